This is an optimization exercise on Yosys and OpenROAD, whose aim is small area and a short achievable clock period, not a production implementation.
Where RTL was checked, it was by simulation tests only, not by an equivalence proof against the original.
Runs are listed by start time; runs that overlapped did not see each other's results, and the first one shown may already differ from the original design.
Not every run is shown, and edits may drop behaviour that the tests do not exercise.
The RTL of run 2 was laid out without a check of its function.

$ cat design/flow/config.mk
export PLATFORM = sky130hd
export DESIGN_NAME = CPU
export DESIGN_NICKNAME = CPU
export VERILOG_FILES = /design/flow/design.v
export SDC_FILE = /design/flow/constraint.sdc
export NUM_CORES = 4
export LEC_CHECK = 0
export CAP_MARGIN = 20
export CORE_MARGIN = 2
export CORE_UTILIZATION = 40
export PLACE_DENSITY = 0.6
export SLEW_MARGIN = 20
$ cat design/flow/run.sh
#!/bin/bash
# synth_recipe.tcl (not shown) runs the flow's synth.tcl, then flattens the netlist and writes it again
# the make line also repeats each setting of config.mk as NAME=value (left out here)
make -C /OpenROAD-flow-scripts/flow DESIGN_CONFIG=/design/flow/config.mk WORK_HOME=/design/flow/orfs CLKGATE_MAP_FILE= SYNTH_SCRIPT=/design/flow/synth_recipe.tcl finish
$ cat design/flow/constraint.sdc
create_clock -name core_clock -period 4.3 [get_ports {clk}]
set_input_delay 0.8600 -clock core_clock [delete_from_list [all_inputs] [get_ports {clk}]]
set_output_delay 0.8600 -clock core_clock [all_outputs]
set_load 0.01 [all_outputs]
$ cat design/flow/design.v
`timescale 1ns / 1ps
module CPU(clk, rst, pc, instr, wb_we, wb_rd, wb_data, st_we, st_addr, st_data);
    input clk;
    input rst;
    output [8:0] pc;           
    input [31:0] instr;        
    output wb_we;              
    output [4:0] wb_rd;
    output [31:0] wb_data;
    output st_we;              
    output [4:0] st_addr;
    output [31:0] st_data;
    wire [8:0] PC_in_x;
    wire [8:0] PC_out_x;
    wire [31:0] IF_ID_out_x;
    wire wreg_x;
    wire mem2reg_x;
    wire wmem_x;
    wire [3:0] aluc_x;
    wire aluimm_x;
    wire regrt_x;
    wire [4:0] rd_or_rt_x;
    wire [31:0] rs_x;
    wire [31:0] rt_x;
    wire [31:0] extender_x;
    wire wreg_EX;
    wire mem2reg_EX;
    wire wmem_EX;
    wire [3:0] aluc_EX;
    wire aluimm_EX;
    wire [4:0] rd_or_rt_EX;
    wire [31:0] rs_EX;
    wire [31:0] rt_EX;
    wire [31:0] extender_EX;
    wire [31:0] Sign_or_RT_out;
    wire [31:0] ALU_out;
    wire wreg_ExMem;
    wire m2reg_ExMem;
    wire wmem_ExMem;
    wire [4:0] rd_rt_ExMem;
    wire [31:0] ALU_ExMem;
    wire [31:0] rt_ExMem;
    wire [31:0] MemFile_out;
    wire wreg_MemW;
    wire m2reg_MemW;
    wire [4:0] rd_rt_MemW;
    wire [31:0] ALU_MemW;
    wire [31:0] MemFile_MemW;
    wire [31:0] WB_mux;
    wire [1:0] fwdb;
    wire [1:0] fwda;
    wire [31:0] forwardA_out;
    wire [31:0] forwardB_out;
    PC PC_x(PC_in_x, PC_out_x, clk, rst);
    Adder Adder_x(PC_out_x, PC_in_x);
    IF_ID IF_ID_x(instr, IF_ID_out_x, clk, rst);
    ControlUnit ControlUnit_x(IF_ID_out_x, wreg_x, mem2reg_x, wmem_x, aluc_x, aluimm_x, regrt_x, rd_rt_ExMem, m2reg_ExMem, wreg_ExMem, rd_or_rt_EX, mem2reg_EX, wreg_EX, fwdb, fwda);
    rd_rt_mux rd_rt_mux_x(regrt_x, IF_ID_out_x, rd_or_rt_x);
    RegFile RegFile_x(clk, rst, IF_ID_out_x, wreg_MemW, rd_rt_MemW, WB_mux, rs_x, rt_x);
    forwardA forwardA_x(fwda, rs_x, ALU_out, ALU_ExMem, MemFile_out, forwardA_out);
    forwardB forwardB_x(fwdb, rt_x, ALU_out, ALU_ExMem, MemFile_out, forwardB_out);
    Extender Extender_x(IF_ID_out_x, extender_x);
    ID_EXE ID_EXE_x(clk, rst, wreg_x, mem2reg_x, wmem_x, aluc_x, aluimm_x, rd_or_rt_x, forwardA_out, forwardB_out, extender_x, wreg_EX, mem2reg_EX, wmem_EX, aluc_EX, aluimm_EX, rd_or_rt_EX, rs_EX, rt_EX, extender_EX);
    Sign_or_RT Sign_or_RT_x(aluimm_EX, extender_EX, rt_EX, Sign_or_RT_out);
    ALU ALU_x(aluc_EX, rs_EX, Sign_or_RT_out, ALU_out);
    EXE_MEM EXE_MEM_x(clk, rst, wreg_EX, mem2reg_EX, wmem_EX, rd_or_rt_EX, ALU_out, rt_EX, wreg_ExMem, m2reg_ExMem, wmem_ExMem, rd_rt_ExMem, ALU_ExMem, rt_ExMem);
    MEMORY_FILE MEMORY_FILE_x(clk, rst, wmem_ExMem, ALU_ExMem, rt_ExMem, MemFile_out);
    MEM_WB MEM_WB_x(clk, rst, wreg_ExMem, m2reg_ExMem, rd_rt_ExMem, ALU_ExMem, MemFile_out, wreg_MemW, m2reg_MemW, rd_rt_MemW, ALU_MemW, MemFile_MemW);
    Mux_ALU_MEM Mux_ALU_MEM_x(ALU_MemW, MemFile_MemW, m2reg_MemW, WB_mux);
    assign pc = PC_out_x;
    assign wb_we = wreg_MemW;
    assign wb_rd = rd_rt_MemW;
    assign wb_data = WB_mux;
    assign st_we = wmem_ExMem;
    assign st_addr = ALU_ExMem[4:0];
    assign st_data = rt_ExMem;
endmodule
module PC(PC_in,PC_out,clk,rst);
    input clk;
    input rst;
    input [8:0] PC_in;    
    output reg [8:0] PC_out;  
    always @(posedge clk) begin
        if (rst)
            PC_out <= 9'd100;   
        else
            PC_out <= PC_in;     
    end
endmodule
module Adder(adder_in,adder_out);       
    input [8:0] adder_in;
    output [8:0] adder_out;
    assign adder_out = adder_in + 9'd4;
endmodule
module IF_ID(IF_ID_in,IF_ID_out,clk,rst);  
    input clk;
    input rst;
    input [31:0] IF_ID_in;
    output reg [31:0] IF_ID_out;
    always @(posedge clk) begin
        if (rst)
            IF_ID_out <= 32'h00000000;    
        else
            IF_ID_out <= IF_ID_in;
    end
endmodule
module ControlUnit(CU_in,wreg,mem2reg,wmem,aluc,aluimm,regrt, mrn, mm2reg, mwreg, ern, em2reg, ewreg, fwdb, fwda);
    input [31:0] CU_in;  
    input [4:0] mrn;
    input mm2reg;
    input mwreg;
    input [4:0] ern;
    input em2reg;
    input ewreg;
    output reg [1:0] fwdb;
    output reg [1:0] fwda;
    output reg wreg;
    output reg mem2reg;
    output reg wmem;
    output reg [3:0] aluc;
    output reg aluimm;
    output reg regrt;
    always @(*) begin
        wreg = 0;
        mem2reg = 0;
        wmem = 0;
        aluc = 0;
        aluimm = 0;
        regrt = 0;
        if (CU_in[31:26] == 6'b100011) begin  
            wreg = 1;
            mem2reg = 1;
            wmem = 0;
            aluc = 2;
            aluimm = 1;
            regrt = 1;
        end
        else if (CU_in[31:26] == 6'b101011) begin  
            wreg = 0;
            mem2reg = 1;  
            wmem = 1;
            aluc = 2;
            aluimm = 1;
            regrt = 1;  
        end
        else if (CU_in[31:26] == 6'b000000) begin  
            case(CU_in[5:0])
                6'b100000 : begin    
                             wreg = 1;
                             mem2reg = 0;
                             wmem = 0;
                             aluc = 2;
                             aluimm = 0;
                             regrt = 0;
                             end
                6'b100010 : begin    
                             wreg = 1;
                             mem2reg = 0;
                             wmem = 0;
                             aluc = 6;
                             aluimm = 0;
                             regrt = 0;
                             end
                 6'b100101 : begin    
                             wreg = 1;
                             mem2reg = 0;
                             wmem = 0;
                             aluc = 1;
                             aluimm = 0;
                             regrt = 0;
                             end
                 6'b100110 : begin    
                             wreg = 1;
                             mem2reg = 0;
                             wmem = 0;
                             aluc = 7;
                             aluimm = 0;
                             regrt = 0;
                             end
                 6'b100100 : begin    
                             wreg = 1;
                             mem2reg = 0;
                             wmem = 0;
                             aluc = 0;
                             aluimm = 0;
                             regrt = 0;
                             end
                 default :   begin    
                              wreg = 0;
                              mem2reg = 0;
                              wmem = 0;
                              aluc = 0;
                              aluimm = 0;
                              regrt = 0;
                              end
            endcase
        end
        if(ern == CU_in [25:21] & ewreg == 1) begin  
            fwda = 1;
        end
        else if (mrn == CU_in [25:21] & mwreg == 1 & mm2reg == 0) begin  
            fwda = 2;
        end
        else if (mrn == CU_in [25:21] & mwreg == 1 & mm2reg == 1) begin  
            fwda = 3;
        end
        else begin
            fwda = 0;
        end
        if(ern == CU_in [20:16] & ewreg == 1) begin  
            fwdb = 1;
        end
        else if (mrn == CU_in [20:16] & mwreg == 1 & mm2reg == 0) begin  
            fwdb = 2;
        end
        else if (mrn == CU_in [20:16] & mwreg == 1 & mm2reg == 1) begin  
            fwdb = 3;
        end
        else begin
            fwdb = 0;
        end
    end
endmodule
module rd_rt_mux(regrt,rd_or_rt_in,rd_or_rt);
    input regrt;                              
    input [31:0] rd_or_rt_in;                   
    output reg [4:0] rd_or_rt;
    always @(*) begin
        if(regrt) begin
            rd_or_rt = rd_or_rt_in[20:16];  
        end
        else begin
            rd_or_rt = rd_or_rt_in[15:11];  
        end
    end
endmodule
module RegFile(clk, rst, RegFile_in, wreg, write, data, rs, rt);
    integer i;
    reg [31:0] regs [0:31];          
    input clk;
    input rst;
    input [31:0] RegFile_in;       
    input wreg;
    input [4:0] write;
    input [31:0] data;
    output [31:0] rs;
    output [31:0] rt;
    always @(posedge clk) begin
        if (rst) begin
            regs[0] <= 32'h00000000;
            regs[1] <= 32'hA00000AA;
            regs[2] <= 32'h10000011;
            regs[3] <= 32'h20000022;
            regs[4] <= 32'h30000033;
            regs[5] <= 32'h40000044;
            regs[6] <= 32'h50000055;
            regs[7] <= 32'h60000066;
            regs[8] <= 32'h70000077;
            regs[9] <= 32'h80000088;
            regs[10] <= 32'h90000099;
            for (i=11; i<32; i = i + 1) begin
                regs[i] <= 0;
            end
        end
        else if (wreg) begin
            regs[write] <= data;
        end
    end
    assign rs = (wreg && write == RegFile_in[25:21]) ? data : regs[RegFile_in[25:21]];
    assign rt = (wreg && write == RegFile_in[20:16]) ? data : regs[RegFile_in[20:16]];
endmodule
module forwardA(fwda, rs, ealu, malu, mfile, forwardA);
    input [1:0] fwda;
    input [31:0] rs;
    input [31:0] ealu;
    input [31:0] malu;
    input [31:0] mfile;
    output reg [31:0] forwardA;
    always @(*) begin
        case(fwda)
                0 : begin
                     forwardA = rs;
                     end
                1 : begin
                     forwardA = ealu;
                     end
                2 : begin
                     forwardA = malu;
                     end
                3 : begin
                     forwardA = mfile;
                     end
                default : begin
                            forwardA = rs;
                            end
        endcase
    end
endmodule
module forwardB(fwdb, rt, ealu, malu, mfile, forwardB);
    input [1:0] fwdb;
    input [31:0] rt;
    input [31:0] ealu;
    input [31:0] malu;
    input [31:0] mfile;
    output reg [31:0] forwardB;
    always @(*) begin
        case(fwdb)
                0 : begin
                     forwardB = rt;
                     end
                1 : begin
                     forwardB = ealu;
                     end
                2 : begin
                     forwardB = malu;
                     end
                3 : begin
                     forwardB = mfile;
                     end
                default : begin
                            forwardB = rt;
                            end
        endcase
    end
endmodule
module Extender(extender_in, extender);
    input [31:0] extender_in;                   
    output [31:0] extender;
    assign extender = {16'h0000,extender_in[15:0]};
endmodule
module ID_EXE(clk, rst, wreg_in, mem2reg_in, wmem_in, aluc_in, aluimm_in, rd_rt_in, read_rs_in , read_rt_in, extender_in2, wreg, mem2reg, wmem, aluc, aluimm, rd_rt, read_rs, read_rt, extender2);
    input clk;
    input rst;
    input wreg_in;
    input mem2reg_in;
    input wmem_in;
    input [3:0] aluc_in;
    input aluimm_in;
    input [4:0] rd_rt_in;
    input [31:0] read_rs_in;
    input [31:0] read_rt_in;
    input [31:0] extender_in2;
    output reg wreg;
    output reg mem2reg;
    output reg wmem;
    output reg [3:0] aluc;
    output reg aluimm;
    output reg [4:0] rd_rt;
    output reg [31:0] read_rs;
    output reg [31:0] read_rt;
    output reg [31:0] extender2;
    always @(posedge clk) begin
        if (rst) begin
            wreg <= 0;
            wmem <= 0;
        end
        else begin
            wreg <= wreg_in;
            wmem <= wmem_in;
        end
        mem2reg <= mem2reg_in;
        aluc <= aluc_in;
        aluimm <= aluimm_in;
        rd_rt <= rd_rt_in;
        read_rs <= read_rs_in;
        read_rt <= read_rt_in;
        extender2 <= extender_in2;
    end
endmodule
module Sign_or_RT(ealuimm,sign,RT,Sign_or_RT_out);
    input ealuimm;
    input [31:0] sign;  
    input [31:0] RT;    
    output reg [31:0] Sign_or_RT_out;
    always @(*) begin
          if (ealuimm) begin  
            Sign_or_RT_out = sign;
          end
          else begin
            Sign_or_RT_out = RT;
          end
    end
endmodule
module ALU(ealuc,RS, Sign_RT, ALU_out);
    input [3:0] ealuc;
    input [31:0] RS;          
    input [31:0] Sign_RT;     
    output reg [31:0] ALU_out;
    always@(*) begin
        if (ealuc == 2) begin
            ALU_out = RS + Sign_RT;  
        end
        else if (ealuc == 6) begin
            ALU_out = RS - Sign_RT;  
        end
        else if (ealuc == 1) begin
            ALU_out = RS | Sign_RT;  
        end
        else if (ealuc == 7) begin
            ALU_out = RS ^ Sign_RT;  
        end
        else begin
            ALU_out = RS & Sign_RT;  
        end
    end
endmodule
module EXE_MEM(clk,rst,wreg_in,m2reg_in,wmem_in,rd_rt_in,ALU_in,rt_in,wreg,m2reg,wmem,rd_rt,ALU,rt);
    input clk;
    input rst;
    input wreg_in;
    input m2reg_in;
    input wmem_in;
    input [4:0] rd_rt_in;
    input [31:0] ALU_in;
    input [31:0] rt_in;
    output reg wreg;
    output reg m2reg;
    output reg wmem;
    output reg [4:0] rd_rt;
    output reg [31:0] ALU;
    output reg [31:0] rt;
    always@(posedge clk)begin
        if (rst) begin
            wreg <= 0;
            wmem <= 0;
        end
        else begin
            wreg <= wreg_in;
            wmem <= wmem_in;
        end
        m2reg <= m2reg_in;
        rd_rt <= rd_rt_in;
        ALU <= ALU_in;
        rt <= rt_in;
    end
endmodule
module MEMORY_FILE(clk, rst, wmem, address, write_data, MemFile_out);
    integer i;
    reg [31:0] MemFile [0:31];
    input clk;
    input rst;
    input wmem;
    input [31:0] address;       
    input [31:0] write_data;
    output [31:0] MemFile_out;
    always@(posedge clk)begin
        if (rst) begin
            for (i=0; i<32; i = i + 1) begin
                MemFile[i] <= 0;
            end
            MemFile[0] <= 32'hA00000AA;
            MemFile[4] <= 32'h10000011;
            MemFile[8] <= 32'h20000022;
            MemFile[12] <= 32'h30000033;
            MemFile[16] <= 32'h40000044;
            MemFile[20] <= 32'h50000055;
            MemFile[24] <= 32'h60000066;
            MemFile[28] <= 32'h70000077;
        end
        else if(wmem == 1)begin  
            MemFile[address[4:0]] <= write_data;
        end
    end
    assign MemFile_out = MemFile[address[4:0]];
endmodule
module MEM_WB(clk,rst,wreg_in,m2reg_in,rd_rt_in,ALU_in,MemFile_in,wreg,mem2reg,rd_rt,ALU,MemFile);
    input clk;
    input rst;
    input wreg_in;
    input m2reg_in;
    input [4:0] rd_rt_in;
    input [31:0] ALU_in;
    input [31:0] MemFile_in;
    output reg wreg;
    output reg mem2reg;
    output reg [4:0] rd_rt;
    output reg [31:0] ALU;
    output reg [31:0] MemFile;
    always@(posedge clk)begin
        if (rst)
            wreg <= 0;
        else
            wreg <= wreg_in;
        mem2reg <= m2reg_in;
        rd_rt <= rd_rt_in;
        ALU <= ALU_in;
        MemFile <= MemFile_in;
    end
endmodule
module Mux_ALU_MEM(ALU, MemFile, m2reg, MuxOut);
    input [31:0 ]ALU;
    input [31:0] MemFile;
    input m2reg;
    output reg [31:0] MuxOut;
    always@(*)begin
        if (m2reg) begin
            MuxOut = MemFile;
        end
        else begin
            MuxOut = ALU;
        end
    end
endmodule
==> notes.md, run 1 <==
worst hold path type=flop to flop; clk sink count=2321; first-pass GRT wire length=547000 µm; routed len/inst=32.7 µm; Num CTS Buffers=263; CORE AREA=274000 µm²; post-synthesis cell type count=83; WP data required=5.06 ns; post-route ant nets=0; Final GP Congestion=0.922; largest net degree at the start of global routing=84; antenna violations before repair=16; Mapped Cells=7899; Rows=192; Setup crit start kind=flop; Reg-to-Reg Start=ID_EXE_x.aluimm; worst skew pair latency=0.91 ns; DIE AREA=280000 µm²; fraction of layout cells with a size suffix above 1=0.247; boundary pin count=119; Die Height=529 µm; yosys warns=14; CTS Buffer Depth=4; post-synth top area share=0.540; DRT iter0 DRCs=10810; sequential fraction of the synthesis area=0.601; Yosys top cell by area=edfxtp_1; Port Buffers=116; CTS Root Cell=clkbuf_16; GRT Overall Usage=0.275; non-filler instance count after layout=11901; r2r endpoint=ID_EXE_x.read_rs[28]; DR vias/cell=6.16; worst-case reg-to-reg path depth=13; Fmax=244 MHz; Nets=8131; Arr. time, crit path=4.86 ns; multi-input logic area=40900 µm²; cell area after layout=127000 µm²; synthesized area=110000 µm²; Post-synth EDFFs=1984; CP max FO=19; largest cells by area after synthesis=edfxtp_1 54%, mux4_2 20%, nor2_1 7.1%; Tcrit/Tclk final=0.954; clock skew=0.0532 ns; Area Growth Syn to Fin=15.1%; Worst slew margin=0.251; Final setup viols=0; WHS Endpoint=MEM_WB_x.ALU[8]; total gr overflow=0; final setup TNS=0 ns; ys async rst share=0; Hold Startpoint=EXE_MEM_x.ALU[8]; Synth Flop Type=edfxtp_1; max cap viols=0; worst hold path cell count=0; Initial Utilization=0.403; Final Hold Viols=0; final WL=389000 µm; Die W=529 µm; drt drc=0; Max H-tree Level=5; Tightest Pin Transition=1.12 ns; vias in the first global route=73216; Tmin final=4.10 ns; Reg clk slew, reported paths=0.06 ns; drt first pass iters=6; Post-DP HPWL=248000 µm; unrepaired setup endpoints after global routing=yes; flop2flop setup slack=0.20 ns; CTS Hold Bufs=0; CTS tree=built; Worst Setup End Kind=flop; Max Slew Vio Count=0; fill count=23860; WS Path Type=flop to flop; Avg Cell Area, Syn=14.0 µm²; FF+latch count, synth=2321; register area=66400 µm²; DR vias=73358; placed insts=11420; Cell Area, Placed=119000 µm²; status=no timing/DRC/antenna violations
## cells in the mapped netlist (10+ instances only)
cell type     n
xor2_1       30
o21bai_1     10
a21o_1       14
mux2i_1      74
o211ai_1     12
a221oi_1     11
clkbuf_1    604
a31oi_1      25
edfxtp_1   1984
nor3_1       30
o221ai_1     12
ha_1         96
nand2_1     284
o31ai_1      15
mux4_2      960
nor4_1       20
and2_1       11
mux2_2       60
or2_2        11
o21ai_0      91
nand2b_1     91
buf_2        86
inv_1       165
nand3_1      16
xnor2_1      24
nor2_1     2101
buf_4        21
dfxtp_1     337
o22ai_1      29
a211oi_1    167
a21oi_1     191
a211o_1      18
and3_1       17
nor2b_1     110
buf_1        44
## area by class of cell
type,instances,area share
Antenna cell,7,0.000138
Timing Repair Buffer,596,0.0471
Inverter,170,0.00503
Clock inverter,103,0.00840
Sequential cell,2321,0.523
Tap cell,3686,0.0363
Multi-Input combinational cell,4647,0.322
Clock buffer,371,0.0577
## sequential cells by signal (all words and copies together) (netlist names)
register / flops
ID_EXE_x.extender2: 16
MEM_WB_x.mem2reg: 1
IF_ID_x.IF_ID_out: 32
PC_x.PC_out: 7
RegFile_x.regs: 1024
MEM_WB_x.ALU: 32
MEM_WB_x.wreg: 1
ID_EXE_x.wreg: 1
MEM_WB_x.rd_rt: 5
ID_EXE_x.read_rs: 32
ID_EXE_x.read_rt: 32
EXE_MEM_x.ALU: 32
ID_EXE_x.aluimm: 1
ID_EXE_x.aluc: 3
EXE_MEM_x.wreg: 1
MEMORY_FILE_x.MemFile: 1024
ID_EXE_x.rd_rt: 5
EXE_MEM_x.rt: 32
EXE_MEM_x.m2reg: 1
EXE_MEM_x.wmem: 1
ID_EXE_x.wmem: 1
MEM_WB_x.MemFile: 32
EXE_MEM_x.rd_rt: 5
## cell usage in the layout, fill, tap and decap left out, drive strengths merged, types with 16 or more instances in the layout
cell / synthesis / routed
a21oi: 191 / 191
mux2: 62 / 62
inv: 165 / 176
xor2: 30 / 30
edfxtp: 1984 / 1984
nor4: 20 / 20
clkinv: 5 / 79
nand3: 16 / 16
mux4: 960 / 960
a211oi: 167 / 167
nor2: 2101 / 2101
ha: 96 / 96
o21ai: 91 / 91
mux2i: 74 / 74
dfxtp: 337 / 337
o31ai: 16 / 16
buf: 158 / 481
nor2b: 110 / 110
a31oi: 27 / 27
nand2b: 91 / 91
xnor2: 24 / 24
clkbuf: 604 / 371
and3: 17 / 17
o22ai: 29 / 29
nand2: 284 / 284
nor3: 30 / 30
a211o: 18 / 18
clkdlybuf4s50: 0 / 115
## worst max-delay path by stage
stage | start | end | depth (start not counted)
2_1_floorplan | ID_EXE_x.aluimm | ID_EXE_x.read_rt[28] | 14
6_report | ID_EXE_x.aluimm | ID_EXE_x.read_rs[28] | 13
3_3_place_gp | ID_EXE_x.aluimm | ID_EXE_x.read_rt[26] | 12
3_5_place_dp | ID_EXE_x.aluimm | ID_EXE_x.read_rt[26] | 12
5_1_grt | ID_EXE_x.aluimm | ID_EXE_x.read_rs[28] | 13
4_1_cts | ID_EXE_x.aluimm | ID_EXE_x.read_rs[28] | 13
## kinds of logic (layout without fill, tap and decap cells)
family / after synthesis / count (layout) / share of synthesized area
AO/OA/AOI/OAI: 668 / 668 / 0.0400
XOR/XNOR: 54 / 54 / 0.00429
adder cells (fa/ha/maj): 98 / 98 / 0.0112
buffers and inverters: 932 / 1240 / 0.0339
flip-flops: 2321 / 2321 / 0.601
multiplexers: 1096 / 1096 / 0.209
other: 1 / 9 / 0.0000340
AND/OR/NAND/NOR: 2729 / 2729 / 0.101
## through the flow
step	hold slack, ns	util	setup WS, ns
final	0.340	0.463	0.198
after global routing	0.344	0.463	0.0151
after global placement	0.318	0.432	0.0816
after detailed placement	0.323	0.432	0.0315
after CTS	0.338	0.463	0.0335
after floorplan	0.310	-	0.390
## repair_timing
item | CTS | global route
setup endpoints to repair | 2 | 10
pin swaps | 0 | 0
buffers inserted | 0 | 0
endpoints found under the hold margin | 0 | 0
gates resized for setup | 1 | 3
## worst max-delay path, cell delays in order (launching register included)
cell,delay (ns)
dfxtp_1,0.39
buf_4,0.40
mux2i_1,0.17
ha_1,0.44
inv_1,0.10
o311ai_2,0.46
a41oi_1,0.18
buf_4,0.18
o41ai_2,0.40
a311o_1,0.45
a21oi_1,0.14
mux2i_1,0.16
o31ai_1,0.16
mux2_1,0.32
## per-layer routing
| metal | global-route usage | wire [µm] | up-vias |
|---|---|---|---|
| met4 | 0.130 | 21400 | 4 |
| met1 | 0.373 | 145000 | 37999 |
| met3 | 0.0609 | 45500 | 838 |
| met2 | 0.422 | 176000 | 4811 |
| li1 | - | - | 29706 |
| met5 | 0 | 22 | - |
Power of run 1 is not shown: the default activity estimate is doubtful for this run.
==> inputs of run 2 (changes only) <==
==> design/flow/design.v (replaced) <==
`timescale 1ns / 1ps
module CPU(clk, rst, pc, instr, wb_we, wb_rd, wb_data, st_we, st_addr, st_data);
    input clk;
    input rst;
    output [8:0] pc;           
    input [31:0] instr;        
    output wb_we;              
    output [4:0] wb_rd;
    output [31:0] wb_data;
    output st_we;              
    output [4:0] st_addr;
    output [31:0] st_data;
    integer k;
    reg [6:0] pc_q;            
    always @(posedge clk) begin
        if (rst) pc_q <= 7'd25;    
        else     pc_q <= pc_q + 7'd1;
    end
    assign pc = {pc_q, 2'b00};
    wire [5:0] f_op = instr[31:26];
    wire [5:0] f_fn = instr[5:0];
    wire f_r   = (f_op == 6'b000000);
    wire f_add = f_r & (f_fn == 6'b100000);
    wire f_sub = f_r & (f_fn == 6'b100010);
    wire f_or  = f_r & (f_fn == 6'b100101);
    wire f_xor = f_r & (f_fn == 6'b100110);
    wire f_and = f_r & (f_fn == 6'b100100);
    wire f_lw  = (f_op == 6'b100011);
    wire f_sw  = (f_op == 6'b101011);
    reg d_wreg, d_wmem;        
    reg d_lw, d_sub, d_or, d_xor, d_and;
    reg [4:0] d_rs, d_rt;
    reg [15:0] d_imm;
    always @(posedge clk) begin
        if (rst) begin
            d_wreg <= 1'b0;
            d_wmem <= 1'b0;
        end else begin
            d_wreg <= f_add | f_sub | f_or | f_xor | f_and | f_lw;
            d_wmem <= f_sw;
        end
        d_lw  <= f_lw;
        d_sub <= f_sub;
        d_or  <= f_or;
        d_xor <= f_xor;
        d_and <= f_and;
        d_rs  <= instr[25:21];
        d_rt  <= instr[20:16];
        d_imm <= instr[15:0];
    end
    function [31:0] rf_init(input integer i);
        case (i)
            1:  rf_init = 32'hA00000AA;
            2:  rf_init = 32'h10000011;
            3:  rf_init = 32'h20000022;
            4:  rf_init = 32'h30000033;
            5:  rf_init = 32'h40000044;
            6:  rf_init = 32'h50000055;
            7:  rf_init = 32'h60000066;
            8:  rf_init = 32'h70000077;
            9:  rf_init = 32'h80000088;
            10: rf_init = 32'h90000099;
            default: rf_init = 32'h00000000;
        endcase
    endfunction
    function [31:0] mem_init(input integer i);
        case (i)
            0:  mem_init = 32'hA00000AA;
            4:  mem_init = 32'h10000011;
            8:  mem_init = 32'h20000022;
            12: mem_init = 32'h30000033;
            16: mem_init = 32'h40000044;
            20: mem_init = 32'h50000055;
            24: mem_init = 32'h60000066;
            28: mem_init = 32'h70000077;
            default: mem_init = 32'h00000000;
        endcase
    endfunction
    reg [31:0] rf [0:31];      
    reg [31:0] rf_ok;          
    reg [31:0] mem [0:31];     
    reg [31:0] mem_ok;
    reg        e_wreg, e_wmem, e_lw, e_sub, e_or, e_xor, e_and;
    reg  [4:0] e_dest;
    reg        m_wreg, m_wmem, m_lw;
    reg  [4:0] m_dest;
    reg [31:0] m_alu, m_st;
    reg        w_we;
    reg  [4:0] w_rd;
    reg [31:0] w_res;
    wire [4:0] d_dest = d_lw ? d_rt : d_imm[15:11];
    wire d_aluimm = d_lw | d_wmem;
    wire [31:0] rs_dec = 32'd1 << d_rs;
    wire [31:0] rt_dec = 32'd1 << d_rt;
    reg [31:0] rs_rf, rt_rf;
    always @(*) begin
        rs_rf = 32'h00000000;
        rt_rf = 32'h00000000;
        for (k = 0; k < 32; k = k + 1) begin
            rs_rf = rs_rf | ({32{rs_dec[k] &  rf_ok[k]}} & rf[k])
                          | ({32{rs_dec[k] & ~rf_ok[k]}} & rf_init(k));
            rt_rf = rt_rf | ({32{rt_dec[k] &  rf_ok[k]}} & rf[k])
                          | ({32{rt_dec[k] & ~rf_ok[k]}} & rf_init(k));
        end
    end
    wire [31:0] rs_val = (w_we && w_rd == d_rs) ? w_res : rs_rf;
    wire [31:0] rt_val = (w_we && w_rd == d_rt) ? w_res : rt_rf;
    wire a1 = e_wreg && e_dest == d_rs;
    wire a2 = !a1 && m_wreg && m_dest == d_rs;
    wire b1 = e_wreg && e_dest == d_rt;
    wire b2 = !b1 && m_wreg && m_dest == d_rt;
    reg [31:0] e_a, e_b;
    reg [15:0] e_imm;
    reg e_a1, e_a2, e_a0;      
    reg e_b1, e_b2, e_b0, e_bi;  
    reg e_s1, e_s2, e_s0;      
    always @(posedge clk) begin
        if (rst) begin
            e_wreg <= 1'b0;
            e_wmem <= 1'b0;
        end else begin
            e_wreg <= d_wreg;
            e_wmem <= d_wmem;
        end
        e_lw   <= d_lw;
        e_sub  <= d_sub;
        e_or   <= d_or;
        e_xor  <= d_xor;
        e_and  <= d_and;
        e_dest <= d_dest;
        e_a    <= rs_val;
        e_b    <= rt_val;
        e_imm  <= d_imm;
        e_a1   <= a1;
        e_a2   <= a2;
        e_a0   <= !a1 && !a2;
        e_b1   <= b1 && !d_aluimm;
        e_b2   <= b2 && !d_aluimm;
        e_b0   <= !b1 && !b2 && !d_aluimm;
        e_bi   <= d_aluimm;
        e_s1   <= b1;
        e_s2   <= b2;
        e_s0   <= !b1 && !b2;
    end
    wire [31:0] opa = ({32{e_a1}} & m_alu) | ({32{e_a2}} & w_res) | ({32{e_a0}} & e_a);
    wire [31:0] opb = ({32{e_b1}} & m_alu) | ({32{e_b2}} & w_res) | ({32{e_b0}} & e_b)
                    | ({32{e_bi}} & {16'h0000, e_imm});
    wire [31:0] sdat = ({32{e_s1}} & m_alu) | ({32{e_s2}} & w_res) | ({32{e_s0}} & e_b);
    wire [31:0] sum = opa + (opb ^ {32{e_sub}}) + {31'd0, e_sub};
    wire e_sum = !(e_or | e_xor | e_and);
    wire [31:0] res = ({32{e_sum}} & sum) | ({32{e_or}} & (opa | opb))
                    | ({32{e_xor}} & (opa ^ opb)) | ({32{e_and}} & (opa & opb));
    always @(posedge clk) begin
        if (rst) begin
            m_wreg <= 1'b0;
            m_wmem <= 1'b0;
        end else begin
            m_wreg <= e_wreg;
            m_wmem <= e_wmem;
        end
        m_lw   <= e_lw;
        m_dest <= e_dest;
        m_alu  <= res;
        m_st   <= sdat;
    end
    wire [4:0] m_addr = m_alu[4:0];
    wire [31:0] m_dec = 32'd1 << m_addr;
    reg [31:0] mem_rd;
    always @(*) begin
        mem_rd = 32'h00000000;
        for (k = 0; k < 32; k = k + 1)
            mem_rd = mem_rd | ({32{m_dec[k] &  mem_ok[k]}} & mem[k])
                            | ({32{m_dec[k] & ~mem_ok[k]}} & mem_init(k));
    end
    always @(posedge clk) begin
        for (k = 0; k < 32; k = k + 1)
            if (m_wmem && m_dec[k]) mem[k] <= m_st;
        if (rst)         mem_ok <= 32'h00000000;
        else if (m_wmem) mem_ok <= mem_ok | m_dec;
    end
    always @(posedge clk) begin
        if (rst) w_we <= 1'b0;
        else     w_we <= m_wreg;
        w_rd  <= m_dest;
        w_res <= m_lw ? mem_rd : m_alu;
    end
    wire [31:0] w_dec = 32'd1 << w_rd;
    always @(posedge clk) begin
        for (k = 0; k < 32; k = k + 1)
            if (w_we && w_dec[k]) rf[k] <= w_res;
        if (rst)       rf_ok <= 32'h00000000;
        else if (w_we) rf_ok <= rf_ok | w_dec;
    end
    assign wb_we   = w_we;
    assign wb_rd   = w_rd;
    assign wb_data = w_res;
    assign st_we   = m_wmem;
    assign st_addr = m_addr;
    assign st_data = m_st;
endmodule
==> notes.md, run 2 <==
Yosys top cell by area=edfxtp_1; Worst Setup EP=e_b[16]; commonest non-fill, non-tap cells in the layout=2048 x edfxtp_1, 889 x a22oi_1, 362 x buf_4; post-synthesis cell type count=70; non-filler instance count after layout=9676; worst hold path type=flop to flop; worst-case reg-to-reg path depth=8; Initial Utilization=0.403; Port Buffers=116; Post-synth EDFFs=2048; Setup crit start kind=flop; CP Depth=8; DRT iter0 DRCs=15599; Reg clk slew, reported paths=0.07 ns; delay-heaviest family, CP=simple AND/OR/NAND/NOR gates; count leader, synth=edfxtp_1; CP startpoint=d_rt[3]; Post-DP HPWL=240000 µm; WP buf/inv=1; yosys warns=3; Final Hold Viols=0; worst skew pair latency=0.90 ns; cell mode on critical path=nor2b_1; Num CTS Buffers=225; CP max stage delay=0.98 ns; met2 WL=178000 µm; vias in the first global route=64875; top flop regs=mem: 1024 flops, rf: 1024 flops; clock skew=0.0689 ns; multi-input logic area=23200 µm²; Max Used Layer=met5; CTS Buffer Depth=3; fraction of layout cells with a size suffix above 1=0.144; CTS Root Cell=clkbuf_16; Mapped Cells=6165; drt first pass iters=14; FF+latch count, synth=2364; final worst slack=-0.136 ns; post-route ant nets=0; slowest cell on the critical path=and3_2; Die Height=486 µm; Final GP Congestion=0.975; drt drc=0; WS Path Type=flop to flop; DR vias=69759; Nets=6574; CORE AREA=230000 µm²; CP max FO=20; DR vias/cell=7.21; placed insts=9241; Synth Flop Type=edfxtp_1; ys async rst share=0; DIE AREA=236000 µm²; Synth top cells by count=2048 x edfxtp_1, 889 x a22oi_1, 421 x clkbuf_1, 333 x nor2_1, 316 x dfxtp_1; clk sink count=2364; synthesized area=92800 µm²; layout check failures=negative setup slack; Tcrit/Tclk final=1.03; critical path cell sequence=nor2b_1, nor2b_1, and3_2, buf_4, a22oi_1, nand4_1, a2111oi_0, a31oi_1; Tightest Pin Transition=1.36 ns; Reg-to-Reg Start=d_rt[3]; Worst Setup End Kind=flop; Tmin final=4.44 ns; Setup Fix Bufs, Post-CTS=0; Fmax=225 MHz; unrepaired setup endpoints after global routing=no; sequential fraction of the synthesis area=0.731; fill count=19646; max cap viols=0; WP data required=4.97 ns; post-synth top area share=0.663; commonest non-fill, non-tap cell in the layout=edfxtp_1; Rows=176; Area Growth Syn to Fin=16.5%; GRT Overall Usage=0.338; Die W=486 µm; largest cells by area after synthesis=edfxtp_1 66%, a22oi_1 7.2%, dfxtp_1 6.8%; Arr. time, crit path=5.10 ns; Avg Cell Area, Syn=15.1 µm²; status=finished with violations; r2r endpoint=e_b[16]; flop2flop setup slack=-0.14 ns; register area=67800 µm²; total gr overflow=0; CTS tree=built; Hold Startpoint=d_xor; Final setup viols=1; antenna violations before repair=23; final WL=411000 µm; Max Slew Vio Count=0; M1 WL=140000 µm; largest net degree at the start of global routing=54; Max H-tree Level=4; Worst slew margin=0.0949; routed length on met3=63400 µm; routed len/inst=42.5 µm; first-pass GRT wire length=551000 µm; boundary pin count=119
[run 2: kinds of logic (layout without fill, tap and decap cells)]
family          count (synthesis)  in the layout  share of synthesized area
buf+inv                       636           1104                     0.0264
xor+xnor                       96             96                    0.00906
flops                        2364           2364                      0.731
simple gates                 1071           1071                     0.0585
fa+ha+maj                      96             96                     0.0130
compound gates               1890           1890                      0.161
other cells                     1             18                  0.0000404
mux                            11             11                    0.00127
[run 2: how the worst min path moves through the flow]
| stage | to | slack (ns) | depth (start not counted) |
|---|---|---|---|
| floorplan | e_and | 0.31 | 0 |
| global placement | e_or | 0.32 | 0 |
| detailed placement | e_or | 0.32 | 0 |
| CTS | e_or | 0.33 | 0 |
| global route | m_lw | 0.33 | 0 |
| finish | e_xor | 0.33 | 0 |
[run 2: final cells by class]
class,instances,area share
flip-flops and latches,2364,0.627
multi-input cells,3166,0.215
clock buffers,279,0.0558
repair buffers,547,0.0485
well taps,3026,0.0350
clock inverters,138,0.0136
inverters,140,0.00486
diodes,16,0.000370
[run 2: through the flow]
| stage | setup slack (ns) | utilization | area [µm²] | TNS [ns] | hold slack (ns) |
|---|---|---|---|---|---|
| 2_1_floorplan | 0.588 | - | 92800 | 0 | 0.310 |
| 3_3_place_gp | 0.170 | 0.437 | 101000 | 0 | 0.316 |
| 3_5_place_dp | 0.284 | 0.437 | 101000 | 0 | 0.316 |
| 4_1_cts | 0.239 | 0.469 | 108000 | 0 | 0.328 |
| 5_1_grt | 0.0751 | 0.469 | 108000 | 0 | 0.332 |
| 6_report | -0.136 | 0.469 | 108000 | -0.136 | 0.327 |
[run 2: metal layers]
metal  track usage  vias up
met4         0.189       16
met1         0.422    34668
met3         0.121     1882
met2         0.511     7123
li1              -    26070
met5       0.00306        -
[run 2: what timing repair did]
item / CTS / global route
endpoints found under the setup margin: 0 / 1
hold buffers: 0 / 0
gates resized for setup: 0 / 1
[run 2: worst register-to-register path, cell delays in order, from the launching register on]
cell	delay, ns
dfxtp_1	0.47
nor2b_1	0.59
nor2b_1	0.33
and3_2	0.98
buf_4	0.50
a22oi_1	0.17
nand4_1	0.12
a2111oi_0	0.11
a31oi_1	0.96
Power of run 2 is not shown: the default activity estimate is doubtful for this run.
==> inputs of run 3 (changes only) <==
--- a/design/flow/design.v
+++ b/design/flow/design.v
@@ -114,3 +114,3 @@
     reg e_a1, e_a2, e_a0;      
-    reg e_b1, e_b2, e_b0, e_bi;  
+    reg e_b1, e_b2, e_b0, e_bi, e_b1n, e_b2n;  
     reg e_s1, e_s2, e_s0;      
@@ -131,3 +131,3 @@
         e_a    <= rs_val;
-        e_b    <= rt_val;
+        e_b    <= rt_val ^ {32{d_sub}};    
         e_imm  <= d_imm;
@@ -136,4 +136,6 @@
         e_a0   <= !a1 && !a2;
-        e_b1   <= b1 && !d_aluimm;
-        e_b2   <= b2 && !d_aluimm;
+        e_b1   <= b1 && !d_aluimm && !d_sub;
+        e_b2   <= b2 && !d_aluimm && !d_sub;
+        e_b1n  <= b1 && d_sub;
+        e_b2n  <= b2 && d_sub;
         e_b0   <= !b1 && !b2 && !d_aluimm;
@@ -146,8 +148,31 @@
     wire [31:0] opb = ({32{e_b1}} & m_alu) | ({32{e_b2}} & w_res) | ({32{e_b0}} & e_b)
+                    | ({32{e_b1n}} & ~m_alu) | ({32{e_b2n}} & ~w_res)
                     | ({32{e_bi}} & {16'h0000, e_imm});
     wire [31:0] sdat = ({32{e_s1}} & m_alu) | ({32{e_s2}} & w_res) | ({32{e_s0}} & e_b);
-    wire [31:0] sum = opa + (opb ^ {32{e_sub}}) + {31'd0, e_sub};
+    wire [31:0] pp = opa ^ opb;
+    wire [31:0] gg = opa & opb;
+    wire [31:0] pl [0:5];
+    wire [31:0] gl [0:5];
+    assign pl[0] = pp;
+    assign gl[0] = {gg[31:1], gg[0] | (pp[0] & e_sub)};
+    genvar s, j;
+    generate
+        for (s = 0; s < 5; s = s + 1) begin : ks
+            for (j = 0; j < 32; j = j + 1) begin : kb
+                if (j >= (1 << s)) begin : op
+                    assign gl[s+1][j] = gl[s][j] | (pl[s][j] & gl[s][j - (1 << s)]);
+                    assign pl[s+1][j] = pl[s][j] & pl[s][j - (1 << s)];
+                end else begin : pass
+                    assign gl[s+1][j] = gl[s][j];
+                    assign pl[s+1][j] = pl[s][j];
+                end
+            end
+        end
+    endgenerate
+    wire [31:0] cin = {gl[5][30:0], e_sub};    
+    wire [31:0] lres = ({32{e_xor}} & pp) | ({32{e_and}} & gg) | ({32{e_or}} & (pp | gg));
     wire e_sum = !(e_or | e_xor | e_and);
-    wire [31:0] res = ({32{e_sum}} & sum) | ({32{e_or}} & (opa | opb))
-                    | ({32{e_xor}} & (opa ^ opb)) | ({32{e_and}} & (opa & opb));
+    wire [31:0] res0 = e_sum ? pp : lres;      
+    wire [31:0] res1 = e_sum ? ~pp : lres;     
+    wire [31:0] res = (cin & res1) | (~cin & res0);
     always @(posedge clk) begin
--- a/design/flow/config.mk
+++ b/design/flow/config.mk
@@ -11,2 +11,3 @@
 export PLACE_DENSITY = 0.6
+export SETUP_SLACK_MARGIN = 1.0
 export SLEW_MARGIN = 20
==> notes.md, run 3 <==
Tcrit/Tclk final=0.817; DIE AREA=237000 µm²; vias in the first global route=65405; Tightest Pin Transition=1.29 ns; ys async rst share=0; Setup crit start kind=flop; clock skew=0.0654 ns; Min Hold Slack=0.329 ns; drt first pass iters=14; first-pass GRT wire length=559000 µm; Max Slew Vio Count=0; boundary pin count=119; CTS Root Cell=clkbuf_16; Area Growth Syn to Fin=17.0%; unrepaired setup endpoints after global routing=yes; CTS tree=built; max cap viols=0; fraction of layout cells with a size suffix above 1=0.163; largest net degree at the start of global routing=54; CTS Buffer Depth=3; Yosys top cell by area=edfxtp_1; Tmin final=3.51 ns; final WL=421000 µm; GRT Overall Usage=0.344; CP max FO=16; clk sink count=2366; Worst slew margin=0.139; DR vias/cell=7.32; post-synthesis cell type count=70; Final Hold Viols=0; WS Path Type=flop to flop; CORE AREA=232000 µm²; Reg clk slew, reported paths=0.06 ns; Nets=6509; routed len/inst=43.5 µm; post-synth top area share=0.660; Rows=177; commonest non-fill, non-tap cells in the layout=2048 x edfxtp_1, 610 x a22oi_1, 385 x a22o_1; drt drc=0; total gr overflow=0; Post-DP HPWL=245000 µm; DR vias=70767; commonest non-fill, non-tap cell in the layout=edfxtp_1; Final setup viols=0; worst hold path type=flop to flop; Mapped Cells=6109; Final GP Congestion=0.997; WP data required=5.04 ns; worst skew pair latency=0.93 ns; Max H-tree Level=4; Die W=487 µm; Avg Cell Area, Syn=15.3 µm²; Arr. time, crit path=4.26 ns; sequential fraction of the synthesis area=0.728; Die Height=487 µm; top flop regs=mem: 1024 flops, rf: 1024 flops; Fmax=285 MHz; Synth Flop Type=edfxtp_1; DRT iter0 DRCs=16798; yosys warns=3; Worst Setup End Kind=flop; Initial Utilization=0.401; count leader, synth=edfxtp_1; status=no timing/DRC/antenna violations; Synth top cells by count=2048 x edfxtp_1, 610 x a22oi_1, 385 x a22o_1, 380 x a221oi_1, 318 x dfxtp_1; synthesized area=93200 µm²; post-route ant nets=0; antenna violations before repair=25; Post-synth EDFFs=2048; FF+latch count, synth=2366; largest cells by area after synthesis=edfxtp_1 66%, dfxtp_1 6.8%, a22oi_1 4.9%; Port Buffers=116; final setup TNS=0 ns; Num CTS Buffers=227
## run 3: path summary, 6_finish.rpt
check	start	end	slack, ns	cells after the start
setup / recovery	d_rt[4]	e_b[7]	0.79	7
hold / removal	d_imm[2]	e_imm[2]	0.33	0
setup reg to reg	d_rt[4]	e_b[7]	0.79	7
hold reg to reg	d_imm[2]	e_imm[2]	0.33	0
## run 3: per-layer routing
layer,GRT usage,wire length [µm]
met4,0.200,31200
met5,0.000612,193
met1,0.456,151000
met3,0.130,67800
met2,0.479,171000
## run 3: critical path, cell delays in order, from the launching register on
cell and delay, ns:
dfxtp_2 0.65, and3b_1 0.33, and3_2 0.85, buf_4 0.43, a22oi_1 0.18, nand4_1 0.14, o22ai_1 0.16, xnor2_2 0.58
## run 3: cells by family (layout without fill, tap and decap cells)
| group | count (synthesis) | count (layout) | synth area share |
|---|---|---|---|
| multiplexers | 61 | 61 | 0.00662 |
| AND/OR/NAND/NOR | 1092 | 1092 | 0.0598 |
| flip-flops | 2366 | 2366 | 0.728 |
| XOR/XNOR | 86 | 86 | 0.00808 |
| buffers and inverters | 647 | 1147 | 0.0299 |
| adder cells (fa/ha/maj) | 65 | 65 | 0.00873 |
| AO/OA/AOI/OAI | 1791 | 1791 | 0.158 |
| other | 1 | 21 | 0.0000403 |
## run 3: cell type report
class                      instances  area (µm²)
antenna                           19        47.5
clock buffer                     296        6220
clock inverter                   133        1430
fill                           19737      123000
inverter                         144         541
multi-input combinational       3097       23600
sequential                      2366       67900
tap                             3043        3810
timing repair buffer             574        5450
## run 3: repair_timing
item / 4_1_cts / 5_1_grt
hold buffers: 0 / 0
resized for setup: 73 / 74
setup buffers: 34 / 22
pin swaps: 7 / 37
gates cloned: 0 / 1
setup endpoints to repair: 76 / 69
hold endpoints to repair: 0 / 0
## run 3: per-stage QoR
step	instance area, µm²	worst slack [ns]	instances	utilization
2_1_floorplan	93200	1.04	6110	-
3_3_place_gp	100000	0.468	9165	0.432
3_5_place_dp	100000	0.468	9166	0.432
4_1_cts	108000	0.967	9629	0.467
5_1_grt	109000	0.816	9655	0.469
6_report	109000	0.785	9672	0.470
Power of run 3 is not shown: the default activity estimate is doubtful for this run.
==> inputs of run 4 (changes only) <==
--- a/design/flow/design.v
+++ b/design/flow/design.v
@@ -32,2 +32,3 @@
     reg [4:0] d_rs, d_rt;
+    reg [31:0] d_rsd, d_rtd;   
     reg [15:0] d_imm;
@@ -48,2 +49,4 @@
         d_rt  <= instr[20:16];
+        d_rsd <= 32'd1 << instr[25:21];
+        d_rtd <= 32'd1 << instr[20:16];
         d_imm <= instr[15:0];
@@ -87,2 +90,3 @@
     reg [31:0] m_alu, m_st;
+    reg [31:0] m_dec;          
     reg        w_we;
@@ -90,6 +94,8 @@
     reg [31:0] w_res;
+    reg [31:0] m_fwn, w_fwn;
+    reg [31:0] m_stn;          
     wire [4:0] d_dest = d_lw ? d_rt : d_imm[15:11];
     wire d_aluimm = d_lw | d_wmem;
-    wire [31:0] rs_dec = 32'd1 << d_rs;
-    wire [31:0] rt_dec = 32'd1 << d_rt;
+    wire [31:0] rs_dec = d_rsd;
+    wire [31:0] rt_dec = d_rtd;
     reg [31:0] rs_rf, rt_rf;
@@ -146,5 +152,5 @@
     end
-    wire [31:0] opa = ({32{e_a1}} & m_alu) | ({32{e_a2}} & w_res) | ({32{e_a0}} & e_a);
-    wire [31:0] opb = ({32{e_b1}} & m_alu) | ({32{e_b2}} & w_res) | ({32{e_b0}} & e_b)
-                    | ({32{e_b1n}} & ~m_alu) | ({32{e_b2n}} & ~w_res)
+    wire [31:0] opa = ({32{e_a1}} & ~m_fwn) | ({32{e_a2}} & ~w_fwn) | ({32{e_a0}} & e_a);
+    wire [31:0] opb = ({32{e_b1}} & ~m_fwn) | ({32{e_b2}} & ~w_fwn) | ({32{e_b0}} & e_b)
+                    | ({32{e_b1n}} & m_fwn) | ({32{e_b2n}} & w_fwn)
                     | ({32{e_bi}} & {16'h0000, e_imm});
@@ -188,6 +194,8 @@
         m_alu  <= res;
+        m_fwn  <= ~res;
+        m_dec  <= 32'd1 << res[4:0];
         m_st   <= sdat;
+        m_stn  <= ~sdat;
     end
     wire [4:0] m_addr = m_alu[4:0];
-    wire [31:0] m_dec = 32'd1 << m_addr;
     reg [31:0] mem_rd;
@@ -201,3 +209,3 @@
         for (k = 0; k < 32; k = k + 1)
-            if (m_wmem && m_dec[k]) mem[k] <= m_st;
+            if (m_wmem && m_dec[k]) mem[k] <= ~m_stn;
         if (rst)         mem_ok <= 32'h00000000;
@@ -210,2 +218,3 @@
         w_res <= m_lw ? mem_rd : m_alu;
+        w_fwn <= ~(m_lw ? mem_rd : m_alu);
     end
@@ -220,3 +229,3 @@
     assign wb_rd   = w_rd;
-    assign wb_data = w_res;
+    assign wb_data = ~w_fwn;
     assign st_we   = m_wmem;
==> design/flow/flow/run.sh (new file) <==
#!/bin/bash
# Own flow: the standard layout, with the synthesis step run through
# flow/my_synth.tcl (the standard synthesis script with a two-part ABC
# mapping, see there). Each step's output goes to a log file here.
set -euo pipefail
W=$(pwd)
export MY_WORK_DIR=$W
export MY_FLOW_DIR=$W/flow
bash standard.sh SYNTH_SCRIPT=$W/flow/my_synth.tcl synth > $W/synth.log 2>&1
bash standard.sh finish > $W/layout.log 2>&1
ls -la $W/out/final.def
==> design/flow/flow/alu_abc.script (new file) <==
strash
dch
map -B 0.9
topo
stime -c
buffer -c
upsize -c
dnsize -c
==> design/flow/flow/my_synth.tcl (new file) <==
# The standard synthesis (synth_recipe.tcl), except that the technology
# mapping of the execute stage's logic (the cone feeding the m_alu
# registers, stopped at registers) is done first with ABC's delay-oriented
# classic mapper; the rest is then mapped with ORFS's usual ABC script.
# Registers are untouched: they are mapped before ABC runs.
proc abc {args} {
  set i [lsearch $args -script]
  set alu_args $args
  lset alu_args [expr {$i + 1}] $::env(MY_FLOW_DIR)/alu_abc.script
  yosys select -set my_dw {c:m_alu*} {c:m_fwn*} {%ci1:+sky130_fd_sc_hd__dfxtp_1[D]} {c:m_alu*} {c:m_fwn*} {%d}
  yosys select -set my_alu {@my_dw} {%ci*:-sky130_fd_sc_hd__dfxtp_1,sky130_fd_sc_hd__edfxtp_1} {t:$_*} {%i}
  yosys select -count {@my_alu}
  yosys abc {*}$alu_args {@my_alu}
  yosys select -clear
  yosys abc {*}$args
}
source $::env(MY_WORK_DIR)/synth_recipe.tcl
==> design/flow/standard.sh (new file) <==
#!/bin/bash
# synth_recipe.tcl (not shown) runs the flow's synth.tcl, then flattens the netlist and writes it again
# the make line also repeats each setting of config.mk as NAME=value (left out here)
make -C /OpenROAD-flow-scripts/flow DESIGN_CONFIG=/design/flow/config.mk WORK_HOME=/design/flow/orfs CLKGATE_MAP_FILE= SYNTH_SCRIPT=/design/flow/synth_recipe.tcl "${@:-finish}"
--- a/design/flow/config.mk
+++ b/design/flow/config.mk
@@ -11,3 +11,3 @@
 export PLACE_DENSITY = 0.6
-export SETUP_SLACK_MARGIN = 1.0
+export SETUP_SLACK_MARGIN = 1.6
 export SLEW_MARGIN = 20
removed: design/flow/run.sh
==> notes.md, run 4 <==
first-pass GRT wire length=582000 µm; Setup crit start kind=flop; Mapped Cells=7117; Final setup viols=0; commonest non-fill, non-tap cell in the layout=edfxtp_1; ys async rst share=0; post-synth top area share=0.619; Synth top cells by count=2048 x edfxtp_1, 932 x a22oi_1, 539 x nand2_1, 510 x dfxtp_1, 390 x nor2_1; CP max FO=16; Tightest Pin Transition=1.27 ns; clk sink count=2558; met3 global-route usage=0.121; Port Buffers=116; Final Hold Viols=0; WS Path Type=flop to flop; Die Height=502 µm; largest cells by area after synthesis=edfxtp_1 62%, dfxtp_1 10%, a22oi_1 7.0%; Reg-to-Reg Start=rf_ok[6]; Hold Startpoint=d_and; fraction of layout cells with a size suffix above 1=0.164; Nets=7473; final WL=439000 µm; synthesized area=99400 µm²; max cap viols=0; DRT iter0 DRCs=15555; met1 usage=0.405; CTS tree=built; boundary pin count=119; Die W=502 µm; post-route ant nets=0; commonest non-fill, non-tap cells in the layout=2048 x edfxtp_1, 932 x a22oi_1, 466 x nand2_1; status=no timing/DRC/antenna violations; worst hold path type=flop to flop; sequential fraction of the synthesis area=0.722; antenna violations before repair=28; Reg clk slew, reported paths=0.07 ns; Fmax=347 MHz; Yosys top cell by area=edfxtp_1; clock skew=0.0831 ns; Area Growth Syn to Fin=16.9%; Synth Flop Type=edfxtp_1; register area=71900 µm²; Post-DP HPWL=246000 µm; total gr overflow=0; GRT Overall Usage=0.335; Final GP Congestion=0.960; Post-synth EDFFs=2048; GRT met2 Usage=0.513; fill count=21483; CTS Hold Bufs=0; DR vias/cell=6.86; critical path cell sequence=and2_2, a22o_1, a221oi_1, nand4_1, o311a_1, nor3_2; WP data required=5.11 ns; CORE AREA=246000 µm²; Tcrit/Tclk final=0.671; slowest cell on the critical path=and2_2; largest net degree at the start of global routing=85; dpl ws=0.871 ns; post-synthesis cell type count=70; yosys warns=3; Num CTS Buffers=241; FF+latch count, synth=2558; Avg Cell Area, Syn=14.0 µm²; count leader, synth=edfxtp_1; DIE AREA=252000 µm²; multi-input logic area=26300 µm²; Tmin final=2.88 ns; final worst slack=1.42 ns; worst skew pair latency=0.95 ns; CP max stage delay=0.68 ns; drt first pass iters=19; Max Slew Vio Count=0; Worst slew margin=0.152; Top Usage Layer GRT=met2; top flop regs=mem: 1024 flops, rf: 1024 flops; Arr. time, crit path=3.70 ns; DR vias=74908; Max H-tree Level=4; routed len/inst=40.2 µm; CTS Root Cell=clkbuf_16; Worst Setup End Kind=flop; drt drc=0; Initial Utilization=0.403; unrepaired setup endpoints after global routing=yes; Min Hold Slack=0.326 ns; CP startpoint=rf_ok[6]; CTS Buffer Depth=3; final setup TNS=0 ns; vias in the first global route=69871; Rows=182
-- run 4: cell types whose count changed in the layout (fill, tap and decap cells not counted), sizes merged, moves of 63 or more --
cell,before,now
inv,158,388
and2,6,132
dfxtp,318,510
a222oi,173,40
a22o,385,278
a22oi,610,932
clkdlybuf4s50,109,46
nor2,281,394
buf,458,344
nand2,166,550
a221oi,388,276
-- run 4: kinds of logic after synthesis --
family                   count (synthesis)  synth area share
AO/OA/AOI/OAI                         1861             0.146
XOR/XNOR                                65           0.00573
adder cells (fa/ha/maj)                 65           0.00818
buffers and inverters                  833            0.0337
flip-flops                            2558             0.722
multiplexers                             5          0.000567
other                                    1         0.0000377
AND/OR/NAND/NOR                       1729            0.0839
-- run 4: final cells by class --
cell class,count,share of cell area
Tap cell,3312,0.0357
Clock inverter,127,0.0107
Sequential cell,2558,0.618
Antenna cell,22,0.000474
Clock buffer,329,0.0572
Timing Repair Buffer,464,0.0387
Multi-Input combinational cell,3730,0.226
Timing Repair inverter,1,0.0000646
Inverter,378,0.0125
-- run 4: routing by layer --
layer	vias up	part of all wire
met5	-	0.00064
met3	2116	0.15
met1	36913	0.33
li1	28462	-
met4	20	0.082
met2	7397	0.44
-- run 4: worst paths after layout --
path | endpoint | slack, ns | cells after the start
setup / recovery | e_b[7] | 1.42 | 6
hold / removal | e_and | 0.33 | 0
setup reg to reg | e_b[7] | 1.42 | 6
hold reg to reg | e_and | 0.33 | 0
-- run 4: critical path: cells and delay by family (launching register included) --
| kind | cells | cell delay, ns |
|---|---|---|
| AND/OR/NAND/NOR | 3 | 1.19 |
| AO/OA/AOI/OAI | 3 | 1.04 |
| flip-flops | 1 | 0.50 |
-- run 4: per-stage QoR --
stage / utilization / instance area, µm² / cells
6_report: 0.472 / 116000 / 10921
5_1_grt: 0.471 / 116000 / 10905
4_1_cts: 0.464 / 114000 / 10832
3_5_place_dp: 0.428 / 106000 / 10348
3_3_place_gp: 0.428 / 106000 / 10346
2_1_floorplan: - / 99400 / 7118
-- run 4: timing repair --
action / in CTS / in global routing
setup buffers: 25 / 60
cloned: 3 / 7
pin swaps: 17 / 61
gates resized for setup: 269 / 274
endpoints found under the setup margin: 336 / 229
Power of run 4 is not shown: the default activity estimate is doubtful for this run.
==> inputs of run 5 (changes only) <==
==> design/flow/flow/run.sh (replaced) <==
#!/bin/bash
# Own flow: the standard layout (standard.sh) with these changes:
#  - synthesis runs flow/my_synth.tcl: the standard synthesis script with a
#    two-part ABC mapping (see there); registers are the standard ones;
#  - port buffers are buf_2 cells, and repairs may resize a cell to any
#    footprint (MATCH_CELL_FOOTPRINT=0);
#  - clock tree: sinks clustered 24 at most, 80 um across, no dummy loads.
# Each step's output goes to a log file in this folder.
set -euo pipefail
W=$(pwd)
export MY_WORK_DIR=$W
export MY_FLOW_DIR=$W/flow
bash standard.sh SYNTH_SCRIPT=$W/flow/my_synth.tcl synth > $W/synth.log 2>&1
bash standard.sh MATCH_CELL_FOOTPRINT=0 \
  "BUFFER_PORTS_ARGS=-buffer_cell sky130_fd_sc_hd__buf_2" \
  "CTS_ARGS=-sink_clustering_enable -repair_clock_nets -sink_clustering_size 24 -sink_clustering_max_diameter 80 -dont_use_dummy_load" \
  finish > $W/layout.log 2>&1
ls -la $W/out/final.def
--- a/design/flow/config.mk
+++ b/design/flow/config.mk
@@ -11,3 +11,3 @@
 export PLACE_DENSITY = 0.6
-export SETUP_SLACK_MARGIN = 1.6
+export SETUP_SLACK_MARGIN = 1.7
 export SLEW_MARGIN = 20
==> notes.md, run 5 <==
status=no timing/DRC/antenna violations; CTS Root Cell=clkbuf_16; post-route ant nets=0; critical path cell sequence=and2_4, buf_4, a22oi_1, nand4_1, nor2_1, a31oi_2, xor2_1; total gr overflow=0; clk sink count=2558; Max H-tree Level=4; Final Hold Viols=0; Min Hold Slack=0.0931 ns; WS Path Type=flop to flop; antenna violations before repair=24; DR vias=74203; Port Buffers=116; Yosys top cell by area=edfxtp_1; first-pass GRT wire length=581000 µm; top flop regs=mem: 1024 flops, rf: 1024 flops; Nets=7431; Compound-Gate Fraction of Synth Area=0.146; CP max FO=16; Initial Utilization=0.403; unrepaired setup endpoints after global routing=yes; Avg Cell Area, Syn=14.0 µm²; final worst slack=1.55 ns; Reg clk slew, reported paths=0.09 ns; vias in the first global route=68416; final WL=444000 µm; FF+latch count, synth=2558; CTS tree=built; Tightest Pin Transition=1.25 ns; Synth Flop Type=edfxtp_1; GRT Overall Usage=0.336; WP data required=4.98 ns; sequential fraction of the synthesis area=0.722; Tmin final=2.75 ns; max cap viols=0; Synth Area in Adders=0.00818; non-filler instance count after layout=10660; Post-DP HPWL=247000 µm; Num CTS Buffers=133; slowest cell on the critical path=and2_4; Area Growth Syn to Fin=13.0%; Die Height=502 µm; largest net degree at the start of global routing=50; dpl ws=1.03 ns; Fmax=363 MHz; DR vias/cell=6.96; CP startpoint=rf_ok[10]; clock skew=0.0997 ns; Hold Startpoint=instr[8]; largest cells by area after synthesis=edfxtp_1 62%, dfxtp_1 10%, a22oi_1 7.0%; commonest non-fill, non-tap cell in the layout=edfxtp_1; CTS Buffer Depth=3; post-synth top area share=0.619; worst skew pair latency=0.88 ns; drt first pass iters=10; Tcrit/Tclk final=0.641; Rows=182; CTS Hold Bufs=0; drt drc=0; boundary pin count=119; ys async rst share=0; multi-input logic area=26900 µm²; Synth top cells by count=2048 x edfxtp_1, 932 x a22oi_1, 539 x nand2_1, 510 x dfxtp_1, 390 x nor2_1; main combinational cell family by area after synthesis=compound AO/OA/AOI/OAI gates; CP max stage delay=0.60 ns; commonest non-fill, non-tap cells in the layout=2048 x edfxtp_1, 932 x a22oi_1, 474 x dfxtp_1; CORE AREA=246000 µm²; Mapped Cells=7117; count leader, synth=edfxtp_1; register area=71800 µm²; Synth Area in Simple Gates=0.0839; Worst Setup End Kind=flop; Worst slew margin=0.167; synthesized area=99400 µm²; worst hold path type=input port to flop; Final GP Congestion=0.960; DIE AREA=252000 µm²; fraction of layout cells with a size suffix above 1=0.171; yosys warns=3; Final setup viols=0; mux share of post-synthesis cell area=0.000567; fill count=21759; Reg-to-Reg Start=rf_ok[10]; DRT iter0 DRCs=15519; Max Slew Vio Count=0; final setup TNS=0 ns; Post-synth EDFFs=2048; routed len/inst=41.7 µm; Post-Synth XOR/XNOR Area=0.00573; post-synthesis cell type count=70; Die W=502 µm; Arr. time, crit path=3.43 ns; placed insts=10347; Setup crit start kind=flop
## run 5: metrics by stage
step | area, µm² | utilization
6_report | 112000 | 0.456
5_1_grt | 112000 | 0.456
4_1_cts | 110000 | 0.446
3_5_place_dp | 105000 | 0.426
3_3_place_gp | 105000 | 0.425
2_1_floorplan | 99400 | -
## run 5: routing by layer
layer / global-route usage / routed length [µm] / vias to the layer above
met1: 0.407 / 146000 / 36836
met5: 0.00171 / 163 / -
met3: 0.111 / 64100 / 2060
met2: 0.520 / 196000 / 7159
li1: - / - / 28130
met4: 0.205 / 38600 / 18
## run 5: final cells by class
type                    instances  area share
inverters                     378      0.0129
repair buffers                527      0.0414
flip-flops and latches       2558       0.639
diodes                         18    0.000401
multi-input cells            3734       0.239
well taps                    3312      0.0369
clock buffers                 133      0.0296
## run 5: worst max-delay path: cells and delay by family (launching register included)
| family | cells | cell delay (ns) |
|---|---|---|
| xor gates and xnor gates | 1 | 0.13 |
| DFF | 1 | 0.53 |
| buffers and inverters | 1 | 0.40 |
| and+or+nand+nor | 3 | 0.82 |
| AOI/OAI and AO/OA | 2 | 0.66 |
## run 5: worst paths after layout
path	end	slack, ns	cells past startpoint
setup / recovery	e_b[9]	1.55	7
hold / removal	d_imm[8]	0.09	1
setup reg to reg	e_b[9]	1.55	7
hold reg to reg	e_imm[7]	0.33	0
## run 5: kinds of logic after synthesis
logic type      after synthesis
compound gates             1861
xor+xnor                     65
fa+ha+maj                    65
buf+inv                     833
flops                      2558
mux                           5
other cells                   1
simple gates               1729
## run 5: repair_timing
action	in CTS	in global routing
gates resized for setup	273	310
gates cloned	7	11
setup endpoints to repair	618	475
setup buffers	64	78
pin swaps	33	104
hold endpoints to repair	0	0
Power of run 5 is not shown: the default activity estimate is doubtful for this run.
==> inputs of run 6 (changes only) <==
--- a/design/flow/design.v
+++ b/design/flow/design.v
@@ -195,3 +195,3 @@
         m_fwn  <= ~res;
-        m_dec  <= 32'd1 << res[4:0];
+        m_dec  <= 32'd1 << (opa[4:0] + e_imm[4:0]);    
         m_st   <= sdat;
==> notes.md, run 6 <==
status=no timing/DRC/antenna violations; CTS Hold Bufs=0; boundary pin count=119; Nets=7454; Die W=503 µm; clock skew=0.115 ns; routed len/inst=41.1 µm; CTS Buffer Depth=3; worst hold path type=input port to flop; ys async rst share=0; Max H-tree Level=4; fill count=22080; Worst slew margin=0.144; Setup crit start kind=flop; post-synthesis cell type count=69; DR vias=74257; Final GP Congestion=0.942; Mapped Cells=7157; Rows=183; first-pass GRT wire length=579000 µm; Port Buffers=116; antenna violations before repair=21; Num CTS Buffers=135; WP data required=4.97 ns; count leader, synth=edfxtp_1; clk sink count=2558; Worst Setup End Kind=flop; synthesized area=99700 µm²; largest cells by area after synthesis=edfxtp_1 62%, dfxtp_1 10%, a22oi_1 7.5%; total gr overflow=0; CP max FO=11; Synth top cells by count=2048 x edfxtp_1, 997 x a22oi_1, 539 x nand2_1, 510 x dfxtp_1, 414 x nor2_1; commonest non-fill, non-tap cells in the layout=2048 x edfxtp_1, 997 x a22oi_1, 478 x dfxtp_1; final setup TNS=0 ns; post-route ant nets=0; Initial Utilization=0.402; max cap viols=0; DIE AREA=253000 µm²; Final setup viols=0; Area Growth Syn to Fin=12.2%; CTS Root Cell=clkbuf_16; yosys warns=3; Final Hold Viols=0; commonest non-fill, non-tap cell in the layout=edfxtp_1; WS Path Type=flop to flop; Fmax=336 MHz; multi-input logic area=26700 µm²; post-synth top area share=0.617; Post-DP HPWL=249000 µm; final WL=439000 µm; final worst slack=1.32 ns; Tcrit/Tclk final=0.692; Post-synth EDFFs=2048; worst skew pair latency=0.87 ns; GRT Overall Usage=0.333; DR vias/cell=6.95; drt first pass iters=10; Arr. time, crit path=3.65 ns; vias in the first global route=69293; Reg clk slew, reported paths=0.10 ns; Tmin final=2.98 ns; DRT iter0 DRCs=15581; Avg Cell Area, Syn=13.9 µm²; FF+latch count, synth=2558; drt drc=0; Die Height=503 µm; Tightest Pin Transition=1.28 ns; CTS tree=built; fraction of layout cells with a size suffix above 1=0.164; register area=71800 µm²; top flop regs=mem: 1024 flops, rf: 1024 flops; sequential fraction of the synthesis area=0.719; largest net degree at the start of global routing=86; dpl ws=0.912 ns; Max Slew Vio Count=0; Synth Flop Type=edfxtp_1; CORE AREA=248000 µm²; unrepaired setup endpoints after global routing=yes; Yosys top cell by area=edfxtp_1
## run 6: layout make-up
type | count | area share
multi-input cells | 3763 | 0.239
clock buffers | 135 | 0.0302
repair buffers | 513 | 0.0394
inverters | 379 | 0.0129
flip-flops and latches | 2558 | 0.641
well taps | 3330 | 0.0372
diodes | 10 | 0.000224
## run 6: kinds of logic after synthesis
logic type / share of synthesized area
flip-flops: 0.719
AO/OA/AOI/OAI: 0.146
AND/OR/NAND/NOR: 0.0831
buffers and inverters: 0.0355
XOR/XNOR: 0.00650
adder cells (fa/ha/maj): 0.00886
multiplexers: 0.000565
other: 0.0000376
## run 6: final timing paths
| path | start | endpoint | slack (ns) | depth (start not counted) |
|---|---|---|---|---|
| setup / recovery | rf_ok[5] | e_b[14] | 1.32 | 7 |
| hold / removal | instr[15] | d_imm[15] | 0.12 | 1 |
| hold reg to reg | d_imm[8] | e_imm[8] | 0.32 | 0 |
| setup reg to reg | rf_ok[5] | e_b[14] | 1.32 | 7 |
## run 6: worst max-delay path: stages, from the launching register on
cell,delay [ns]
dfxtp_1,0.56
and2_4,0.51
buf_4,0.41
a22oi_1,0.15
nand4_1,0.13
nor2_1,0.07
a31oi_1,0.78
xor2_1,0.15
## run 6: metrics by stage
| step | utilization | cells | cell area [µm²] | hold slack (ns) |
|---|---|---|---|---|
| CTS | 0.443 | 10608 | 110000 | 0.0827 |
| floorplan | - | 7158 | 99700 | 0.310 |
| global route | 0.451 | 10680 | 112000 | 0.0867 |
| finish | 0.451 | 10688 | 112000 | 0.116 |
| detailed placement | 0.424 | 10416 | 105000 | 0.312 |
| global placement | 0.424 | 10415 | 105000 | 0.317 |
## run 6: per-layer routing
layer | routed length (µm) | global-route usage | part of all wire
met1 | 147000 | 0.410 | 0.33
met2 | 192000 | 0.514 | 0.44
met3 | 64400 | 0.104 | 0.15
met4 | 35400 | 0.197 | 0.081
met5 | 207 | 0 | 0.00047
## run 6: timing repair
item / in CTS / in global routing
endpoints found under the hold margin: 0 / 0
gates cloned: 1 / 9
pin swaps: 30 / 96
resized for setup: 215 / 308
setup endpoints to repair: 621 / 253
buffers inserted: 56 / 57
Power of run 6 is not shown: the default activity estimate is doubtful for this run.
==> inputs of run 7 (changes only) <==
--- a/design/flow/design.v
+++ b/design/flow/design.v
@@ -32,3 +32,3 @@
     reg [4:0] d_rs, d_rt;
-    reg [31:0] d_rsd, d_rtd;   
+    reg d_byps, d_bypt;        
     reg [15:0] d_imm;
@@ -49,4 +49,4 @@
         d_rt  <= instr[20:16];
-        d_rsd <= 32'd1 << instr[25:21];
-        d_rtd <= 32'd1 << instr[20:16];
+        d_byps <= !rst && m_wreg && m_dest == instr[25:21];
+        d_bypt <= !rst && m_wreg && m_dest == instr[20:16];
         d_imm <= instr[15:0];
@@ -98,4 +98,13 @@
     wire d_aluimm = d_lw | d_wmem;
-    wire [31:0] rs_dec = d_rsd;
-    wire [31:0] rt_dec = d_rtd;
+    wire [31:0] w_dec = 32'd1 << w_rd;
+    wire [31:0] rf_nx = rst ? 32'h00000000 : w_we ? (rf_ok | w_dec) : rf_ok;
+    wire [31:0] f_rsd = 32'd1 << instr[25:21];
+    wire [31:0] f_rtd = 32'd1 << instr[20:16];
+    reg [31:0] d_rsv, d_rtv, d_rsi, d_rti;
+    always @(posedge clk) begin
+        d_rsv <= f_rsd & rf_nx;
+        d_rtv <= f_rtd & rf_nx;
+        d_rsi <= f_rsd & ~rf_nx;
+        d_rti <= f_rtd & ~rf_nx;
+    end
     reg [31:0] rs_rf, rt_rf;
@@ -105,10 +114,8 @@
         for (k = 0; k < 32; k = k + 1) begin
-            rs_rf = rs_rf | ({32{rs_dec[k] &  rf_ok[k]}} & rf[k])
-                          | ({32{rs_dec[k] & ~rf_ok[k]}} & rf_init(k));
-            rt_rf = rt_rf | ({32{rt_dec[k] &  rf_ok[k]}} & rf[k])
-                          | ({32{rt_dec[k] & ~rf_ok[k]}} & rf_init(k));
-        end
-    end
-    wire [31:0] rs_val = (w_we && w_rd == d_rs) ? w_res : rs_rf;
-    wire [31:0] rt_val = (w_we && w_rd == d_rt) ? w_res : rt_rf;
+            rs_rf = rs_rf | ({32{d_rsv[k]}} & rf[k]) | ({32{d_rsi[k]}} & rf_init(k));
+            rt_rf = rt_rf | ({32{d_rtv[k]}} & rf[k]) | ({32{d_rti[k]}} & rf_init(k));
+        end
+    end
+    wire [31:0] rs_val = d_byps ? w_res : rs_rf;
+    wire [31:0] rt_val = d_bypt ? w_res : rt_rf;
     wire a1 = e_wreg && e_dest == d_rs;
@@ -220,3 +227,2 @@
     end
-    wire [31:0] w_dec = 32'd1 << w_rd;
     always @(posedge clk) begin
==> notes.md, run 7 <==
GRT Overall Usage=0.356; final WL=472000 µm; Synth top cells by count=2048 x edfxtp_1, 715 x a22oi_1, 687 x nand3_1, 547 x nand2_1, 532 x dfxtp_1; Final Hold Viols=0; CTS tree=built; Tmin final=2.79 ns; yosys warns=3; WP data required=4.96 ns; Tcrit/Tclk final=0.649; post-synth top area share=0.610; met2 WL=190000 µm; worst hold path type=input port to flop; Max H-tree Level=4; ys async rst share=0; Rows=184; clock skew=0.106 ns; largest net degree at the start of global routing=64; Nets=7885; Initial Utilization=0.402; CP max FO=17; routed length on met3=79400 µm; largest cells by area after synthesis=edfxtp_1 61%, dfxtp_1 11%, a22oi_1 5.3%; fraction of layout cells with a size suffix above 1=0.159; Mapped Cells=7509; synthesized area=101000 µm²; first-pass GRT wire length=627000 µm; CORE AREA=251000 µm²; Fmax=358 MHz; Setup crit start kind=flop; final setup TNS=0 ns; Max Used Layer=met5; Max Slew Vio Count=0; Avg Cell Area, Syn=13.4 µm²; fill count=22305; fin util=0.454; DIE AREA=256000 µm²; non-filler instance count after layout=11154; Tightest Pin Transition=1.25 ns; drt drc=0; Post-synth EDFFs=2048; CTS Root Cell=clkbuf_16; post-synthesis cell type count=65; post-route ant nets=0; Area Growth Syn to Fin=12.9%; Worst Setup EP=e_a[7]; worst skew pair latency=0.89 ns; DRT iter0 DRCs=18098; cell area after layout=114000 µm²; count leader, synth=edfxtp_1; Num CTS Buffers=135; sequential fraction of the synthesis area=0.715; commonest non-fill, non-tap cells in the layout=2048 x edfxtp_1, 715 x a22oi_1, 674 x nand3_1; Cell Area, Placed=108000 µm²; boundary pin count=119; worst-case reg-to-reg path depth=5; Final GP Congestion=1.01; CTS Hold Bufs=0; Die Height=506 µm; Yosys top cell by area=edfxtp_1; Arr. time, crit path=3.45 ns; Worst slew margin=0.168; FF+latch count, synth=2580; total gr overflow=0; Die W=506 µm; Reg clk slew, reported paths=0.10 ns; DR vias/cell=7.14; r2r endpoint=e_a[7]; max cap viols=0; Reg-to-Reg Start=d_rsv[3]; Post-DP HPWL=288000 µm; vias in the first global route=73668; commonest non-fill, non-tap cell in the layout=edfxtp_1; Worst Setup End Kind=flop; flop2flop setup slack=1.51 ns; routed len/inst=42.3 µm; antenna violations before repair=35; clk sink count=2580; DR vias=79662; status=no timing/DRC/antenna violations; CP startpoint=d_rsv[3]; CTS Buffer Depth=3; Port Buffers=116; WS Path Type=flop to flop; drt first pass iters=19; unrepaired setup endpoints after global routing=yes; M1 WL=158000 µm; Synth Flop Type=edfxtp_1; Final setup viols=0; top flop regs=mem: 1024 flops, rf: 1024 flops; placed insts=10903
run 7: cell count changes in the layout (fill, tap and decap cells not counted), sizes merged, moves of 45 or more:
cell and delta:
nor2 -100, and2 -70, nand3 +583, a222oi +49, a22oi -285, nor4 +45, a21oi +52, buf +102
run 7: what timing repair did:
action	in CTS	in global routing
setup buffers	48	33
gates cloned	2	6
resized for setup	224	203
pin swaps	25	30
endpoints found under the setup margin	439	157
hold endpoints to repair	0	0
run 7: cells by family after synthesis:
| group | after synthesis | share of synthesized area |
|---|---|---|
| AND/OR/NAND/NOR | 2317 | 0.113 |
| other | 1 | 0.0000372 |
| multiplexers | 5 | 0.000558 |
| flip-flops | 2580 | 0.715 |
| AO/OA/AOI/OAI | 1568 | 0.121 |
| adder cells (fa/ha/maj) | 70 | 0.00876 |
| buffers and inverters | 890 | 0.0342 |
| XOR/XNOR | 78 | 0.00677 |
run 7: metal layers:
metal / up-vias / GRT usage
met5: - / 0.00370
met3: 2299 / 0.153
met2: 8495 / 0.497
met4: 33 / 0.251
met1: 39228 / 0.441
li1: 29607 / -
run 7: worst min-delay path by stage:
stage,start,cells after the start,endpoint
after floorplan,d_and,0,e_and
after global placement,d_imm[2],0,e_imm[2]
after detailed placement,d_imm[3],0,e_imm[3]
after CTS,instr[8],1,d_imm[8]
after global routing,instr[7],1,d_imm[7]
final,instr[7],1,d_imm[7]
run 7: stage by stage:
step	hold slack, ns	setup WS (ns)
after global placement	0.315	0.977
final	0.117	1.51
after CTS	0.0937	1.58
after global routing	0.0925	1.54
after detailed placement	0.312	1.09
after floorplan	0.310	1.27
run 7: critical path, stage by stage (launching register included):
cell	delay (ns)
dfxtp_2	1.06
buf_4	0.43
a221oi_1	0.14
nand4_1	0.20
nor3_1	0.09
a32oi_1	0.64
run 7: area by class of cell:
| cell class | count | area, µm² | share of cell area |
|---|---|---|---|
| diodes | 27 | 67.6 | 0.000593 |
| repair inverters | 1 | 7.51 | 0.0000659 |
| well taps | 3348 | 4190 | 0.0368 |
| inverters | 407 | 1550 | 0.0136 |
| multi-input cells | 4040 | 27200 | 0.239 |
| repair buffers | 616 | 5180 | 0.0455 |
| flip-flops and latches | 2580 | 72400 | 0.635 |
| clock buffers | 135 | 3380 | 0.0297 |
Power of run 7 is not shown: the default activity estimate is doubtful for this run.
==> inputs of run 8 (changes only) <==
--- a/design/flow/flow/run.sh
+++ b/design/flow/flow/run.sh
@@ -3,3 +3,5 @@
 #  - synthesis runs flow/my_synth.tcl: the standard synthesis script with a
-#    two-part ABC mapping (see there); registers are the standard ones;
+#    two-part ABC mapping (see there), and without the full/half adder cell
+#    extraction (ADDER_MAP_FILE empty), so ABC maps adders as plain logic;
+#    registers are the standard ones;
 #  - port buffers are buf_2 cells, and repairs may resize a cell to any
@@ -12,3 +14,3 @@
 export MY_FLOW_DIR=$W/flow
-bash standard.sh SYNTH_SCRIPT=$W/flow/my_synth.tcl synth > $W/synth.log 2>&1
+bash standard.sh SYNTH_SCRIPT=$W/flow/my_synth.tcl ADDER_MAP_FILE= synth > $W/synth.log 2>&1
 bash standard.sh MATCH_CELL_FOOTPRINT=0 \
==> notes.md, run 8 <==
largest cells by area after synthesis=edfxtp_1 61%, dfxtp_1 11%, a22oi_1 4.5%; Tcrit/Tclk final=0.666; Die Height=507 µm; largest net degree at the start of global routing=65; mux share of post-synthesis cell area=0.000556; final WL=482000 µm; Compound-Gate Fraction of Synth Area=0.123; DIE AREA=257000 µm²; boundary pin count=119; fill count=22473; Arr. time, crit path=3.51 ns; count leader, synth=edfxtp_1; Synth Area in Simple Gates=0.124; WHS Endpoint=d_imm[15]; Nets=7972; DR vias/cell=7.18; Die W=507 µm; DR vias=81268; CORE AREA=252000 µm²; Avg Cell Area, Syn=13.2 µm²; Rows=184; post-synthesis cell type count=68; Worst Setup End Kind=flop; DRT iter0 DRCs=19029; commonest non-fill, non-tap cells in the layout=2048 x edfxtp_1, 788 x nand3_1, 611 x a22oi_1; commonest non-fill, non-tap cell in the layout=edfxtp_1; Synth Area in Adders=0; flop2flop setup slack=1.43 ns; Reg-to-Reg Start=d_rsv[7]; Synth Flop Type=edfxtp_1; Setup crit start kind=flop; clock skew=0.110 ns; vias in the first global route=74598; Max H-tree Level=4; Tmin final=2.87 ns; Max Slew Vio Count=0; final setup TNS=0 ns; GRT Overall Usage=0.361; Post-synth EDFFs=2048; Hold Startpoint=instr[15]; Post-Synth XOR/XNOR Area=0.00614; unrepaired setup endpoints after global routing=yes; sequential fraction of the synthesis area=0.712; CP max FO=18; Post-DP HPWL=295000 µm; CTS Root Cell=clkbuf_16; post-synth top area share=0.607; Final setup viols=0; max cap viols=0; Yosys top cell by area=edfxtp_1; drt drc=0; Tightest Pin Transition=1.24 ns; status=no timing/DRC/antenna violations; CTS Buffer Depth=3; Num CTS Buffers=136; Port Buffers=116; FF+latch count, synth=2580; Synth top cells by count=2048 x edfxtp_1, 794 x nand3_1, 612 x a22oi_1, 609 x nand2_1, 532 x dfxtp_1; worst-case reg-to-reg path depth=6; r2r endpoint=e_a[22]; clk sink count=2580; post-route ant nets=0; Final GP Congestion=0.997; main combinational cell family by area after synthesis=simple AND/OR/NAND/NOR gates; Fmax=349 MHz; Reg clk slew, reported paths=0.10 ns; routed len/inst=42.6 µm; WP data required=4.94 ns; Mapped Cells=7700; CTS tree=built; Worst slew margin=0.174; fraction of layout cells with a size suffix above 1=0.144; total gr overflow=0; drt first pass iters=13; Final Hold Viols=0; yosys warns=3; worst hold path cell count=1; synthesized area=101000 µm²; antenna violations before repair=37; Initial Utilization=0.403; ys async rst share=0; worst hold path type=input port to flop; Area Growth Syn to Fin=11.7%; top flop regs=mem: 1024 flops, rf: 1024 flops; WS Path Type=flop to flop; first-pass GRT wire length=637000 µm; worst skew pair latency=0.87 ns
run 8: changes by cell type after synthesis, moves of 40 or more:
cell     delta
a22o_1     +45
ha_1       -69
a22oi_1   -103
nor3_1     -43
o21ai_0    +83
nand3_1   +107
nor2_1     +46
o22ai_1    -40
nand2_1    +62
run 8: what timing repair did:
action / in CTS / in global routing
hold buffers: 0 / 0
gates resized for setup: 125 / 106
gates cloned: 0 / 1
endpoints found under the setup margin: 680 / 176
pin swaps: 13 / 11
setup buffers: 27 / 16
run 8: layout make-up:
type | count | area (µm²) | share of cell area
flip-flops and latches | 2580 | 72400 | 0.639
multi-input cells | 4247 | 26800 | 0.237
clock buffers | 136 | 3400 | 0.0301
repair buffers | 574 | 4800 | 0.0424
inverters | 399 | 1540 | 0.0136
well taps | 3348 | 4190 | 0.0370
diodes | 29 | 72.6 | 0.000641
run 8: cells by family (layout without fill, tap and decap cells):
kind of cell,Yosys count,in the layout
mux,5,5
other cells,1,31
flops,2580,2580
compound gates,1620,1620
simple gates,2549,2549
xor+xnor,71,71
buf+inv,874,1109
run 8: how the worst max path moves through the flow:
stage | start | to | slack, ns | cells past startpoint
2_1_floorplan | w_rd[1] | rf[11][0] | 1.03 | 4
6_report | d_rsv[7] | e_a[22] | 1.43 | 6
3_3_place_gp | e_a0 | m_dec[14] | 1.09 | 9
4_1_cts | w_rd[1] | wb_rd[1] | 1.44 | 2
5_1_grt | e_b0 | m_alu[31] | 1.69 | 15
3_5_place_dp | e_b2 | m_alu[13] | 1.13 | 13
run 8: worst max-delay path, cell delays in order (launching register included):
cell and delay, ns:
dfxtp_2 0.72, buf_4 0.62, a22o_1 0.27, a221oi_1 0.06
nand4_1 0.19, nor3_4 0.10, a21oi_1 0.64
run 8: routing by layer:
| metal | GRT usage | vias up | part of all wire |
|---|---|---|---|
| met1 | 0.452 | 39768 | 0.33 |
| met3 | 0.151 | 2298 | 0.17 |
| met5 | 0.00444 | - | 0.00099 |
| met4 | 0.240 | 40 | 0.086 |
| met2 | 0.511 | 8973 | 0.41 |
| li1 | - | 30189 | - |
run 8: through the flow:
stage,cell area (µm²),util,setup WS [ns],std cells,hold WS (ns)
finish,113000,0.450,1.43,11313,0.103
global route,113000,0.450,1.69,11290,0.0823
CTS,112000,0.447,1.44,11263,0.0730
detailed placement,108000,0.430,1.13,11100,0.312
global placement,108000,0.430,1.09,11096,0.314
floorplan,101000,-,1.03,7701,0.310
Power of run 8 is not shown: the default activity estimate is doubtful for this run.
==> inputs of run 9 (changes only) <==
--- a/design/flow/config.mk
+++ b/design/flow/config.mk
@@ -11,3 +11,3 @@
 export PLACE_DENSITY = 0.6
-export SETUP_SLACK_MARGIN = 1.7
+export SETUP_SLACK_MARGIN = 1.9
 export SLEW_MARGIN = 20
==> notes.md, run 9 <==
status=no timing/DRC/antenna violations; yosys warns=3; CORE AREA=252000 µm²; max cap viols=0; Mapped Cells=7700; commonest non-fill, non-tap cell in the layout=edfxtp_1; boundary pin count=119; final WL=494000 µm; Final Hold Viols=0; Final setup viols=0; Tmin final=2.56 ns; cell area after layout=116000 µm²; GRT Overall Usage=0.366; WS Path Type=flop to flop; routed len/inst=43.1 µm; Tcrit/Tclk final=0.595; Tightest Pin Transition=1.12 ns; Die W=507 µm; post-synthesis cell type count=68; synthesized area=101000 µm²; dpl ws=1.26 ns; clock skew=0.109 ns; commonest non-fill, non-tap cells in the layout=2048 x edfxtp_1, 779 x nand3_1, 607 x a22oi_1; Rows=184; Synth top cells by count=2048 x edfxtp_1, 794 x nand3_1, 612 x a22oi_1, 609 x nand2_1, 532 x dfxtp_1; drt drc=0; Port Buffers=116; Initial Utilization=0.403; ys async rst share=0; CTS tree=built; final setup TNS=0 ns; FF+latch count, synth=2580; vias in the first global route=74920; Min Hold Slack=0.0875 ns; worst hold path type=input port to flop; Final GP Congestion=0.994; largest net degree at the start of global routing=69; post-route ant nets=0; Worst Setup End Kind=flop; CTS Root Cell=clkbuf_16; CP max FO=12; CTS Buffer Depth=3; Worst slew margin=0.251; DRT iter0 DRCs=19377; Die Height=507 µm; Post-DP HPWL=292000 µm; Fmax=391 MHz; Avg Cell Area, Syn=13.2 µm²; Yosys top cell by area=edfxtp_1; DR vias/cell=7.19; CTS Hold Bufs=0; met1 usage=0.449; Max Slew Vio Count=0; Hold Startpoint=instr[13]; Area Growth Syn to Fin=14.1%; final worst slack=1.74 ns; Synth Flop Type=edfxtp_1; fraction of layout cells with a size suffix above 1=0.176; first-pass GRT wire length=644000 µm; total gr overflow=0; unrepaired setup endpoints after global routing=yes; CP startpoint=m_dec[21]; Reg-to-Reg Start=m_dec[21]; Cell Area, Placed=108000 µm²; worst skew pair latency=0.86 ns; DR vias=82299; Post-synth EDFFs=2048; GRT met2 Usage=0.517; antenna violations before repair=40; count leader, synth=edfxtp_1; Top Usage Layer GRT=met2; Arr. time, crit path=3.27 ns; WP data required=5.02 ns; drt first pass iters=13; Reg clk slew, reported paths=0.10 ns; sequential fraction of the synthesis area=0.712; top flop regs=mem: 1024 flops, rf: 1024 flops; clk sink count=2580; post-synth top area share=0.607; Num CTS Buffers=137; DIE AREA=257000 µm²; largest cells by area after synthesis=edfxtp_1 61%, dfxtp_1 11%, a22oi_1 4.5%; Setup crit start kind=flop; Max H-tree Level=4; met3 global-route usage=0.159; Nets=8108
run 9: cell types whose count changed in the layout (fill, tap and decap cells not counted), moves of 12 or more:
cell and change:
buf_4 +67, dfxtp_4 +33, buf_12 +31, dfxtp_1 -31, nand2_1 -30, buf_6 +23, and2_4 +20, nand2_4 +16
nor2_1 -15, nand2_2 +14, inv_2 +12
run 9: per-stage QoR:
stage                util  std cells
floorplan               -       7701
global placement    0.430      11095
detailed placement  0.430      11095
CTS                 0.451      11305
global route        0.459      11423
finish              0.459      11450
run 9: cell families (layout without fill, tap and decap cells):
logic type,after synthesis,after routing,synth area share
muxes,5,5,0.000556
and+or+nand+nor,2549,2551,0.124
AOI/OAI and AO/OA,1620,1620,0.123
other,1,32,0.0000370
DFF,2580,2580,0.712
xor gates and xnor gates,71,71,0.00614
buffers and inverters,874,1243,0.0339
run 9: critical path: stages, from the launching register on:
cell,delay (ns)
dfxtp_1,0.56
buf_4,0.34
nand3_1,0.11
nand4_1,0.11
nor4_2,0.57
nand3_1,0.46
o21a_1,0.23
run 9: path summary, 6_finish.rpt:
path,end,slack [ns],cells past startpoint
worst min-delay path,d_imm[13],0.09,1
worst max register to register,w_res[8],1.74,6
worst min register to register,e_imm[5],0.33,0
worst max-delay path,w_res[8],1.74,6
run 9: layout make-up:
type	count	area [µm²]
tap	3348	4190
fill	22181	136000
timing repair buffer	703	6370
multi-input combinational	4249	27500
clock buffer	137	3430
sequential	2580	72500
antenna	30	75.1
timing repair inverter	4	37.5
inverter	399	1560
run 9: repair_timing:
item / in CTS / in global routing
gates resized for setup: 293 / 258
gates cloned: 6 / 6
pin swaps: 27 / 37
buffers inserted: 67 / 108
endpoints found under the setup margin: 1547 / 170
run 9: layer usage:
metal / vias up / routed length, µm
met5: - / 698
met4: 33 / 45500
met3: 2510 / 86100
met2: 9082 / 200000
met1: 40190 / 162000
li1: 30484 / -
Power of run 9 is not shown: the default activity estimate is doubtful for this run.

## static timing again, ports no longer ideal
The results above use ideal ports. As a check the final layouts listed here were re-extracted and re-timed, cells and wires unchanged. Step 1, drivers: a clkbuf_16 drives clk and a buf_2 each remaining input, both assumed. Step 2, shift: input delay + t, output delay - t, t = (earliest + latest rising clock arrival at the registers) / 2. This alone moves slack from input paths to output paths. Three values: ideal ports, drivers, drivers and shift; two values: the first two.
run | t, ns | slack for setup (ns) | worst register clock-pin slew, ns | pins driven straight from the clock port
run 1 | 0.976 | 0.198 / 0.153 / 0.198 | 0.07 / 0.07 | 1
run 2 | 0.955 | -0.136 / -0.136 / -0.136 | 0.07 / 0.07 | 1
run 3 | 0.988 | 0.785 / 0.785 / 0.785 | 0.07 / 0.07 | 1
run 4 | 1.003 | 1.415 / 1.415 / 1.415 | 0.08 / 0.08 | 1
run 5 | 0.914 | 1.546 / 1.546 / 1.546 | 0.11 / 0.11 | 1
run 6 | 0.907 | 1.325 / 1.325 / 1.325 | 0.10 / 0.10 | 1
run 7 | 0.930 | 1.510 / 1.510 / 1.510 | 0.11 / 0.11 | 1
run 8 | 0.931 | 1.435 / 1.435 / 1.435 | 0.11 / 0.11 | 1
run 9 | 0.910 | 1.742 / 1.668 / 1.654 | 0.11 / 0.11 | 1
For run 9, which loses most, drivers alone change the setup slack by -0.074 ns; drivers and shift together by -0.088 ns.
